Background: an optimization exercise with open tools, aiming at small area. Do not read the settings as production practice.
Function was checked by simulation only, so behaviour that the tests miss may differ from the original.
Runs are listed by start time; runs that overlapped did not see each other's results, and the first one shown may already differ from the original design.
Some runs may be left out. An edit can pass the tests and still lose a function that they never use.
Power and IR drop assume default switching activity.

<file path="design/flow/design.v">
module traffic_lights #(
  parameter BLINK_HALF_PERIOD_MS  = 2,
  parameter BLINK_GREEN_TIME_TICK = 5,
  parameter RED_YELLOW_MS         = 10,
  parameter WIDTH                 = 16
) (
  input  logic               clk_i,           
  input  logic               srst_i,          
  input  logic [2:0]         cmd_type_i,      
  input  logic               cmd_valid_i,     
  input  logic [WIDTH-1:0]   cmd_data_i,      
  output logic               red_o,           
  output logic               yellow_o,        
  output logic               green_o          
);
typedef struct packed {
  logic [WIDTH-1:0] green_time;
  logic [WIDTH-1:0] yellow_time;
  logic [WIDTH-1:0] red_time;
} light_time;
localparam COUNT_TICK_SIZE        = $clog2(BLINK_GREEN_TIME_TICK);
localparam COUNT_HALF_PERIOD_SIZE = $clog2(BLINK_HALF_PERIOD_MS);
localparam COUNT_RED_YELLOW_SIZE  = $clog2(RED_YELLOW_MS);
localparam COUNT_WIDTH            = $clog2(WIDTH);
logic [COUNT_TICK_SIZE-1:0]        counter_tick;
logic [COUNT_HALF_PERIOD_SIZE-1:0] counter_half_period;
logic [COUNT_RED_YELLOW_SIZE-1:0]  counter_red_yellow;
logic [WIDTH-1:0]                  counter_width;
logic                              half_for_tick;
light_time                         time_entity;
enum logic [2:0] {
  NORMAL_CMD       = 3'd0,     
  SHUTDOWN_CMD     = 3'd1,     
  NOTRANSITION_CMD = 3'd2,     
  SET_GREEN_CMD    = 3'd3,     
  SET_RED_CMD      = 3'd4,     
  SET_YELLOW_CMD   = 3'd5      
} command;
enum logic [1:0] {
  IDLE_M,            
  NORMAL_M,          
  NOTRANSITION_M     
} mode, next_mode;
enum logic [2:0] {
  RED_S,             
  RED_YELLOW_S,      
  GREEN_S,           
  GREEN_BLINK_S,     
  YELLOW_S,          
  YELLOW_BLINK_S     
} state, next_state;
always_comb
  begin
    next_mode = mode;
    case( mode )
      IDLE_M:
        begin
          if( cmd_valid_i )
            case ( cmd_type_i )
              NORMAL_CMD      : next_mode = NORMAL_M;
              NOTRANSITION_CMD: next_mode = NOTRANSITION_M;
              default         : next_mode = IDLE_M;
            endcase
        end
      NORMAL_M:
        begin
          if( cmd_valid_i )
            case ( cmd_type_i )
              SHUTDOWN_CMD    : next_mode = IDLE_M;
              NOTRANSITION_CMD: next_mode = NOTRANSITION_M;
              default         : next_mode = NORMAL_M;
            endcase
        end
      NOTRANSITION_M:
        begin
          if( cmd_valid_i )
            case ( cmd_type_i )
              SHUTDOWN_CMD :  next_mode = IDLE_M;
              NORMAL_CMD   :  next_mode = NORMAL_M;
              default:        next_mode = NOTRANSITION_M;
            endcase
        end
      default:
        begin
          next_mode = IDLE_M;
        end
    endcase
  end
always_ff @( posedge clk_i )
  if( srst_i )   
    mode <= IDLE_M;
    else 
      mode <= next_mode;
always_ff @( posedge clk_i )
  if ( srst_i )
    begin
      time_entity.green_time  <= '0;
      time_entity.red_time    <= '0;
      time_entity.yellow_time <= '0;
    end
    else
      if( cmd_valid_i && mode == NOTRANSITION_M )
        begin
          case ( cmd_type_i )
            SET_GREEN_CMD : time_entity.green_time  <= ( cmd_data_i ) ? cmd_data_i : (WIDTH)'(1);
            SET_RED_CMD   : time_entity.red_time    <= ( cmd_data_i ) ? cmd_data_i : (WIDTH)'(1);
            SET_YELLOW_CMD: time_entity.yellow_time <= ( cmd_data_i ) ? cmd_data_i : (WIDTH)'(1);
          endcase
        end
always_comb
  begin
    next_state = state;
    case( mode )
      IDLE_M:
        begin
          if( cmd_valid_i )
            case ( cmd_type_i )
              NORMAL_CMD      : next_state = RED_S;
              NOTRANSITION_CMD: next_state = YELLOW_BLINK_S;
              default:
                begin
                end
            endcase
        end
      NORMAL_M:
        begin
          if( cmd_valid_i )
            case ( cmd_type_i )
              NOTRANSITION_CMD: next_state = YELLOW_BLINK_S;
              default: 
                begin
                end
            endcase
          case ( state )
            RED_S:
                if ( counter_width == time_entity.red_time - 1 )
                  next_state = RED_YELLOW_S;
            RED_YELLOW_S:
                if ( counter_red_yellow == RED_YELLOW_MS - 1 )
                  next_state = GREEN_S;
            GREEN_S:
                if ( counter_width == time_entity.green_time - 1 )
                  next_state = GREEN_BLINK_S;
            GREEN_BLINK_S:
                if ( counter_tick == BLINK_GREEN_TIME_TICK - 1 && half_for_tick && counter_half_period )
                  next_state = YELLOW_S;
            YELLOW_S:
                if ( counter_width == time_entity.yellow_time - 1 )
                  next_state = RED_S;
            default: 
                next_state = RED_S;
          endcase
        end
      NOTRANSITION_M:
        begin
          if( cmd_valid_i )
            case ( cmd_type_i )
              NORMAL_CMD: next_state = RED_S;
              default:
                begin
                end
            endcase
        end
    endcase
  end
always_ff @( posedge clk_i )
  state <= next_state;
always_ff @ ( posedge clk_i )
  begin
    if ( srst_i )
      begin
        red_o    <= 1'b0;
        green_o  <= 1'b0;
        yellow_o <= 1'b0;
      end
      else
        if ( next_mode != IDLE_M )
          begin
            if ( mode != NOTRANSITION_M && next_mode == NOTRANSITION_M )
              begin
                red_o    <= 1'b0;
                green_o  <= 1'b0;
                yellow_o <= 1'b1;
              end
            case( next_state )
            RED_S:
              begin
                red_o    <= 1'b1;
                green_o  <= 1'b0;
                yellow_o <= 1'b0;
              end
            RED_YELLOW_S:
              begin
                yellow_o <= 1'b1;
              end
            GREEN_S:
              begin
                red_o    <= 1'b0;
                green_o  <= 1'b1;
                yellow_o <= 1'b0;
              end
            GREEN_BLINK_S:              
              begin
                if ( counter_half_period == BLINK_HALF_PERIOD_MS - 1 ) green_o <= ~green_o;  
              end
            YELLOW_S:
              begin
                green_o  <= 1'b0;
                yellow_o <= 1'b1;
              end
            YELLOW_BLINK_S: 
              begin
                if ( counter_half_period == BLINK_HALF_PERIOD_MS - 1 ) yellow_o <= ~yellow_o;
              end
            default:
              begin
                red_o    <= 1'b0;
                green_o  <= 1'b0;
                yellow_o <= 1'b0;
              end
          endcase
          end
        else
          begin
            red_o    <= 1'b0;
            green_o  <= 1'b0;
            yellow_o <= 1'b0;
          end
  end
always_ff @( posedge clk_i )
  begin
    if ( srst_i )
      counter_tick <= 1'b0;
      else
        if ( next_mode == NORMAL_M && mode != NORMAL_M )
          counter_tick <= 1'b0;
      else
        if ( counter_tick == BLINK_GREEN_TIME_TICK - 1 && half_for_tick && counter_half_period )
          counter_tick <= 1'b0;
      else 
        if ( mode == NORMAL_M && counter_half_period == BLINK_HALF_PERIOD_MS - 1 && half_for_tick && state == GREEN_BLINK_S )
          counter_tick <= counter_tick + (COUNT_TICK_SIZE)'(1);
      else 
        if ( mode == NOTRANSITION_M && counter_half_period == BLINK_HALF_PERIOD_MS - 1 && half_for_tick && state == YELLOW_BLINK_S )
          counter_tick <= counter_tick + (COUNT_TICK_SIZE)'(1);
  end
always_ff @( posedge clk_i )
  begin
    if ( srst_i )
      half_for_tick <= 1'b0;
      else
        if ( next_state == GREEN_BLINK_S && state != GREEN_BLINK_S )
          half_for_tick <= 1'b0;
      else
        if ( counter_half_period == BLINK_HALF_PERIOD_MS - 1 )
          half_for_tick <= ~half_for_tick;
  end
always_ff @( posedge clk_i )
  begin
    if ( srst_i )
      counter_half_period <= 1'b0;
      else
        if ( ( next_mode == NORMAL_M  && mode != NORMAL_M ) || ( next_mode == NOTRANSITION_M && mode != NOTRANSITION_M ) )
          counter_half_period <= 1'b0;
      else
        if ( counter_half_period == BLINK_HALF_PERIOD_MS - 1 )
          counter_half_period <= 1'b0;
      else 
        if ( mode == NOTRANSITION_M && state == YELLOW_BLINK_S )
          counter_half_period <= counter_half_period + (COUNT_HALF_PERIOD_SIZE)'(1);
      else 
        if ( mode == NORMAL_M && state == GREEN_BLINK_S )
          counter_half_period <= counter_half_period + (COUNT_HALF_PERIOD_SIZE)'(1);
  end
always_ff @( posedge clk_i )
  begin
    if ( srst_i )
      counter_red_yellow <= 1'b0;
      else  
        if ( next_state == RED_YELLOW_S && state != RED_YELLOW_S )
          counter_red_yellow <= 1'b0;
      else
        if ( counter_red_yellow == RED_YELLOW_MS - 1 )
          counter_red_yellow <= 1'b0;
      else 
        if ( mode == NORMAL_M && state == RED_YELLOW_S )
          counter_red_yellow <= counter_red_yellow + (COUNT_RED_YELLOW_SIZE)'(1);
  end
always_ff @( posedge clk_i )
  begin
    if ( srst_i )
      counter_width <= 1'b0;
      else  
        if ( ( next_state == RED_S && state != RED_S ) || ( next_state == GREEN_S  && state != GREEN_S ) || ( next_state == YELLOW_S  && state != YELLOW_S ) )
          counter_width <= 1'b0;
      else
        if ( state == RED_S && counter_width == time_entity.red_time - 1 )
          counter_width <= 1'b0;
      else
        if ( state == GREEN_S && counter_width == time_entity.green_time - 1 )
          counter_width <= 1'b0;
      else
        if ( state == YELLOW_S && counter_width == time_entity.yellow_time - 1 )
          counter_width <= 1'b0;
      else 
        if ( mode == NORMAL_M && ( state == RED_S || state == GREEN_S || state == YELLOW_S ) )
          counter_width <= counter_width + (COUNT_WIDTH)'(1);
  end
endmodule
</file>
<file path="design/flow/run.sh">
#!/bin/bash
# synth_recipe.tcl (not shown) runs the flow's synth.tcl, then flattens the netlist and writes it again
# the make line also repeats each setting of config.mk as NAME=value (left out here)
make -C /OpenROAD-flow-scripts/flow DESIGN_CONFIG=/design/flow/config.mk WORK_HOME=/design/flow/orfs CLKGATE_MAP_FILE= SYNTH_SCRIPT=/design/flow/synth_recipe.tcl finish
</file>
<file path="design/flow/config.mk">
export PLATFORM = sky130hd
export DESIGN_NAME = traffic_lights
export DESIGN_NICKNAME = traffic_lights
export VERILOG_FILES = /design/flow/design.v
export SDC_FILE = /design/flow/constraint.sdc
export NUM_CORES = 4
export LEC_CHECK = 0
export CAP_MARGIN = 20
export CORE_MARGIN = 2
export CORE_UTILIZATION = 40
export SLEW_MARGIN = 20
</file>
<file path="design/flow/constraint.sdc">
create_clock -name core_clock -period 10.0 [get_ports {clk_i}]
set_input_delay 2.0000 -clock core_clock [delete_from_list [all_inputs] [get_ports {clk_i}]]
set_output_delay 2.0000 -clock core_clock [all_outputs]
set_load 0.01 [all_outputs]
</file>
==> summary.txt, run 1 <==
sequential area share after synthesis=29.4%; fin crit share=a little over half; critical path class=in2reg; final core occ=45.6%; Synth Flop Type=dfxtp_1; row count=42; initial antenna violation count=0; Starting Density=41.3%; Max Cap Viol=0; synth unique cells=73; CTS tree=yes; crit path cell chain=clkdlybuf4s50_1 > nor3b_1 > a21oi_1 > nor2_1 > o2111ai_1 > o221a_2 > a311oi_4 > inv_2 > nor3_4 > nor4b_1; total CTS buffers=9; Leak=2.17 nW; total core area=around 13,000 µm²; GRT overflow=0; RePlAce Congestion=0.907; residual DRC count=0; FF-to-FF Start=time_entity[18]$_SDFFE_PP0P_; via count of the routed design=between 5,000 and 6,000; Peak Freq=~0.19 GHz; Slew Viols, Final=0; post-CTS setup buffers=0; die outline area=14,700 µm²; Min-Delay Path Class=reg2reg; Post-Syn Nets=742; post_cts resized=0; GRT Util Overall=a little over a fifth; Post-Place Cells=862; Die Span Y=roughly 120 µm; mean routed wirelength per cell=around 17 µm; Post-synth EDFFs=0; crit end category=flop; first-pass GRT wire length=24,700 µm; ys async rst share=0%; clk buf depth=2; Ports=25; CP arrival=5.52 ns; die width=121 µm; final WL=~15,000 µm; clock root cell=clkbuf_16; DR iter-0 viols=~300; hold path endpoint=time_entity[40]$_SDFFE_PP0P_; final hold violations=0; DR vias/cell=5.74; Port-buffer cells=24; largest net degree at the start of global routing=57; Setup Skew=about 0.0072 ns; Reg2Reg Setup Slack=between 5 and 6 ns; Synthesis Warnings=1; unrepaired setup endpoints after global routing=no; final setup TNS=0 ns; Max-slew headroom=30.7%; minimum clock period=roughly 5.3 ns; final instance count without filler cells=between 800 and 900; reg2reg end=counter_width[3]$_SDFFE_PP0P_; TritonRoute pass-1 iters=5; R2R cell count=10; WHS Path Cells=2; diode count=0; vias in the first global route=between 4,000 and 5,000; Worst Max-Slew Pin Slew=just over 1 ns; synthesized area=5510 µm²; htree depth=3; result of the run=complete, no violations; nets=slightly above 700; Max FO, Critical Path=16; hold_buf cts=0; worst skew pair latency=about 0.34 ns; clk sinks=81; final setup vio count=0; Layout area overhead=10.5%; WP data required=between 10 and 15 ns; Mapped Cells=around 710; PwrDens=between 100 and 150 nW/µm²; CTS clk-pin slew, worst paths=around 0.060 ns; Max stage delay on crit path=roughly 0.85 ns; Avg Cell Area, Syn=between 7 and 8 µm²; CP Launch Type=input port; hold_sp=time_entity[40]$_SDFFE_PP0P_; antenna-violating nets left=0; dpl hpwl=11,300 µm; Min Hold Slack=0.481 ns; VDD IR max=approximately 0.000096 V; layout cells sized above 1=under 10%; Seq cells post-synth=a little over 80; Slowest-stage cell, CP=nor3b_1
[placed cells by master (no fill, tap or decap), drive strengths merged, types with 3 or more instances in the layout]
cell type      synthesis  routed
nor4                  19      19
dfxtp                 81      81
a2111oi                3       3
o211ai                 3       3
nor2                  67      67
nor3                  41      41
xor2                  29      29
nor3b                  5       5
clkdlybuf4s50          0      23
xnor2                 47      47
or2                    4       4
mux2i                 22      22
nand3b                 5       5
o21ai                 20      20
or4b                   4       4
o2111ai                3       3
nor2b                 11      11
o31ai                  4       4
clkbuf                43      10
a21oi                 47      47
a311oi                 3       3
nand4                 13      13
nand2                101     101
ha                     8       8
nand3                 10      10
and3                   3       3
or3                   11      11
a211oi                12      12
o21a                   3       3
inv                   17      17
nand4b                 5       5
or4                    8       8
nand2b                12      12
nor4b                  3       3
[worst max path at each step]
| stage | endpoint | slack [ns] | cells after the start | startpoint |
|---|---|---|---|---|
| floorplan | counter_width[10]$_SDFFE_PP0P_ | 5.44 | 11 | cmd_type_i[0] |
| global placement | counter_width[1]$_SDFFE_PP0P_ | 4.48 | 10 | cmd_type_i[0] |
| detailed placement | counter_width[4]$_SDFFE_PP0P_ | 4.40 | 10 | cmd_type_i[0] |
| CTS | counter_width[3]$_SDFFE_PP0P_ | 4.75 | 10 | cmd_type_i[0] |
| global route | counter_width[2]$_SDFFE_PP0P_ | 4.43 | 10 | cmd_type_i[0] |
| finish | counter_width[1]$_SDFFE_PP0P_ | 4.67 | 10 | cmd_type_i[0] |
[routing by layer]
metal	share of wire, %	wire [µm]	up-vias	GRT usage [%]
met3	5.0	759	25	3.85
met2	48	7270	135	35.4
met5	0	0	-	0
met4	2.4	360	0	7.18
met1	45	6900	2385	28.7
li1	-	-	2482	-
[critical path, delay by kind of cell]
| family | cells | cell delay, ns |
|---|---|---|
| and+or+nand+nor | 4 | 1.80 |
| buffers and inverters | 2 | 0.70 |
| AOI/OAI and AO/OA | 4 | 1.00 |
[flip-flops by register name (all words and copies together), names as in the netlist]
name,count
time_entity,48
red_o,1
counter_red_yellow,4
mode,2
counter_tick,3
half_for_tick,1
counter_half_period,1
yellow_o,1
counter_width,16
green_o,1
state,3
[synthesized netlist by cell type (all sizes together) (8+ instances only)]
master,count,area share [%]
or4,8,1.2
nand4,13,1.5
a211oi,12,1.6
a21oi,47,4.3
xnor2,47,7.5
buf,8,0.93
or3,11,1.2
clkbuf,43,2.9
nor2,67,4.6
inv,17,1.2
ha,8,1.8
nor2b,11,1.2
dfxtp,81,29
nand2,101,6.9
nor4,19,2.8
nand3,10,0.91
o21ai,20,1.8
mux2i,22,4.0
nand2b,12,1.4
nor3,41,4.7
xor2,29,4.6
[logic make-up (layout without fill, tap and decap cells)]
group | Yosys count | after routing | synth area share, %
adders and majority gates | 8 | 8 | 1.82
xor gates and xnor gates | 76 | 76 | 12.1
DFF | 81 | 81 | 29.4
muxes | 24 | 24 | 4.41
buffers and inverters | 68 | 56 | 5.02
and+or+nand+nor | 329 | 329 | 31.7
AOI/OAI and AO/OA | 126 | 126 | 15.5
[per-stage QoR]
stage                     power, mW  instance area (µm²)  setup WS (ns)
after floorplan               0.393                 5510           5.44
after global placement        0.418                 5770           4.48
after detailed placement      0.418                 5770           4.40
after CTS                     0.761                 6070           4.75
after global routing          0.782                 6080           4.43
final                         0.755                 6080           4.67
[report_power, final]
part | leakage (nW) | switching [mW] | internal, mW
clock network | 0.148 | 0.127 | 0.215
registers | 0.653 | 0.00711 | 0.326
logic | 1.36 | 0.0514 | 0.0290
[layout make-up]
type	count	area, µm²
multi-input combinational	563	3640
fill	1323	7260
timing repair buffer	25	243
inverter	17	63.8
sequential	81	1620
clock buffer	10	229
clock inverter	4	70.1
tap	176	220
==> run 2, diff against run 1 <==
==> design/flow/design.v (replaced) <==
module traffic_lights #(
  parameter BLINK_HALF_PERIOD_MS  = 2,
  parameter BLINK_GREEN_TIME_TICK = 5,
  parameter RED_YELLOW_MS         = 10,
  parameter WIDTH                 = 16
) (
  input  logic               clk_i,           
  input  logic               srst_i,          
  input  logic [2:0]         cmd_type_i,      
  input  logic               cmd_valid_i,     
  input  logic [WIDTH-1:0]   cmd_data_i,      
  output logic               red_o,           
  output logic               yellow_o,        
  output logic               green_o          
);
localparam int GB_TICKS = 2 * BLINK_HALF_PERIOD_MS * BLINK_GREEN_TIME_TICK;
localparam logic [1:0] IDLE_M = 2'd0,
                       NORM_M = 2'd1,
                       NT_M   = 2'd2;
logic [1:0]       mode;
logic             aux;
logic [WIDTH-1:0] cnt;
logic [WIDTH-1:0] green_time, red_time, yellow_time;
logic cmd0, cmd1, cmd2;
assign cmd0 = cmd_valid_i && ( cmd_type_i == 3'd0 );
assign cmd1 = cmd_valid_i && ( cmd_type_i == 3'd1 );
assign cmd2 = cmd_valid_i && ( cmd_type_i == 3'd2 );
logic in_r, in_ry, in_g, in_gb, in_y;
assign in_gb = aux;
assign in_r  = red_o && !yellow_o;
assign in_ry = red_o &&  yellow_o;
assign in_g  = green_o && !aux;
assign in_y  = yellow_o && !red_o;
logic cnt_one, cnt_zero;
assign cnt_one  = ( cnt == WIDTH'(1) );
assign cnt_zero = ( cnt == '0 );
logic             n_red, n_yel, n_grn, n_aux;
logic [1:0]       n_mode;
logic             ld_r, ld_g, ld_y, ld_ry, ld_gb, ld_z;
logic             dec;
always_comb
  begin
    n_mode = mode;
    n_aux  = aux;
    n_red  = red_o;
    n_yel  = yellow_o;
    n_grn  = green_o;
    ld_r   = 1'b0;
    ld_g   = 1'b0;
    ld_y   = 1'b0;
    ld_ry  = 1'b0;
    ld_gb  = 1'b0;
    ld_z   = 1'b0;
    dec    = 1'b0;
    case ( mode )
      NORM_M:
        begin
          if ( cnt_one )
            begin
              if ( in_gb )
                begin
                  n_aux = 1'b0; n_red = 1'b0; n_yel = 1'b1; n_grn = 1'b0; ld_y = 1'b1;
                end
              else if ( in_ry )
                begin
                  n_red = 1'b0; n_yel = 1'b0; n_grn = 1'b1; ld_g = 1'b1;
                end
              else if ( in_r )
                begin
                  n_yel = 1'b1; ld_ry = 1'b1;
                end
              else if ( in_g )
                begin
                  n_aux = 1'b1; ld_gb = 1'b1;
                end
              else
                begin
                  n_red = 1'b1; n_yel = 1'b0; ld_r = 1'b1;
                end
            end
          else
            begin
              dec = !cnt_zero;
              if ( in_gb && cnt[0] )
                n_grn = !green_o;
            end
          if ( cmd1 )
            begin
              n_mode = IDLE_M;
              n_red  = 1'b0; n_yel = 1'b0; n_grn = 1'b0;
              n_aux  = in_r && !cnt_one;
            end
          else if ( cmd2 )
            begin
              n_mode = NT_M;
              if ( !cnt_one )
                begin
                  n_red = 1'b0; n_yel = 1'b1; n_grn = 1'b0; n_aux = 1'b1; ld_z = 1'b1;
                  ld_r = 1'b0; ld_g = 1'b0; ld_y = 1'b0; ld_ry = 1'b0; ld_gb = 1'b0;
                  dec = 1'b0;
                end
              else
                begin
                  n_aux = 1'b0;
                  if ( !( in_y || in_ry ) )
                    begin
                      n_red = 1'b0; n_yel = 1'b1; n_grn = 1'b0;
                    end
                end
            end
        end
      NT_M:
        begin
          if ( aux )
            begin
              dec = 1'b1;
              if ( cnt[0] )
                n_yel = !yellow_o;
            end
          if ( cmd0 )
            begin
              n_mode = NORM_M;
              n_red = 1'b1; n_yel = 1'b0; n_grn = 1'b0; n_aux = 1'b0; ld_r = 1'b1; dec = 1'b0;
            end
          else if ( cmd1 )
            begin
              n_mode = IDLE_M;
              n_red = 1'b0; n_yel = 1'b0; n_grn = 1'b0; n_aux = 1'b0;
            end
        end
      default:
        begin
          n_red = 1'b0; n_yel = 1'b0; n_grn = 1'b0;
          if ( aux && cnt_one )
            ld_r = 1'b1;
          if ( cmd0 )
            begin
              n_mode = NORM_M;
              n_red  = 1'b1; n_aux = 1'b0;
              if ( !aux )
                ld_r = 1'b1;
            end
          else if ( cmd2 )
            begin
              n_mode = NT_M;
              n_yel  = 1'b1; n_aux = 1'b1; ld_z = 1'b1; ld_r = 1'b0;
            end
        end
    endcase
  end
always_ff @( posedge clk_i )
  if ( srst_i )
    begin
      mode     <= IDLE_M;
      aux      <= 1'b0;
      red_o    <= 1'b0;
      yellow_o <= 1'b0;
      green_o  <= 1'b0;
    end
  else
    begin
      mode     <= n_mode;
      aux      <= n_aux;
      red_o    <= n_red;
      yellow_o <= n_yel;
      green_o  <= n_grn;
    end
always_ff @( posedge clk_i )
  if ( ld_r || ld_g || ld_y || ld_ry || ld_gb || ld_z )
    cnt <= ( {WIDTH{ld_r}} & red_time    )
         | ( {WIDTH{ld_g}} & green_time  )
         | ( {WIDTH{ld_y}} & yellow_time )
         | ( {WIDTH{ld_ry}} & WIDTH'(RED_YELLOW_MS) )
         | ( {WIDTH{ld_gb}} & WIDTH'(GB_TICKS) );
  else if ( dec )
    cnt <= cnt - WIDTH'(1);
logic [WIDTH-1:0] set_val;
assign set_val = ( cmd_data_i != '0 ) ? cmd_data_i : WIDTH'(1);
always_ff @( posedge clk_i )
  if ( srst_i )
    begin
      green_time  <= '0;
      red_time    <= '0;
      yellow_time <= '0;
    end
  else if ( cmd_valid_i && mode == NT_M )
    case ( cmd_type_i )
      3'd3: green_time  <= set_val;
      3'd4: red_time    <= set_val;
      3'd5: yellow_time <= set_val;
      default: ;
    endcase
endmodule
==> run 2 against run 1 <==
Against the previous run: largest power group is now registers; non-clock buffer count increased by 2; via count decreased by 35%; critical endpoint is now cnt[1]$_DFFE_PP_; setup slack improved by 0.63 ns; sequential power decreased by 7.2%; synthesized cell count decreased by 38%; sequential cell count decreased by 11; final area decreased by 28%; critical path type unchanged; global-route usage decreased by 1.7 points; die area decreased by 28%; utilization decreased by 0.18 points.
==> summary.txt, run 2 <==
result of the run=complete, no violations; nets=476; synth unique cells=60; Tot Pwr=between 0.6 and 0.7 mW; switch share=27.5%; clock root cell=clkbuf_8; most common cell after layout, fill and taps aside=nand2_1; total core area=a little under 10,000 µm²; Clock power frac=between 30% and 40%; Post-DP Area=4180 µm²; FF-to-FF Start=cnt[6]$_DFFE_PP_; WP data required=~10 ns; Die Span Y=~100 µm; final hold violations=0; TritonRoute pass-1 iters=4; Setup WS pre-CTS=4.94 ns; hold path endpoint=red_time[6]$_SDFFE_PP0P_; fin crit share=a little under half; die width=~100 µm; unrepaired setup endpoints after global routing=no; final WL=9680 µm; R2R cell count=5; CP Launch Type=input port; Peak Freq=around 0.21 GHz; Min Hold Slack=~0.46 ns; CTS tree=yes; critical path class=in2reg; FF+latch area=~1600 µm²; sequential area share after synthesis=between 30% and 40%; final core occ=45.4%; GRT Util Overall=19.9%; Ports=25; Reg2Reg Setup Slack=6.39 ns; vias in the first global route=about 3,000; switching power total=0.170 mW; WHS Path Cells=2; post-CTS setup buffers=0; row count=36; residual DRC count=0; area of the multi-input gates=2160 µm²; hold_sp=red_time[6]$_SDFFE_PP0P_; die outline area=~11,000 µm²; Post-Place Cells=between 500 and 600; share of power burned in registers=50.1%; dpl hpwl=about 7000 µm; antenna-violating nets left=0; post-route cell area=between 4000 and 5000 µm²; clk buf depth=2; Synthesis Warnings=1; initial antenna violation count=0; Fillers=between 900 and 1,000; layout cells sized above 1=a little over 10%; Synth Flop Type=dfxtp_1; Port-buffer cells=24; post_cts resized=0; crit end category=flop; DR vias/cell=roughly 5.6; fin worst setup slack=between 5 and 6 ns; Synth top cells by count=nand2_1, dfxtp_1, nor2_1, mux2i_1, a21oi_1; final setup TNS=0 ns; Synth top area share=27.5%; CTS clk-pin slew, worst paths=approximately 0.070 ns; VDD IR max=0.0000882 V; GRT overflow=0; Starting Density=between 40% and 50%; final instance count without filler cells=slightly below 600; minimum clock period=~4.7 ns; mean routed wirelength per cell=16.5 µm; final setup vio count=0; Max FO, Critical Path=17; Min-Delay Path Class=reg2reg; internal power=roughly 0.45 mW; Max-slew headroom=29.7%; diode count=0; PwrDens=141 nW/µm²; Logic pwr share=roughly 12%; hold_buf cts=0; Area contributors post-synth=dfxtp_1, edfxtp_1, mux2i_1; RePlAce Congestion=0.885; CP arrival=about 4.7 ns; Leak=~1.5 nW; Post-Syn Nets=470; Worst Max-Slew Pin Slew=1.05 ns; htree depth=3; Post-synth EDFFs=16; Avg Cell Area, Syn=just under 9 µm²; synthesized area=between 3000 and 4000 µm²; reg2reg end=cnt[1]$_DFFE_PP_; first-pass GRT wire length=approximately 16,000 µm; Seq cells post-synth=70; worst skew pair latency=between 0.3 and 0.4 ns; top-count cell post-synth=nand2_1; via count of the routed design=about 3,300; clk sinks=70; area leader, netlist=dfxtp_1; Max Cap Viol=0; Slew Viols, Final=0; Mapped Cells=approximately 440; ys async rst share=0%; Layout area overhead=11.5%; DR iter-0 viols=284; commonest non-fill, non-tap cells in the layout=nand2_1, dfxtp_1, nor2_1, mux2i_1, a21oi_1; total CTS buffers=9; Setup Skew=approximately 0.011 ns; largest net degree at the start of global routing=between 50 and 60
## run 2: cell count changes in the layout (fill, tap and decap cells not counted), sizes merged, moves of 16 or more
cell	change
nor3	-35
nor2	-20
dfxtp	-27
a21oi	-22
xnor2	-40
nand2	-31
edfxtp	+16
xor2	-23
## run 2: worst max-delay path by stage
| stage | from | end | slack, ns | cells past startpoint |
|---|---|---|---|---|
| final | cmd_type_i[1] | cnt[1]$_DFFE_PP_ | 5.30 | 6 |
| after global placement | cmd_type_i[1] | cnt[7]$_DFFE_PP_ | 5.04 | 6 |
| after CTS | cmd_type_i[1] | cnt[9]$_DFFE_PP_ | 5.33 | 6 |
| after global routing | cmd_type_i[1] | cnt[1]$_DFFE_PP_ | 5.12 | 6 |
| after detailed placement | cmd_type_i[1] | cnt[7]$_DFFE_PP_ | 4.94 | 6 |
| after floorplan | cmd_type_i[0] | cnt[0]$_DFFE_PP_ | 6.01 | 6 |
## run 2: critical path, stage by stage
cell and delay (ns):
clkdlybuf4s50_1 0.59, or4b_1 0.66, o21ai_0 0.23, a31o_4 0.24, and2_4 0.35, or3_1 0.60
## run 2: cell type report
type                    instances  share of cell area (%)
flip-flops and latches         70                    35.7
clock buffers                  10                    2.92
repair buffers                 27                    5.89
inverters                       8                   0.686
clock inverters                 6                    1.57
well taps                     133                    3.80
multi-input cells             333                    49.4
## run 2: power groups by stage
stage	Combinational [mW]	Sequential, mW	Clock [mW]
floorplan	0.0543	0.313	0
global placement	0.0728	0.315	0
detailed placement	0.0743	0.315	0
CTS	0.0745	0.309	0.239
global route	0.0823	0.310	0.252
finish	0.0747	0.309	0.233
## run 2: kinds of logic (layout without fill, tap and decap cells)
family | count (synthesis) | count (layout) | synth area share, %
AO/OA/AOI/OAI | 105 | 105 | 20.0
multiplexers | 31 | 31 | 8.03
adder cells (fa/ha/maj) | 5 | 5 | 1.59
XOR/XNOR | 13 | 13 | 2.90
buffers and inverters | 40 | 51 | 5.29
flip-flops | 70 | 70 | 39.8
AND/OR/NAND/NOR | 179 | 179 | 22.4
## run 2: per-layer routing
metal	routed length (µm)	GRT usage, %	vias up
met4	156	6.28	0
met2	4150	29.0	85
met1	4890	29.5	1542
met3	473	4.00	12
li1	-	-	1621
met5	0	0	-
==> run 3, diff against run 2 <==
--- a/design/flow/design.v
+++ b/design/flow/design.v
@@ -165,29 +165,27 @@
       yellow_o <= n_yel;
       green_o  <= n_grn;
     end
+logic             ld_any;
+logic [WIDTH-1:0] ld_val;
+assign ld_any = ld_r || ld_g || ld_y || ld_ry || ld_gb || ld_z;
+assign ld_val = ( {WIDTH{ld_r}} & red_time    )
+              | ( {WIDTH{ld_g}} & green_time  )
+              | ( {WIDTH{ld_y}} & yellow_time )
+              | ( {WIDTH{ld_ry}} & WIDTH'(RED_YELLOW_MS) )
+              | ( {WIDTH{ld_gb}} & WIDTH'(GB_TICKS) );
 always_ff @( posedge clk_i )
-  if ( ld_r || ld_g || ld_y || ld_ry || ld_gb || ld_z )
-    cnt <= ( {WIDTH{ld_r}} & red_time    )
-         | ( {WIDTH{ld_g}} & green_time  )
-         | ( {WIDTH{ld_y}} & yellow_time )
-         | ( {WIDTH{ld_ry}} & WIDTH'(RED_YELLOW_MS) )
-         | ( {WIDTH{ld_gb}} & WIDTH'(GB_TICKS) );
-  else if ( dec )
-    cnt <= cnt - WIDTH'(1);
+  cnt <= ld_any ? ld_val : cnt - WIDTH'(dec);
 logic [WIDTH-1:0] set_val;
-assign set_val = ( cmd_data_i != '0 ) ? cmd_data_i : WIDTH'(1);
+logic             set_ok, we_g, we_r, we_y;
+assign set_val = ( ( cmd_data_i != '0 ) ? cmd_data_i : WIDTH'(1) ) & {WIDTH{!srst_i}};
+assign set_ok  = cmd_valid_i && ( mode == NT_M );
+assign we_g    = srst_i || ( set_ok && cmd_type_i == 3'd3 );
+assign we_r    = srst_i || ( set_ok && cmd_type_i == 3'd4 );
+assign we_y    = srst_i || ( set_ok && cmd_type_i == 3'd5 );
 always_ff @( posedge clk_i )
-  if ( srst_i )
-    begin
-      green_time  <= '0;
-      red_time    <= '0;
-      yellow_time <= '0;
-    end
-  else if ( cmd_valid_i && mode == NT_M )
-    case ( cmd_type_i )
-      3'd3: green_time  <= set_val;
-      3'd4: red_time    <= set_val;
-      3'd5: yellow_time <= set_val;
-      default: ;
-    endcase
+  begin
+    if ( we_g ) green_time  <= set_val;
+    if ( we_r ) red_time    <= set_val;
+    if ( we_y ) yellow_time <= set_val;
+  end
 endmodule
==> design/flow/flow/run.sh (new file) <==
#!/bin/bash
# The standard layout, with three changes:
#  - synthesis runs synth_recipe.tcl unchanged, but ABC maps the logic with an
#    area-oriented script (flow/abc_area_map.script) instead of ORFS's speed script
#  - ports are buffered with sky130_fd_sc_hd__buf_1
#  - the clock tree uses clkbuf_4 and no dummy loads
set -euo pipefail
HERE=$PWD
rm -rf "$HERE/scripts_abc"
cp -r "$FLOW_HOME/scripts" "$HERE/scripts_abc"
cp "$HERE/flow/abc_area_map.script" "$HERE/scripts_abc/abc_speed.script"
cat >> config.mk <<'E2'
export BUFFER_PORTS_ARGS = -buffer_cell sky130_fd_sc_hd__buf_1
export CTS_ARGS = -sink_clustering_enable -repair_clock_nets -dont_use_dummy_load -buf_list sky130_fd_sc_hd__clkbuf_4
E2
bash standard.sh SCRIPTS_DIR="$HERE/scripts_abc" synth > synth_make.log 2>&1
bash standard.sh > layout_make.log 2>&1
==> design/flow/flow/abc_area_map.script (new file) <==
strash
&get -n
&st
&syn2
&dch -f
&nf -R 1000 -p
&put
==> design/flow/standard.sh (new file) <==
#!/bin/bash
# synth_recipe.tcl (not shown) runs the flow's synth.tcl, then flattens the netlist and writes it again
# the make line also repeats each setting of config.mk as NAME=value (left out here)
make -C /OpenROAD-flow-scripts/flow DESIGN_CONFIG=/design/flow/config.mk WORK_HOME=/design/flow/orfs CLKGATE_MAP_FILE= SYNTH_SCRIPT=/design/flow/synth_recipe.tcl "${@:-finish}"
--- a/design/flow/config.mk
+++ b/design/flow/config.mk
@@ -9,3 +9,5 @@
 export CORE_MARGIN = 2
 export CORE_UTILIZATION = 40
 export SLEW_MARGIN = 20
+export BUFFER_PORTS_ARGS = -buffer_cell sky130_fd_sc_hd__buf_1
+export CTS_ARGS = -sink_clustering_enable -repair_clock_nets -dont_use_dummy_load -buf_list sky130_fd_sc_hd__clkbuf_4
removed: design/flow/run.sh
==> run 3 against run 2 <==
Against the previous run: still clean on timing, DRC and antenna; synthesized area decreased by 20%; power fell by 5.2%; critical path depth is 10 higher; critical path type unchanged.
==> summary.txt, run 3 <==
Synth top cells by count=edfxtp_1, nand2_1, nor2_1, dfxtp_1, nor2b_1; switch share=between 20% and 30%; Avg Cell Area, Syn=between 10 and 15 µm²; residual DRC count=0; VDD IR max=just over 0.00008 V; die outline area=8550 µm²; final setup vio count=0; Fillers=702; Logic pwr share=between 15 and 20%; hold_buf cts=0; DR iter-0 viols=~190; Seq cells post-synth=70; reg2reg end=cnt[2]$_DFF_P_; GRT overflow=0; Setup WS pre-CTS=between 5 and 6 ns; final setup TNS=0 ns; Post-synth EDFFs=48; worst skew pair latency=about 0.4 ns; crit path cell chain=buf_1 > nor2b_1 > nand2_1 > or2_0 > a32oi_1 > nor2_1 > ha_1 > nand2_1 > nor2_1 > nand2_1 > nor4_1 > nand2b_1 > nor4_1 > xor2_1 > nand2_1 > nand2_1; CP Launch Type=input port; area leader, netlist=edfxtp_1; Post-Syn Nets=306; Worst Max-Slew Pin Slew=~0.92 ns; nets=between 300 and 400; synthesized area=approximately 3100 µm²; clk buf depth=2; Mapped Cells=between 200 and 300; WP data required=between 10 and 15 ns; Ports=25; diode count=0; Port-buffer cells=24; clock root cell=clkbuf_4; Synth top area share=between 40 and 50%; Max-slew headroom=a little under two fifths; Max Cap Viol=0; post-CTS setup buffers=0; CP dominant cell by count=nand2_1; Clock power frac=between 20% and 30%; row count=32; Synthesis Warnings=1; Reg2Reg Setup Slack=just under 7 ns; final core occ=a little under half; delay-heaviest family, CP=simple AND/OR/NAND/NOR gates; FF-to-FF Start=cnt[6]$_DFF_P_; sequential area share after synthesis=between 60 and 70%; R2R cell count=10; total CTS buffers=9; critical path class=in2reg; Slowest-stage cell, CP=nor4_1; WHS Path Cells=2; most common cell after layout, fill and taps aside=edfxtp_1; Layout area overhead=10.6%; hold path endpoint=cnt[1]$_DFF_P_; Leak=1.24 nW; dpl hpwl=4480 µm; vias in the first global route=roughly 2,200; largest net degree at the start of global routing=20; top-count cell post-synth=edfxtp_1; htree depth=3; clk sinks=70; hold_sp=red_time[1]$_DFFE_PP_; Die Span Y=92.5 µm; Tot Pwr=just under 0.6 mW; Starting Density=roughly two fifths; layout cells sized above 1=4.72%; RePlAce Congestion=0.901; minimum clock period=4.23 ns; total core area=7650 µm²; commonest non-fill, non-tap cells in the layout=edfxtp_1, nand2_1, nor2_1, buf_1, dfxtp_1; unrepaired setup endpoints after global routing=no; die width=slightly above 90 µm; CP arrival=about 4.6 ns; crit end category=flop; synth unique cells=38; antenna-violating nets left=0; internal power=0.423 mW; CTS clk-pin slew, worst paths=approximately 0.11 ns; final hold violations=0; fin crit share=a little over two fifths; ys async rst share=0%; Max stage delay on crit path=about 0.39 ns; final WL=about 6500 µm; initial antenna violation count=0; switching power total=0.161 mW; first-pass GRT wire length=10,700 µm; post_cts resized=0; Min-Delay Path Class=reg2reg; CTS tree=yes; TritonRoute pass-1 iters=6; Slew Viols, Final=0; DR vias/cell=roughly 5.4; mean routed wirelength per cell=15.4 µm; via count of the routed design=about 2,300; result of the run=complete, no violations; PwrDens=roughly 170 nW/µm²; Min Hold Slack=around 0.47 ns; Synth Flop Type=edfxtp_1; GRT Util Overall=16.4%; fin worst setup slack=roughly 5.8 ns; Area contributors post-synth=edfxtp_1, dfxtp_1, nand2_1; worst path bufs/invs=1; Setup Skew=around 0.036 ns; Max FO, Critical Path=6; Peak Freq=between 0.2 and 0.25 GHz; share of power burned in registers=a little over three fifths
[run 3: cell types whose count changed in the layout (fill, tap and decap cells not counted), moves of 16 or more]
cell             change
buf_1               +24
a21oi_1             -16
dfxtp_1             -32
mux2i_1             -28
nor2_1              -20
nor2b_1             +19
clkdlybuf4s50_1     -23
nand2_1             -25
edfxtp_1            +32
[run 3: layout make-up]
class | count | area (µm²) | share of cell area (%)
inverter | 6 | 22.5 | 0.651
multi-input combinational | 203 | 1220 | 35.4
sequential | 70 | 1880 | 54.4
tap | 102 | 128 | 3.69
timing repair buffer | 30 | 135 | 3.91
clock buffer | 9 | 67.6 | 1.95
[run 3: stage by stage]
step                      std cells  area (µm²)
final                           420        3460
after global routing            420        3460
after CTS                       420        3460
after detailed placement        411        3390
after global placement          409        3380
after floorplan                 279        3130
[run 3: worst max path at each step]
stage	startpoint	to	slack, ns	cells past startpoint
4_1_cts	cmd_valid_i	cnt[15]$_DFF_P_	5.84	16
2_1_floorplan	cmd_valid_i	cnt[2]$_DFF_P_	5.54	7
3_3_place_gp	cmd_valid_i	cnt[15]$_DFF_P_	5.57	16
5_1_grt	cmd_valid_i	cnt[15]$_DFF_P_	5.49	16
6_report	cmd_valid_i	cnt[15]$_DFF_P_	5.77	16
3_5_place_dp	cmd_valid_i	cnt[15]$_DFF_P_	5.43	16
[run 3: cells by family (layout without fill, tap and decap cells)]
group           after synthesis  in the layout  synth area share, %
fa+ha+maj                     5              5                 2.00
xor+xnor                     13             13                 3.64
flops                        70             70                 60.1
buf+inv                       6             45                0.720
compound gates               55             55                 13.0
simple gates                128            128                 19.8
mux                           2              2                0.640
[run 3: metal layers]
layer  vias to the layer above  wire length, µm  track usage [%]  share of wire [%]
li1                       1143                -                -                  -
met1                      1050             3110             22.3                 48
met2                        64             2920             24.9                 45
met3                        12              292             3.58                4.5
met4                         0              140             7.96                2.2
met5                         -                0                0                  0
[run 3: worst reg2reg max path: stages, from the launching register on]
cell      delay [ns]
dfxtp_1         0.35
nor2_1          0.15
nand2_1         0.09
nor4b_1         0.36
nand4_1         0.19
nand2b_1        0.33
nor2b_1         0.22
o21ai_0         0.18
o21ai_0         0.17
nor2_1          0.73
a221o_1         0.26
[run 3: power groups by stage]
stage	Clock (mW)	Combinational (mW)	Sequential, mW
floorplan	0	0.0680	0.368
global placement	0	0.0921	0.373
detailed placement	0	0.0918	0.373
CTS	0.130	0.0930	0.367
global route	0.141	0.105	0.372
finish	0.124	0.0927	0.367
==> run 4, diff against run 3 <==
==> design/flow/design.v (replaced) <==
module traffic_lights #(
  parameter BLINK_HALF_PERIOD_MS  = 2,
  parameter BLINK_GREEN_TIME_TICK = 5,
  parameter RED_YELLOW_MS         = 10,
  parameter WIDTH                 = 16
) (
  input  logic               clk_i,           
  input  logic               srst_i,          
  input  logic [2:0]         cmd_type_i,      
  input  logic               cmd_valid_i,     
  input  logic [WIDTH-1:0]   cmd_data_i,      
  output logic               red_o,           
  output logic               yellow_o,        
  output logic               green_o          
);
localparam int GB_TICKS = 2 * BLINK_HALF_PERIOD_MS * BLINK_GREEN_TIME_TICK;
logic             mode_n, mode_u, mode_i;
logic             aux;
logic [WIDTH-1:0] cnt;
logic [WIDTH-1:0] green_time, red_time, yellow_time;
logic c0, c1, c2;
assign c0 = cmd_valid_i && ( cmd_type_i == 3'd0 );
assign c1 = cmd_valid_i && ( cmd_type_i == 3'd1 );
assign c2 = cmd_valid_i && ( cmd_type_i == 3'd2 );
assign mode_i = !mode_n && !mode_u;
logic p_r, p_ry, p_g, p_y;
assign p_r  = red_o && !yellow_o;
assign p_ry = red_o &&  yellow_o;
assign p_g  = green_o && !aux;
assign p_y  = yellow_o && !red_o;
logic one, zero, fire;
assign one  = ( cnt == WIDTH'(1) );
assign zero = ( cnt == '0 );
assign fire = mode_n && one;
logic n_n, n_u, n_aux, n_red, n_yel, n_grn;
assign n_n = !srst_i && ( c0 || ( mode_n && !c1 && !c2 ) );
assign n_u = !srst_i && ( c2 || ( mode_u && !c0 && !c1 ) );
always_comb
  begin
    if ( mode_n )
      begin
        if ( c1 )
          begin
            n_aux = p_r && !one;
            n_red = 1'b0;
            n_yel = 1'b0;
            n_grn = 1'b0;
          end
        else if ( c2 )
          begin
            n_aux = !one;
            n_red = one && p_y;
            n_yel = !( one && yellow_o );
            n_grn = one && p_ry;
          end
        else if ( one )
          begin
            n_aux = p_g;
            n_red = p_r || p_y;
            n_yel = p_r || aux;
            n_grn = p_ry || p_g;
          end
        else
          begin
            n_aux = aux;
            n_red = red_o;
            n_yel = yellow_o;
            n_grn = green_o ^ ( aux && cnt[0] );
          end
      end
    else if ( mode_u )
      begin
        n_aux = !c0 && !c1 && aux;
        n_red = c0 || ( !c1 && red_o );
        n_yel = !c0 && !c1 && ( yellow_o ^ ( aux && cnt[0] ) );
        n_grn = !c0 && !c1 && green_o;
      end
    else
      begin
        n_aux = c2 || ( !c0 && aux );
        n_red = c0;
        n_yel = c2;
        n_grn = 1'b0;
      end
  end
always_ff @( posedge clk_i )
  if ( srst_i )
    begin
      mode_n   <= 1'b0;
      mode_u   <= 1'b0;
      aux      <= 1'b0;
      red_o    <= 1'b0;
      yellow_o <= 1'b0;
      green_o  <= 1'b0;
    end
  else
    begin
      mode_n   <= n_n;
      mode_u   <= n_u;
      aux      <= n_aux;
      red_o    <= n_red;
      yellow_o <= n_yel;
      green_o  <= n_grn;
    end
logic ld_r, ld_g, ld_y, ld_ry, ld_gb, ld_z, ld_any, dec;
assign ld_r   = ( fire && p_y ) || ( mode_u && c0 )
             || ( mode_i && !c2 && ( aux ? one : c0 ) );
assign ld_g   = fire && p_ry;
assign ld_y   = fire && aux;
assign ld_ry  = fire && p_r;
assign ld_gb  = fire && p_g;
assign ld_z   = c2 && ( mode_i || ( mode_n && !one ) );
assign ld_any = ld_r || ld_g || ld_y || ld_ry || ld_gb || ld_z;
assign dec    = ( mode_n && !zero ) || ( mode_u && aux );
logic [WIDTH-1:0] ld_val;
assign ld_val = ( {WIDTH{ld_r}} & red_time    )
              | ( {WIDTH{ld_g}} & green_time  )
              | ( {WIDTH{ld_y}} & yellow_time )
              | ( {WIDTH{ld_ry}} & WIDTH'(RED_YELLOW_MS) )
              | ( {WIDTH{ld_gb}} & WIDTH'(GB_TICKS) );
always_ff @( posedge clk_i )
  cnt <= ld_any ? ld_val : cnt - WIDTH'(dec);
logic [WIDTH-1:0] set_val;
logic             set_ok, we_g, we_r, we_y;
assign set_val = ( ( cmd_data_i != '0 ) ? cmd_data_i : WIDTH'(1) ) & {WIDTH{!srst_i}};
assign set_ok  = cmd_valid_i && mode_u;
assign we_g    = srst_i || ( set_ok && cmd_type_i == 3'd3 );
assign we_r    = srst_i || ( set_ok && cmd_type_i == 3'd4 );
assign we_y    = srst_i || ( set_ok && cmd_type_i == 3'd5 );
always_ff @( posedge clk_i )
  begin
    if ( we_g ) green_time  <= set_val;
    if ( we_r ) red_time    <= set_val;
    if ( we_y ) yellow_time <= set_val;
  end
endmodule
==> design/flow/config.mk (replaced) <==
export PLATFORM = sky130hd
export DESIGN_NAME = traffic_lights
export DESIGN_NICKNAME = traffic_lights
export VERILOG_FILES = /design/flow/design.v
export SDC_FILE = /design/flow/constraint.sdc
export NUM_CORES = 4
export LEC_CHECK = 0
export CAP_MARGIN = 0
export CORE_MARGIN = 2
export CORE_UTILIZATION = 75
export GPL_TIMING_DRIVEN = 0
export PLACE_DENSITY = 0.85
export SLEW_MARGIN = 0
export BUFFER_PORTS_ARGS = -buffer_cell sky130_fd_sc_hd__buf_1
export CTS_ARGS = -sink_clustering_enable -repair_clock_nets -dont_use_dummy_load -buf_list sky130_fd_sc_hd__clkbuf_4
==> run 4 against run 3 <==
Against the previous run: combinational power is 2.7% lower; synthesized cell count is 7.9% lower; clock power hardly changed; critical path depth is 5 lower; utilization is 38 points higher; sequential share of layout area is 3.2 points higher; first-iteration DRC count is 33% higher; wire length is 4.4% lower; non-clock buffer count is 5 lower; cell count is 19% lower.
==> summary.txt, run 4 <==
diode count=0; Mapped Cells=about 260; clk sinks=70; area of the multi-input gates=1130 µm²; unrepaired setup endpoints after global routing=no; vias in the first global route=1,878; Post-Syn Nets=284; final WL=6190 µm; total CTS buffers=9; sequential area share after synthesis=between 60% and 70%; Seq cells post-synth=70; row count=23; GRT Util Overall=29.4%; residual DRC count=0; Peak Freq=approximately 0.25 GHz; CTS clk-pin slew, worst paths=around 0.10 ns; commonest non-fill, non-tap cells in the layout=edfxtp_1, nand2_1, buf_1, dfxtp_1, nor2b_1; Die Span Y=approximately 68 µm; Starting Density=roughly three quarters; Worst Max-Slew Pin Slew=0.758 ns; die width=~68 µm; CP arrival=around 4.4 ns; die outline area=about 4600 µm²; R2R cell count=8; synthesized area=just over 3000 µm²; Tot Pwr=approximately 0.60 mW; via count of the routed design=2,243; Min-Delay Path Class=reg2reg; hold_buf cts=0; CP Launch Type=input port; largest net degree at the start of global routing=18; synth unique cells=37; final setup TNS=0 ns; total core area=between 3000 and 4000 µm²; PwrDens=about 180 nW/µm²; Port-buffer cells=24; Max-slew headroom=between 40% and 50%; antenna-violating nets left=0; initial antenna violation count=0; clk buf depth=2; ys async rst share=0%; TritonRoute pass-1 iters=5; Synthesis Warnings=1; first-pass GRT wire length=between 9000 and 10,000 µm; final setup vio count=0; Avg Cell Area, Syn=between 10 and 15 µm²; mean routed wirelength per cell=about 18 µm; htree depth=3; Ports=25; FF+latch area=about 1900 µm²; RePlAce Congestion=between 0.8 and 0.9; WP data required=10.35 ns; minimum clock period=between 4 and 5 ns; Max Cap Viol=0; post_cts resized=0; Synth top cells by count=edfxtp_1, nand2_1, dfxtp_1, nor2b_1, nor2_1; Fillers=236; clock root cell=clkbuf_4; nets=320; layout cells sized above 1=3.78%; Area contributors post-synth=edfxtp_1, dfxtp_1, nand2_1; post-CTS setup buffers=0; DR iter-0 viols=248; dpl hpwl=~4200 µm; Leak=1.18 nW; VDD IR max=0.000110 V; area leader, netlist=edfxtp_1; Setup Skew=around 0.023 ns; worst skew pair latency=approximately 0.4 ns; Layout area overhead=7.80%; Slew Viols, Final=0; final hold violations=0; Synth Flop Type=edfxtp_1; fin crit share=between 40 and 50%; Synth top area share=47.6%; WHS Path Cells=2; crit end category=flop; Max FO, Critical Path=17; critical path class=in2reg; top-count cell post-synth=edfxtp_1; result of the run=complete, no violations; most common cell after layout, fill and taps aside=edfxtp_1; GRT overflow=0; DR vias/cell=6.58; CTS tree=yes; Post-synth EDFFs=48
==> run 4: kinds of logic (layout without fill, tap and decap cells) <==
family	count (synthesis)	after routing	synth area share (%)
buf+inv	5	39	0.619
xor+xnor	12	12	3.47
simple gates	110	110	17.6
compound gates	54	54	13.8
mux	1	1	0.330
flops	70	70	62.1
fa+ha+maj	5	5	2.06
==> run 4: power by group <==
part           total, mW  internal, mW  switching (mW)  leakage [nW]
combinational     0.0902        0.0419          0.0483         0.458
sequential         0.381         0.348          0.0334         0.677
clock              0.126        0.0418          0.0842        0.0414
total              0.597         0.432           0.166          1.18
==> run 4: critical path, stage by stage <==
cell	delay, ns
buf_1	0.09
nand2b_1	0.21
nor2_1	0.11
nand2_1	0.26
o211ai_1	0.18
a21oi_1	0.06
a221o_1	0.56
nor3_2	0.51
buf_6	0.22
nor2b_1	0.06
a31oi_1	0.12
==> run 4: final timing paths <==
check / end / start / slack [ns]
hold / removal: cnt[4]$_DFF_P_ / red_time[4]$_DFFE_PP_ / 0.47
setup / recovery: cnt[9]$_DFF_P_ / cmd_type_i[2] / 5.96
setup reg to reg: cnt[2]$_DFF_P_ / cnt[10]$_DFF_P_ / 6.84
hold reg to reg: cnt[4]$_DFF_P_ / red_time[4]$_DFFE_PP_ / 0.47
==> run 4: metal layers <==
layer | share of wire [%] | vias to the layer above | global-route usage [%]
met2 | 46 | 124 | 43.6
li1 | - | 1071 | -
met4 | 2.0 | 0 | 10.5
met1 | 42 | 1036 | 41.8
met3 | 9.9 | 12 | 8.33
met5 | 0 | - | 0
==> run 4: stage by stage <==
step	hold slack, ns	cell area [µm²]	std cells	utilization [%]	worst slack, ns
finish	0.466	3270	341	82.9	5.96
global route	0.483	3270	341	82.9	5.80
CTS	0.464	3270	341	82.9	6.01
detailed placement	0.448	3200	332	81.1	5.61
global placement	0.425	3180	331	80.7	4.60
floorplan	0.421	3030	257	-	5.51
==> run 4: layout make-up <==
| type | count | share of cell area, % |
|---|---|---|
| Clock buffer | 9 | 2.07 |
| Inverter | 5 | 0.574 |
| Multi-Input combinational cell | 182 | 34.7 |
| Sequential cell | 70 | 57.6 |
| Tap cell | 50 | 1.91 |
| Timing Repair Buffer | 25 | 3.10 |
==> run 5, diff against run 4 <==
--- a/design/flow/config.mk
+++ b/design/flow/config.mk
@@ -7,9 +7,8 @@
 export LEC_CHECK = 0
 export CAP_MARGIN = 0
 export CORE_MARGIN = 2
-export CORE_UTILIZATION = 75
+export CORE_UTILIZATION = 40
 export GPL_TIMING_DRIVEN = 0
-export PLACE_DENSITY = 0.85
 export SLEW_MARGIN = 0
 export BUFFER_PORTS_ARGS = -buffer_cell sky130_fd_sc_hd__buf_1
 export CTS_ARGS = -sink_clustering_enable -repair_clock_nets -dont_use_dummy_load -buf_list sky130_fd_sc_hd__clkbuf_4
==> run 5 against run 4 <==
Against the previous run: still clean; die area rose by 82%; clock power barely moved; cell count rose by 14%; sequential share of layout area fell by 1.1 points; synthesized area did not move; combinational power barely moved; non-clock buffer count did not move; sequential power barely moved; wire length rose by 0.65%; utilization fell by 37 points; largest power group unchanged.
==> summary.txt, run 5 <==
post_cts resized=0; Synthesis Warnings=1; initial antenna violation count=0; top-count cell post-synth=edfxtp_1; via count of the routed design=~2,100; final hold violations=0; dpl hpwl=about 4200 µm; total CTS buffers=9; final setup TNS=0 ns; Leak=around 1.2 nW; area leader, netlist=edfxtp_1; vias in the first global route=just over 2,000; diode count=0; Die Span Y=approximately 90 µm; Avg Cell Area, Syn=11.8 µm²; die outline area=between 8000 and 9000 µm²; Mapped Cells=257; post-CTS setup buffers=0; sequential area share after synthesis=~62%; CTS tree=yes; Worst Max-Slew Pin Slew=roughly 0.8 ns; commonest non-fill, non-tap cells in the layout=edfxtp_1, nand2_1, buf_1, dfxtp_1, nor2b_1; hold_buf cts=0; CP Launch Type=input port; Post-Place Cells=between 300 and 400; Seq cells post-synth=70; Max stage delay on crit path=0.56 ns; Slew Viols, Final=0; synthesized area=slightly above 3000 µm²; fin crit share=about two fifths; most common cell after layout, fill and taps aside=edfxtp_1; WHS Path Cells=1; WP data required=between 10 and 15 ns; Post-synth EDFFs=48; mean routed wirelength per cell=between 15 and 20 µm; Post-Syn Nets=284; delay-heaviest family, CP=simple AND/OR/NAND/NOR gates; Max Cap Viol=0; clk buf depth=2; largest net degree at the start of global routing=18; hold_sp=red_time[3]$_DFFE_PP_; htree depth=3; Starting Density=roughly 42%; crit path cell chain=buf_1 > nand2b_1 > nor2_1 > nand2_1 > o211ai_1 > a21oi_1 > a221o_1 > nor3_2 > buf_6 > mux2i_1; Min Hold Slack=0.471 ns; Synth Flop Type=edfxtp_1; GRT Util Overall=between 15 and 20%; TritonRoute pass-1 iters=6; die width=between 90 and 100 µm; Layout area overhead=9.83%; post-route cell area=around 3300 µm²; worst path bufs/invs=2; final WL=about 6200 µm; crit end category=flop; Reg2Reg Setup Slack=about 7.0 ns; Ports=25; minimum clock period=between 3 and 4 ns; CTS clk-pin slew, worst paths=around 0.080 ns; nets=320; synth unique cells=37; layout cells sized above 1=~3.8%; critical path class=in2reg; FF-to-FF Start=cnt[10]$_DFF_P_; ys async rst share=0%; unrepaired setup endpoints after global routing=no; first-pass GRT wire length=roughly 10,000 µm; DR iter-0 viols=about 210; PwrDens=178 nW/µm²; row count=31; result of the run=complete, no violations; Port-buffer cells=24; VDD IR max=0.0000904 V; hold path endpoint=cnt[3]$_DFF_P_; Min-Delay Path Class=reg2reg; Area contributors post-synth=edfxtp_1, dfxtp_1, nand2_1; RePlAce Congestion=0.819; GRT overflow=0; R2R cell count=8; antenna-violating nets left=0; clock root cell=clkbuf_4; Peak Freq=between 0.2 and 0.3 GHz; residual DRC count=0; reg2reg end=cnt[1]$_DFF_P_; final setup vio count=0; Max FO, Critical Path=17; Synth top area share=between 40 and 50%; clk sinks=70; Synth top cells by count=edfxtp_1, nand2_1, dfxtp_1, nor2b_1, nor2_1; Post-DP Area=3260 µm²; Setup Skew=between 0.02 and 0.03 ns; final instance count without filler cells=390; Slowest-stage cell, CP=a221o_1; DR vias/cell=5.49; worst skew pair latency=around 0.41 ns; CP arrival=~4.3 ns; total core area=around 7300 µm²; Max-slew headroom=around 45%
## run 5: worst max-delay path by stage
stage | startpoint | to | slack [ns] | cells past startpoint
after floorplan | cmd_type_i[2] | cnt[7]$_DFF_P_ | 5.51 | 9
after global placement | cmd_type_i[2] | cnt[7]$_DFF_P_ | 4.41 | 10
after detailed placement | cmd_valid_i | cnt[9]$_DFF_P_ | 5.65 | 11
after CTS | cmd_valid_i | cnt[9]$_DFF_P_ | 6.06 | 11
after global routing | cmd_valid_i | cnt[9]$_DFF_P_ | 5.84 | 11
final | cmd_valid_i | cnt[0]$_DFF_P_ | 6.03 | 10
## run 5: per-layer routing
| layer | vias up | routed length (µm) | GRT usage [%] |
|---|---|---|---|
| met2 | 63 | 2740 | 22.3 |
| met5 | - | 0 | 0 |
| li1 | 1068 | - | - |
| met1 | 1000 | 3060 | 23.5 |
| met3 | 11 | 297 | 2.74 |
| met4 | 0 | 131 | 8.21 |
## run 5: cell families after synthesis
group	Yosys count	share of synthesized area [%]
simple gates	110	17.6
fa+ha+maj	5	2.06
mux	1	0.330
compound gates	54	13.8
xor+xnor	12	3.47
flops	70	62.1
buf+inv	5	0.619
## run 5: stage by stage
step / setup WS (ns) / util [%] / power, mW
6_report: 6.03 / 45.6 / 0.593
5_1_grt: 5.84 / 45.6 / 0.628
4_1_cts: 6.06 / 45.6 / 0.599
3_5_place_dp: 5.65 / 44.7 / 0.477
3_3_place_gp: 4.41 / 44.5 / 0.474
2_1_floorplan: 5.51 / - / 0.448
## run 5: power breakdown
part           switching (mW)  internal (mW)
clock                  0.0814         0.0418
combinational          0.0482         0.0420
sequential             0.0320          0.348
total                   0.162          0.432
## run 5: cell type report
class | instances | area, µm²
Fill cell | 726 | 3960
Timing Repair Buffer | 25 | 101
Inverter | 5 | 18.8
Tap cell | 99 | 124
Clock buffer | 9 | 67.6
Multi-Input combinational cell | 182 | 1130
Sequential cell | 70 | 1880
==> run 6, diff against run 5 <==
==> design/flow/flow/abc_area_map.script (replaced) <==
strash
&get -n
&st
&deepsyn -J 1000 -T 600
&dch -f
&nf -R 1000 -p
&put
==> run 6 against run 5 <==
Against the previous run: hold slack lost 0.0080 ns; non-clock buffer count shrank 1; sequential share of layout area grew 1.7 points; combinational power shrank 16%; synthesized area shrank 2.8%; die area shrank 2.7%; critical path depth shrank 1; setup slack lost 0.64 ns; first-iteration DRC count shrank 15%; power shrank 3.1%; highest routed layer unchanged.
==> summary.txt, run 6 <==
result of the run=complete, no violations; hold_sp=red_time[15]$_DFFE_PP_; clk buf depth=2; Area contributors post-synth=edfxtp_1, dfxtp_1, nor2b_1; Worst Max-Slew Pin Slew=roughly 1.2 ns; worst skew pair latency=approximately 0.40 ns; Max-slew headroom=21.4%; nets=roughly 300; final setup TNS=0 ns; htree depth=3; CTS tree=yes; Mapped Cells=between 200 and 250; Synth top area share=approximately half; Seq cells post-synth=70; VDD IR max=between 0.00009 and 0.0001 V; Synthesis Warnings=1; residual DRC count=0; minimum clock period=between 4 and 5 ns; synth unique cells=35; CP startpoint=cmd_type_i[2]; Synth Flop Type=edfxtp_1; final core occ=between 40% and 50%; Ports=25; Die Span Y=89.8 µm; layout cells sized above 1=~4%; die outline area=8070 µm²; Port-buffer cells=24; row count=31; Post-synth EDFFs=48; DR vias/cell=~5.3; top-count cell post-synth=edfxtp_1; post_cts resized=0; GRT Util Overall=about 16%; Peak Freq=0.217 GHz; critical path class=in2reg; Leak=roughly 1.1 nW; Min Hold Slack=~0.46 ns; FF-to-FF Start=cnt[8]$_DFF_P_; CP arrival=between 4 and 5 ns; DR iter-0 viols=~180; CP Launch Type=input port; largest net degree at the start of global routing=22; Max FO, Critical Path=17; diode count=0; Setup WS pre-CTS=around 4.9 ns; ys async rst share=0%; PwrDens=178 nW/µm²; Post-Syn Nets=268; WP data required=10.28 ns; area leader, netlist=edfxtp_1; WHS Path Cells=2; most common cell after layout, fill and taps aside=edfxtp_1; TritonRoute pass-1 iters=4; final setup vio count=0; die width=around 90 µm; Synth top cells by count=edfxtp_1, dfxtp_1, nand2_1, o21ai_0, nor2b_1; Slew Viols, Final=0; fin crit share=a little under half; post-route cell area=3230 µm²; GRT overflow=0; R2R cell count=9; crit end category=flop; initial antenna violation count=0; clk sinks=70; hold_buf cts=0; RePlAce Congestion=roughly 0.77; Min-Delay Path Class=reg2reg; post-CTS setup buffers=0; fin worst setup slack=5.39 ns; Setup Skew=0.0405 ns; Layout area overhead=9.77%; total CTS buffers=9; dpl hpwl=3940 µm; clock root cell=clkbuf_4; mean routed wirelength per cell=roughly 16 µm; CTS clk-pin slew, worst paths=approximately 0.090 ns; synthesized area=2950 µm²; total core area=7180 µm²; unrepaired setup endpoints after global routing=no; antenna-violating nets left=0; commonest non-fill, non-tap cells in the layout=edfxtp_1, buf_1, dfxtp_1, nand2_1, o21ai_0; vias in the first global route=between 1,500 and 2,000; final WL=roughly 6000 µm; Avg Cell Area, Syn=12.2 µm²; Post-DP Area=about 3200 µm²; via count of the routed design=between 1,500 and 2,000; Max Cap Viol=0; Starting Density=between 40 and 50%; sequential area share after synthesis=a little under two thirds; final hold violations=0; first-pass GRT wire length=around 9900 µm
[run 6: cell types whose count changed in the layout (fill, tap and decap cells not counted), moves of 4 or more]
cell	change
a222oi_1	-5
o21ai_0	+12
nand2_1	-19
a21oi_1	+4
a22o_1	+7
nor3_1	-4
[run 6: power breakdown]
part	internal, mW	switching [mW]	total, mW	leakage [nW]
Combinational	0.0334	0.0422	0.0755	0.358
Clock	0.0418	0.0829	0.125	0.0414
Sequential	0.347	0.0276	0.375	0.677
Total	0.422	0.153	0.575	1.08
[run 6: routing by layer]
layer | routed length (µm) | vias up | global-route usage, %
li1 | - | 1001 | -
met3 | 258 | 7 | 4.11
met5 | 0 | - | 0
met4 | 101 | 0 | 6.92
met1 | 2810 | 943 | 22.0
met2 | 2800 | 43 | 24.6
[run 6: layout make-up]
type | instances | area [µm²]
well taps | 99 | 124
flip-flops and latches | 70 | 1880
multi-input cells | 166 | 1050
fillers | 677 | 3940
repair buffers | 24 | 90.1
inverters | 5 | 18.8
clock buffers | 9 | 67.6
[run 6: cells by family after synthesis]
family | count (synthesis) | synth area share (%)
AO/OA/AOI/OAI | 63 | 14.7
XOR/XNOR | 11 | 3.27
adder cells (fa/ha/maj) | 5 | 2.12
buffers and inverters | 5 | 0.637
flip-flops | 70 | 63.9
multiplexers | 1 | 0.340
AND/OR/NAND/NOR | 86 | 15.0
[run 6: stage by stage]
step,instances,total power [mW]
CTS,373,0.580
finish,373,0.575
global placement,364,0.455
detailed placement,364,0.457
floorplan,241,0.430
global route,373,0.606
[run 6: final timing paths]
check | to | slack, ns
worst max-delay path | cnt[3]$_DFF_P_ | 5.39
worst min-delay path | cnt[15]$_DFF_P_ | 0.46
worst max register to register | cnt[3]$_DFF_P_ | 6.00
worst min register to register | cnt[15]$_DFF_P_ | 0.46
[run 6: critical path, cell delays in order]
cell      delay [ns]
buf_1           0.09
nand2b_1        0.22
nor2_1          0.28
mux2i_1         0.15
nor2b_1         0.19
o21ai_0         0.09
nand3_1         0.60
or4_1           1.00
o211ai_1        0.26
==> run 7, diff against run 6 <==
--- a/design/flow/design.v
+++ b/design/flow/design.v
@@ -22,11 +22,15 @@
 assign c0 = cmd_valid_i && ( cmd_type_i == 3'd0 );
 assign c1 = cmd_valid_i && ( cmd_type_i == 3'd1 );
 assign c2 = cmd_valid_i && ( cmd_type_i == 3'd2 );
+logic in_n, in_u, gb;
+assign in_n   = mode_n;
+assign in_u   = mode_u && !mode_n;
+assign gb     = mode_n && mode_u;
 assign mode_i = !mode_n && !mode_u;
 logic p_r, p_ry, p_g, p_y;
 assign p_r  = red_o && !yellow_o;
 assign p_ry = red_o &&  yellow_o;
-assign p_g  = green_o && !aux;
+assign p_g  = green_o && !gb;
 assign p_y  = yellow_o && !red_o;
 logic one, zero, fire;
 assign one  = ( cnt == WIDTH'(1) );
@@ -34,7 +38,7 @@
 assign fire = mode_n && one;
 logic n_n, n_u, n_aux, n_red, n_yel, n_grn;
 assign n_n = !srst_i && ( c0 || ( mode_n && !c1 && !c2 ) );
-assign n_u = !srst_i && ( c2 || ( mode_u && !c0 && !c1 ) );
+assign n_u = !srst_i && ( c2 || ( in_u && !c0 && !c1 ) || ( in_n && !c1 && ( one ? p_g : gb ) ) );
 always_comb
   begin
     if ( mode_n )
@@ -55,20 +59,20 @@
           end
         else if ( one )
           begin
-            n_aux = p_g;
+            n_aux = p_r && !one;
             n_red = p_r || p_y;
-            n_yel = p_r || aux;
+            n_yel = p_r || gb;
             n_grn = p_ry || p_g;
           end
         else
           begin
-            n_aux = aux;
+            n_aux = p_r && !one;
             n_red = red_o;
             n_yel = yellow_o;
-            n_grn = green_o ^ ( aux && cnt[0] );
+            n_grn = green_o ^ ( gb && cnt[0] );
           end
       end
-    else if ( mode_u )
+    else if ( in_u )
       begin
         n_aux = !c0 && !c1 && aux;
         n_red = c0 || ( !c1 && red_o );
@@ -103,15 +107,15 @@
       green_o  <= n_grn;
     end
 logic ld_r, ld_g, ld_y, ld_ry, ld_gb, ld_z, ld_any, dec;
-assign ld_r   = ( fire && p_y ) || ( mode_u && c0 )
+assign ld_r   = ( fire && p_y ) || ( in_u && c0 )
              || ( mode_i && !c2 && ( aux ? one : c0 ) );
 assign ld_g   = fire && p_ry;
-assign ld_y   = fire && aux;
+assign ld_y   = fire && gb;
 assign ld_ry  = fire && p_r;
 assign ld_gb  = fire && p_g;
 assign ld_z   = c2 && ( mode_i || ( mode_n && !one ) );
 assign ld_any = ld_r || ld_g || ld_y || ld_ry || ld_gb || ld_z;
-assign dec    = ( mode_n && !zero ) || ( mode_u && aux );
+assign dec    = ( mode_n && !zero ) || ( in_u && aux );
 logic [WIDTH-1:0] ld_val;
 assign ld_val = ( {WIDTH{ld_r}} & red_time    )
               | ( {WIDTH{ld_g}} & green_time  )
@@ -123,7 +127,7 @@
 logic [WIDTH-1:0] set_val;
 logic             set_ok, we_g, we_r, we_y;
 assign set_val = ( ( cmd_data_i != '0 ) ? cmd_data_i : WIDTH'(1) ) & {WIDTH{!srst_i}};
-assign set_ok  = cmd_valid_i && mode_u;
+assign set_ok  = cmd_valid_i && in_u;
 assign we_g    = srst_i || ( set_ok && cmd_type_i == 3'd3 );
 assign we_r    = srst_i || ( set_ok && cmd_type_i == 3'd4 );
 assign we_y    = srst_i || ( set_ok && cmd_type_i == 3'd5 );
==> design/flow/flow/run.sh (replaced) <==
#!/bin/bash
# The standard layout, with these changes:
#  - synthesis runs synth_recipe.tcl unchanged, but ABC maps the logic with an
#    area-oriented script (flow/abc_area_map.script) instead of ORFS's speed
#    script, and adders are left to ABC (no ADDER_MAP_FILE half-adder cells)
#  - ports are buffered with sky130_fd_sc_hd__buf_1
#  - the clock tree uses clkbuf_4 and no dummy loads
set -euo pipefail
HERE=$PWD
rm -rf "$HERE/scripts_abc"
cp -r "$FLOW_HOME/scripts" "$HERE/scripts_abc"
cp "$HERE/flow/abc_area_map.script" "$HERE/scripts_abc/abc_speed.script"
cat >> config.mk <<'E2'
export ADDER_MAP_FILE =
export BUFFER_PORTS_ARGS = -buffer_cell sky130_fd_sc_hd__buf_1
export CTS_ARGS = -sink_clustering_enable -repair_clock_nets -dont_use_dummy_load -buf_list sky130_fd_sc_hd__clkbuf_4
E2
bash standard.sh SCRIPTS_DIR="$HERE/scripts_abc" synth > synth_make.log 2>&1
bash standard.sh > layout_make.log 2>&1
--- a/design/flow/config.mk
+++ b/design/flow/config.mk
@@ -10,5 +10,6 @@
 export CORE_UTILIZATION = 40
 export GPL_TIMING_DRIVEN = 0
 export SLEW_MARGIN = 0
+export ADDER_MAP_FILE =
 export BUFFER_PORTS_ARGS = -buffer_cell sky130_fd_sc_hd__buf_1
 export CTS_ARGS = -sink_clustering_enable -repair_clock_nets -dont_use_dummy_load -buf_list sky130_fd_sc_hd__clkbuf_4
==> run 7 against run 6 <==
Against the previous run: sequential power is essentially flat; global-route usage shrank 0.25 points; hold slack lost 0.017 ns; synthesized cell count shrank 0.41%; via count shrank 2.5%; sequential cell count is the same; utilization grew 0.90 points; clock power shrank 3%; clock skew shrank 0.0063 ns; first-iteration DRC count grew 11%; largest cell class unchanged.
==> summary.txt, run 7 <==
compound-cell area share of the yosys netlist=12.1%; Synth Area in XOR/XNOR=about 2.1%; fraction of synthesized area in multiplexers=0%; GRT Util Overall=15.9%; largest family of logic cells by synthesized area=simple AND/OR/NAND/NOR gates; total CTS buffers=9; crit end category=flop; Synth Flop Type=edfxtp_1; delay-heaviest family, CP=simple AND/OR/NAND/NOR gates; die width=slightly below 90 µm; internal power=approximately 0.43 mW; sequential area share after synthesis=approximately 66%; post-route cell area=around 3100 µm²; minimum clock period=4.03 ns; Peak Freq=around 0.25 GHz; GRT overflow=0; FF+latch area=about 1900 µm²; Post-Syn Nets=between 200 and 300; crit path cell chain=buf_1 > nand2b_1 > nor3_1 > a21oi_1 > nor2b_1 > o21ai_0 > nor2_1 > xor2_1; via count of the routed design=1,944; largest net degree at the start of global routing=22; DR vias/cell=between 5 and 6; switching power total=0.149 mW; total core area=a little under 7000 µm²; switch share=about 26%; Die Span Y=~88 µm; critical path class=in2reg; post-CTS setup buffers=0; VDD IR max=0.0000882 V; Max FO, Critical Path=16; Max Cap Viol=0; Setup Skew=0.0343 ns; dpl hpwl=3660 µm; final setup vio count=0; Max-slew headroom=roughly 14%; result of the run=complete, no violations; clk sinks=70; Slowest-stage cell, CP=nor2b_1; CP Launch Type=input port; htree depth=3; mean routed wirelength per cell=around 15 µm; Slew Viols, Final=0; Logic pwr share=14.6%; worst path bufs/invs=1; WP data required=around 10 ns; final WL=roughly 5600 µm; Port-buffer cells=24; clock root cell=clkbuf_4; diode count=0; Tot Pwr=between 0.5 and 0.6 mW; worst skew pair latency=approximately 0.38 ns; clk buf depth=2; residual DRC count=0; share of power burned in registers=between 60 and 70%; Ports=25; PwrDens=around 190 nW/µm²; Min-Delay Path Class=reg2reg; final setup TNS=0 ns; synth unique cells=32; top-count cell post-synth=edfxtp_1; RePlAce Congestion=~0.85; fin worst setup slack=about 6.0 ns; synthesized area=roughly 2900 µm²; Worst Max-Slew Pin Slew=around 1.3 ns; row count=30; DR iter-0 viols=196; most common cell after layout, fill and taps aside=edfxtp_1; Layout area overhead=10.0%; Clock power frac=a little over a fifth; Post-Synth Simple-Gate Area=between 10% and 20%; CTS clk-pin slew, worst paths=0.08 ns; vias in the first global route=around 1,800; Synth top cells by count=edfxtp_1, nand2_1, dfxtp_1, nor2b_1, nor2_1; area of the multi-input gates=965 µm²; Seq cells post-synth=70; antenna-violating nets left=0; die outline area=7820 µm²; post-synthesis adder-cell area fraction=0%; area leader, netlist=edfxtp_1; hold_buf cts=0; Starting Density=approximately two fifths; first-pass GRT wire length=roughly 9000 µm; Area contributors post-synth=edfxtp_1, dfxtp_1, nand2_1; commonest non-fill, non-tap cells in the layout=edfxtp_1, nand2_1, buf_1, dfxtp_1, nor2b_1; nets=around 300; Max stage delay on crit path=0.88 ns; layout cells sized above 1=between 4 and 5%; Setup WS pre-CTS=around 5.6 ns; fin crit share=roughly two fifths; Leak=1.13 nW; Mapped Cells=between 200 and 250; post_cts resized=0; CTS tree=yes; TritonRoute pass-1 iters=5; Avg Cell Area, Syn=~12 µm²; Fillers=about 650; CP arrival=about 4.3 ns; Post-DP Area=around 3100 µm²; unrepaired setup endpoints after global routing=no; final hold violations=0; Synthesis Warnings=1; ys async rst share=0%; Post-synth EDFFs=48; final core occ=about 46%; initial antenna violation count=0; Synth top area share=between 50% and 60%
run 7: stage by stage:
stage          instances  hold slack [ns]
2_1_floorplan        240            0.418
3_3_place_gp         360            0.430
3_5_place_dp         360            0.434
4_1_cts              369            0.451
5_1_grt              369            0.485
6_report             369            0.446
run 7: worst min-delay path, stage by stage (launching register included):
cell	delay, ns
edfxtp_1	0.32
nand2_1	0.05
nand3_1	0.05
run 7: area by class of cell:
cell class                 instances  share of cell area, %
clock buffer                       9                   2.15
inverter                           4                  0.478
multi-input combinational        166                   30.7
sequential                        70                   59.9
tap                               96                   3.83
timing repair buffer              24                   2.87
run 7: routing by layer:
| metal | vias to the layer above | GRT usage [%] | share of wire [%] |
|---|---|---|---|
| met5 | - | 0 | 0 |
| met4 | 0 | 8.54 | 2.1 |
| met3 | 8 | 3.64 | 3.4 |
| met2 | 43 | 25.4 | 48 |
| met1 | 915 | 20.0 | 47 |
| li1 | 978 | - | - |
run 7: path summary, 6_finish.rpt:
kind | start | end | slack (ns) | depth (start not counted)
worst min-delay path | red_time[0]$_DFFE_PP_ | cnt[0]$_DFF_P_ | 0.45 | 2
worst min register to register | red_time[0]$_DFFE_PP_ | cnt[0]$_DFF_P_ | 0.45 | 2
worst max-delay path | cmd_type_i[2] | cnt[15]$_DFF_P_ | 5.97 | 8
worst max register to register | cnt[5]$_DFF_P_ | cnt[15]$_DFF_P_ | 6.29 | 9
run 7: kinds of logic after synthesis:
kind of cell           after synthesis
buffers and inverters                4
AO/OA/AOI/OAI                       47
AND/OR/NAND/NOR                    112
XOR/XNOR                             7
flip-flops                          70
run 7: power groups by stage:
| stage | Combinational (mW) | Clock [mW] | Sequential (mW) |
|---|---|---|---|
| after floorplan | 0.0666 | 0 | 0.376 |
| after global placement | 0.0854 | 0 | 0.383 |
| after detailed placement | 0.0859 | 0 | 0.384 |
| after CTS | 0.0865 | 0.126 | 0.377 |
| after global routing | 0.0996 | 0.136 | 0.383 |
| final | 0.0852 | 0.121 | 0.377 |
==> run 8, diff against run 7 <==
==> design/flow/flow/abc_area_map.script (replaced) <==
strash
&get -n
&st
&deepsyn -J 300 -T 600 -S 7
&dch -f
&nf -R 1000 -p
&put
==> run 8 against run 7 <==
Against the previous run: critical path depth unchanged; largest power group unchanged; hold slack gained 0.0096 ns; sequential cell count is the same; die area decreased by 1.2%; power decreased by 0.58%; first-iteration DRC count grew 16%; still clean; combinational power is about 10% lower; sequential power hardly changed; highest routed layer unchanged; non-clock buffer count up 3; synthesized area is 1.3% lower; via count is 3.2% higher.
==> summary.txt, run 8 <==
delay-heaviest family, CP=compound AO/OA/AOI/OAI gates; die outline area=7730 µm²; vias in the first global route=1,845; row count=30; Synth top cells by count=edfxtp_1, dfxtp_1, nand2_1, o21ai_0, nor2b_1; Synth top area share=approximately half; TritonRoute pass-1 iters=5; largest family of logic cells by synthesized area=compound AO/OA/AOI/OAI gates; first-pass GRT wire length=between 9000 and 10,000 µm; DR iter-0 viols=between 200 and 250; worst path bufs/invs=2; WP data required=just over 10 ns; Max FO, Critical Path=10; die width=between 80 and 90 µm; switching power total=~0.15 mW; DR vias/cell=approximately 5.6; CP startpoint=cmd_type_i[0]; CTS tree=yes; area leader, netlist=edfxtp_1; minimum clock period=approximately 4.2 ns; Leak=1.05 nW; final instance count without filler cells=356; residual DRC count=0; via count of the routed design=2,007; Stages on worst setup path=8; CP arrival=4.49 ns; fraction of synthesized area in multiplexers=0%; share of power burned in registers=65.3%; Fillers=approximately 650; R2R cell count=12; Ports=25; initial antenna violation count=0; antenna-violating nets left=0; final setup TNS=0 ns; final hold violations=0; Reg2Reg Setup Slack=between 6 and 7 ns; sequential area share after synthesis=roughly two thirds; commonest non-fill, non-tap cells in the layout=edfxtp_1, buf_1, dfxtp_1, nand2_1, o21ai_0; Setup Skew=roughly 0.020 ns; Worst Setup EP=cnt[4]$_DFF_P_; FF-to-FF Start=cnt[1]$_DFF_P_; top-count cell post-synth=edfxtp_1; PwrDens=approximately 190 nW/µm²; post_cts resized=0; post-synthesis adder-cell area fraction=0%; layout cells sized above 1=5.38%; total core area=~6800 µm²; Die Span Y=87.9 µm; critical path class=in2reg; internal power=between 0.4 and 0.5 mW; ys async rst share=0%; fin crit share=a little over two fifths; Max stage delay on crit path=0.75 ns; Synth Flop Type=edfxtp_1; Logic pwr share=around an eighth; nets=about 280; Port-buffer cells=24; CTS clk-pin slew, worst paths=0.10 ns; dpl hpwl=around 4100 µm; fin worst setup slack=5.81 ns; Avg Cell Area, Syn=around 13 µm²; Post-synth EDFFs=between 40 and 50; post-CTS setup buffers=0; Max Cap Viol=0; Min-Delay Path Class=reg2reg; total CTS buffers=9; clk buf depth=2; Synth Area in XOR/XNOR=3.11%; Layout area overhead=11.3%; hold_buf cts=0; GRT overflow=0; Seq cells post-synth=70; GRT Util Overall=17.0%; RePlAce Congestion=around 0.83; final setup vio count=0; Worst Max-Slew Pin Slew=1.05 ns; unrepaired setup endpoints after global routing=no; Mapped Cells=approximately 220; CP Launch Type=input port; clk sinks=70; Setup WS pre-CTS=roughly 5.4 ns; synth unique cells=31; Slowest-stage cell, CP=a31oi_1; Post-Place Cells=roughly 350; synthesized area=roughly 2800 µm²; compound-cell area share of the yosys netlist=between 10% and 20%; final core occ=between 40% and 50%; Post-Synth Simple-Gate Area=between 10% and 20%; Peak Freq=0.238 GHz; diode count=0; Clock power frac=a little over a fifth; Starting Density=between 40% and 50%; result of the run=complete, no violations; CP dominant cell by count=a31oi_1; crit end category=flop; Post-Syn Nets=around 250; htree depth=3; Tot Pwr=0.580 mW; final WL=a little under 6000 µm; Max-slew headroom=roughly 30%; worst skew pair latency=~0.4 ns; reg2reg end=cnt[15]$_DFF_P_; Area contributors post-synth=edfxtp_1, dfxtp_1, a222oi_1; VDD IR max=a little under 0.00009 V; Synthesis Warnings=1; Slew Viols, Final=0; most common cell after layout, fill and taps aside=edfxtp_1; largest net degree at the start of global routing=22; clock root cell=clkbuf_4; switch share=roughly a quarter; mean routed wirelength per cell=about 17 µm; crit path cell chain=buf_1 > nand3b_1 > nor3_1 > a31oi_1 > a32oi_1 > a31oi_1 > clkinv_1 > o211ai_1
-- run 8: changes by cell type after synthesis, sizes merged, moves of 3 or more --
cell	before	now
a31oi	3	6
nor2b	19	15
o21ai	8	17
a222oi	10	14
clkinv	4	7
nand3	8	2
nand2b	7	3
nor2	16	12
nor4	4	10
nand2	40	21
a22oi	3	0
-- run 8: cells by family (layout without fill, tap and decap cells) --
kind of cell	after synthesis	count (layout)
compound gates	58	58
xor+xnor	10	10
buf+inv	7	43
flops	70	70
simple gates	79	79
-- run 8: metal layers --
metal / global-route usage (%) / vias up / part of all wire [%]
li1: - / 960 / -
met1: 24.7 / 976 / 48
met2: 24.8 / 64 / 46
met3: 2.83 / 7 / 4.1
met4: 8.39 / 0 / 1.4
met5: 0 / - / 0
-- run 8: final cells by class --
class / instances / area [µm²] / share of cell area (%)
multi-input combinational: 147 / 920 / 29.3
sequential: 70 / 1880 / 60.0
inverter: 7 / 26.3 / 0.838
tap: 96 / 120 / 3.83
timing repair buffer: 27 / 120 / 3.83
clock buffer: 9 / 67.6 / 2.15
-- run 8: metrics by stage --
stage,instance area (µm²),hold WS (ns)
after CTS,3140,0.456
after floorplan,2820,0.408
after detailed placement,3070,0.422
final,3140,0.456
after global placement,3030,0.423
after global routing,3140,0.481
-- run 8: power by group through the flow --
stage	Sequential, mW	Combinational, mW	Clock (mW)
6_report	0.379	0.0767	0.125
3_3_place_gp	0.384	0.0752	0
3_5_place_dp	0.385	0.0764	0
5_1_grt	0.384	0.0874	0.141
2_1_floorplan	0.377	0.0571	0
4_1_cts	0.379	0.0772	0.129
-- run 8: how the worst min path moves through the flow --
stage,from,end,slack (ns),cells after the start
floorplan,yellow_time[11]$_DFFE_PP_,cnt[11]$_DFF_P_,0.41,2
global placement,yellow_time[11]$_DFFE_PP_,cnt[11]$_DFF_P_,0.42,2
detailed placement,yellow_time[11]$_DFFE_PP_,cnt[11]$_DFF_P_,0.42,2
CTS,yellow_time[11]$_DFFE_PP_,cnt[11]$_DFF_P_,0.46,2
global route,yellow_time[11]$_DFFE_PP_,cnt[11]$_DFF_P_,0.48,2
finish,yellow_time[11]$_DFFE_PP_,cnt[11]$_DFF_P_,0.46,2
-- run 8: worst register-to-register path, cell delays in order, from the launching register on --
cell	delay (ns)
dfxtp_1	0.42
nor4_1	0.09
nand4_1	0.13
and2_0	0.20
a31oi_1	0.10
nor4_1	0.46
nand2b_1	0.23
nor4_1	0.61
nand2_1	0.24
or3_1	0.44
nor4_1	0.26
xnor2_1	0.16
o21ai_0	0.08
==> run 9, diff against run 8 <==
==> design/flow/flow/abc_area_map.script (replaced) <==
strash
&get -n
&st
&deepsyn -J 300 -T 600 -S 2
&nf -R 1000 -p
&put
==> run 9 against run 8 <==
Against the previous run: synthesized area increased by 0.27%; first-iteration DRC count is 26% lower; power is 0.70% lower; utilization decreased by 0.58 points; sequential cell count is the same; sequential power hardly changed; critical path type unchanged; critical endpoint is now cnt[5]$_DFF_P_; highest routed layer unchanged.
==> summary.txt, run 9 <==
GRT overflow=0; Leak=1.03 nW; layout cells sized above 1=4.25%; Avg Cell Area, Syn=about 13 µm²; TritonRoute pass-1 iters=5; Port-buffer cells=24; Reg2Reg Setup Slack=around 6.6 ns; synth unique cells=31; hold_sp=red_time[0]$_DFFE_PP_; row count=30; Seq cells post-synth=70; Synthesis Warnings=1; crit path cell chain=buf_1 > nor3_1 > nor2_1 > a22oi_1 > o21ai_1 > buf_4 > a222oi_1 > o21ai_0; dpl hpwl=3780 µm; post-CTS setup buffers=0; Worst Max-Slew Pin Slew=about 1.3 ns; final setup TNS=0 ns; post_cts resized=0; via count of the routed design=about 1,900; Max Cap Viol=0; Slowest-stage cell, CP=nor3_1; Layout area overhead=10.2%; Synth top cells by count=edfxtp_1, dfxtp_1, nor2b_1, o21ai_0, nor2_1; Die Span Y=~88 µm; Post-Syn Nets=roughly 250; DR vias/cell=5.43; DR iter-0 viols=around 170; Area contributors post-synth=edfxtp_1, dfxtp_1, nor2b_1; initial antenna violation count=0; fin worst setup slack=a little over 6 ns; Starting Density=41.3%; ys async rst share=0%; largest net degree at the start of global routing=22; Max-slew headroom=a little over an eighth; Synth Flop Type=edfxtp_1; Setup Skew=between 0.03 and 0.04 ns; most common cell after layout, fill and taps aside=edfxtp_1; Setup WS pre-CTS=roughly 5.8 ns; Ports=25; clk sinks=70; Synth top area share=51.0%; CP arrival=4.07 ns; delay-heaviest family, CP=compound AO/OA/AOI/OAI gates; final setup vio count=0; residual DRC count=0; die width=88.0 µm; total CTS buffers=9; die outline area=a little under 8000 µm²; CP Launch Type=input port; worst skew pair latency=0.41 ns; sequential area share after synthesis=66.6%; vias in the first global route=1,868; RePlAce Congestion=between 0.8 and 0.9; CP startpoint=cmd_type_i[0]; first-pass GRT wire length=between 9000 and 10,000 µm; CTS clk-pin slew, worst paths=0.10 ns; total core area=a little under 7000 µm²; htree depth=3; worst path bufs/invs=2; PwrDens=185 nW/µm²; Post-synth EDFFs=48; clk buf depth=2; Min-Delay Path Class=reg2reg; final WL=around 5800 µm; GRT Util Overall=between 15 and 20%; result of the run=complete, no violations; Max FO, Critical Path=12; top-count cell post-synth=edfxtp_1; synthesized area=2820 µm²; WP data required=10.25 ns; CTS tree=yes; clock root cell=clkbuf_4; VDD IR max=a little under 0.0001 V; crit end category=flop; area leader, netlist=edfxtp_1; fin crit share=38.3%; critical path class=in2reg; minimum clock period=roughly 3.8 ns; antenna-violating nets left=0; mean routed wirelength per cell=16.3 µm; commonest non-fill, non-tap cells in the layout=edfxtp_1, buf_1, dfxtp_1, nor2b_1, o21ai_0; Slew Viols, Final=0; nets=283; diode count=0; unrepaired setup endpoints after global routing=no; final core occ=a little under half; Peak Freq=0.261 GHz; final hold violations=0; Mapped Cells=around 230; hold_buf cts=0; Max stage delay on crit path=roughly 0.48 ns; FF-to-FF Start=cnt[12]$_DFF_P_
run 9: changes by cell type in the layout (fill, tap and decap cells not counted), sizes merged, moves of 3 or more:
cell,delta
nand2,-7
nor2b,+4
nor2,+4
nor4,-3
a222oi,-3
nand2b,+3
a31oi,-5
a21oi,+4
clkinv,-3
nor3,+3
o21a,+3
run 9: layer usage:
| layer | GRT usage (%) | wire (µm) |
|---|---|---|
| met1 | 22.3 | 2690 |
| met2 | 25.3 | 2730 |
| met3 | 3.77 | 341 |
| met4 | 7.44 | 31 |
| met5 | 0 | 0 |
run 9: worst register-to-register path, delay by kind of cell (launching register included):
kind | cells | cell delay, ns
compound gates | 1 | 0.08
xor+xnor | 1 | 0.16
flops | 1 | 0.39
simple gates | 11 | 2.65
run 9: path summary, 6_finish.rpt:
check,depth (start not counted),to
worst min register to register,2,cnt[0]$_DFF_P_
worst min-delay path,2,cnt[0]$_DFF_P_
worst max register to register,13,cnt[15]$_DFF_P_
worst max-delay path,8,cnt[5]$_DFF_P_
run 9: cell type report:
type | count | area [µm²]
Fill cell | 673 | 3720
Sequential cell | 70 | 1880
Multi-Input combinational cell | 151 | 931
Tap cell | 96 | 120
Timing Repair Buffer | 25 | 97.6
Clock buffer | 9 | 67.6
Inverter | 4 | 15.0
run 9: where the power goes:
group | leakage, nW | switching (mW) | total, mW | internal (mW)
logic | 0.317 | 0.0376 | 0.0733 | 0.0356
registers | 0.676 | 0.0282 | 0.378 | 0.350
clock network | 0.0414 | 0.0829 | 0.125 | 0.0419
total | 1.03 | 0.149 | 0.576 | 0.427
run 9: through the flow:
step,hold WS (ns),cells,instance area (µm²),power [mW]
after floorplan,0.408,225,2820,0.434
after global placement,0.424,345,3030,0.456
after detailed placement,0.422,346,3050,0.458
after CTS,0.445,355,3110,0.580
after global routing,0.476,355,3110,0.612
final,0.449,355,3110,0.576
run 9: cell families after synthesis:
family / after synthesis / synth area share, %
compound gates: 63 / 15.6
xor+xnor: 9 / 2.79
buf+inv: 4 / 0.532
flops: 70 / 66.6
simple gates: 79 / 14.4
==> run 10, diff against run 9 <==
--- a/design/flow/design.v
+++ b/design/flow/design.v
@@ -14,8 +14,8 @@
   output logic               green_o          
 );
 localparam int GB_TICKS = 2 * BLINK_HALF_PERIOD_MS * BLINK_GREEN_TIME_TICK;
-logic             mode_n, mode_u, mode_i;
-logic             aux;
+logic             st_a, st_b;
+logic             lit, mode_n, mode_i, aux;
 logic [WIDTH-1:0] cnt;
 logic [WIDTH-1:0] green_time, red_time, yellow_time;
 logic c0, c1, c2;
@@ -23,10 +23,13 @@
 assign c1 = cmd_valid_i && ( cmd_type_i == 3'd1 );
 assign c2 = cmd_valid_i && ( cmd_type_i == 3'd2 );
 logic in_n, in_u, gb;
+assign lit    = red_o || yellow_o || green_o;
+assign mode_n = st_a && ( lit || st_b );
 assign in_n   = mode_n;
-assign in_u   = mode_u && !mode_n;
-assign gb     = mode_n && mode_u;
-assign mode_i = !mode_n && !mode_u;
+assign in_u   = !st_a && ( lit || st_b );
+assign gb     = st_a && st_b;
+assign mode_i = !lit && !st_b;
+assign aux    = mode_i ? st_a : st_b;
 logic p_r, p_ry, p_g, p_y;
 assign p_r  = red_o && !yellow_o;
 assign p_ry = red_o &&  yellow_o;
@@ -90,18 +93,16 @@
 always_ff @( posedge clk_i )
   if ( srst_i )
     begin
-      mode_n   <= 1'b0;
-      mode_u   <= 1'b0;
-      aux      <= 1'b0;
+      st_a     <= 1'b0;
+      st_b     <= 1'b0;
       red_o    <= 1'b0;
       yellow_o <= 1'b0;
       green_o  <= 1'b0;
     end
   else
     begin
-      mode_n   <= n_n;
-      mode_u   <= n_u;
-      aux      <= n_aux;
+      st_a     <= n_n || ( !n_u && n_aux );
+      st_b     <= n_u && ( n_n || n_aux );
       red_o    <= n_red;
       yellow_o <= n_yel;
       green_o  <= n_grn;
==> design/flow/flow/abc_area_map.script (replaced) <==
strash
&get -n
&st
&deepsyn -J 300 -T 600 -S 7
&nf -R 1000 -p
&put
==> run 10 against run 9 <==
Against the previous run: synthesized cell count unchanged; combinational power is 3.8% lower; hold slack got worse by 0.0050 ns; setup slack worse by 0.12 ns; cell count rose by 0.85%; largest cell class unchanged; global-route usage decreased by 0.16 points; critical path depth down 2; utilization rose by 0.79 points; still clean; wire length shrank 1.0%; synthesized area rose by 0.18%.
==> summary.txt, run 10 <==
final core occ=46.4%; total core area=just under 7000 µm²; via count of the routed design=1,979; highest routed metal layer=met4; row count=30; Slew Viols, Final=0; result of the run=complete, no violations; Ports=25; final setup TNS=0 ns; Min-Delay Path Class=reg2reg; unrepaired setup endpoints after global routing=no; antenna-violating nets left=0; Starting Density=approximately two fifths; first-pass GRT wire length=a little over 9000 µm; met2 routed WL=approximately 2500 µm; Synthesis Warnings=1; Post-DP Area=~3100 µm²; Port-buffer cells=24; final instance count without filler cells=roughly 360; Peak Freq=0.254 GHz; Tot Pwr=roughly 0.56 mW; GRT Util Overall=between 15 and 20%; hold_buf cts=0; RePlAce Congestion=between 0.9 and 1; Mapped Cells=between 200 and 250; diode count=0; metal1 wirelength=about 2900 µm; Die Span Y=slightly below 90 µm; final hold violations=0; Layout area overhead=11.9%; fin crit share=between 30 and 40%; synth unique cells=36; met3 routed WL=about 280 µm; initial antenna violation count=0; total CTS buffers=9; GRT overflow=0; CTS tree=yes; CP Launch Type=input port; Seq cells post-synth=slightly below 70; dpl hpwl=between 3000 and 4000 µm; Max Cap Viol=0; Post-synth EDFFs=48; commonest non-fill, non-tap cells in the layout=edfxtp_1, buf_1, dfxtp_1, nor2b_1, nor2_1; Post-Syn Nets=approximately 250; synthesized area=roughly 2800 µm²; Min Hold Slack=0.444 ns; post-CTS setup buffers=0; WP data required=around 10 ns; Max-slew headroom=between 10% and 20%; fin worst setup slack=6.06 ns; CTS clk-pin slew, worst paths=roughly 0.08 ns; nets=between 200 and 300; ys async rst share=0%; area leader, netlist=edfxtp_1; critical path class=in2reg; TritonRoute pass-1 iters=5; crit end category=flop; worst skew pair latency=0.39 ns; PwrDens=176 nW/µm²; post-route cell area=3170 µm²; CP arrival=4.24 ns; clock root cell=clkbuf_4; Avg Cell Area, Syn=12.6 µm²; top-count cell post-synth=edfxtp_1; Post-Place Cells=about 350; DR vias/cell=5.53; Max FO, Critical Path=16; Worst Max-Slew Pin Slew=roughly 1.2 ns; mean routed wirelength per cell=between 15 and 20 µm; post_cts resized=0; minimum clock period=approximately 4 ns; die width=just under 90 µm; largest net degree at the start of global routing=19; final WL=~5700 µm; Leak=between 1 and 1.5 nW; clk sinks=a little under 70; Synth top cells by count=edfxtp_1, dfxtp_1, nor2b_1, o21ai_0, nor2_1; Area contributors post-synth=edfxtp_1, dfxtp_1, a222oi_1; vias in the first global route=between 1,500 and 2,000; most common cell after layout, fill and taps aside=edfxtp_1; die outline area=7760 µm²; DR iter-0 viols=159; clk buf depth=2; Setup WS pre-CTS=between 5 and 6 ns; Setup Skew=0.0296 ns; VDD IR max=0.0000820 V; Synth top area share=between 50% and 60%; residual DRC count=0; final setup vio count=0; sequential area share after synthesis=between 60% and 70%; Synth Flop Type=edfxtp_1; layout cells sized above 1=between 6 and 7%; htree depth=3
==> run 10: cell count changes after synthesis, sizes merged, moves of 3 or more <==
cell | previous run | this run
o21ai | 19 | 16
and2 | 2 | 5
o21a | 4 | 1
or4 | 0 | 3
or3 | 2 | 5
==> run 10: where the power goes <==
part / switching [mW] / leakage, nW / internal [mW]
clock network: 0.0819 / 0.0414 / 0.0419
registers: 0.0225 / 0.663 / 0.341
logic: 0.0383 / 0.322 / 0.0322
total: 0.143 / 1.03 / 0.416
==> run 10: path summary, 6_finish.rpt <==
check	start	end	slack, ns	cells after the start
min	red_time[4]$_DFFE_PP_	cnt[4]$_DFF_P_	0.44	1
min reg2reg	red_time[4]$_DFFE_PP_	cnt[4]$_DFF_P_	0.44	1
max	cmd_valid_i	cnt[6]$_DFF_P_	6.06	6
max reg2reg	cnt[2]$_DFF_P_	cnt[6]$_DFF_P_	6.34	9
==> run 10: layer usage <==
layer | GRT usage, % | vias up
met1 | 23.6 | 940
met4 | 8.26 | 0
li1 | - | 967
met3 | 3.30 | 7
met2 | 23.3 | 65
met5 | 0 | -
==> run 10: critical path, stage by stage <==
cell and delay [ns]:
buf_1 0.13, or3b_1 0.40, o31a_1 0.27, nor2_1 0.92, a222oi_1 0.35, o21ai_0 0.15
==> run 10: logic make-up after synthesis <==
kind of cell / synth area share (%)
compound gates: 14.9
xor+xnor: 2.48
buf+inv: 0.398
flops: 65.8
simple gates: 16.5
==> run 10: cell type report <==
type,count,area [µm²]
inverters,3,11.3
fillers,668,3660
flip-flops and latches,69,1860
repair buffers,28,135
well taps,96,120
clock buffers,9,67.6
multi-input cells,153,971
==> run 11, diff against run 10 <==
==> design/flow/flow/abc_area_map.script (replaced) <==
strash
&get -n
&st
&deepsyn -J 300 -T 600 -S 10
&nf -R 1000 -p
&put
==> run 11 against run 10 <==
Against the previous run: final area shrank 2.3%; synthesized area is 0.75% lower; die area is 0.71% lower; count of clock-buffer cells in the layout unchanged; register-to-register slack got worse by 0.22 ns; largest cell class unchanged; largest power group unchanged.
==> summary.txt, run 11 <==
sequential area share after synthesis=between 60% and 70%; residual DRC count=0; internal power=roughly 0.42 mW; gr busiest metal=met2; die outline area=~7700 µm²; CP arrival=a little over 4 ns; Synth top cells by count=edfxtp_1, dfxtp_1, nor2b_1, nor2_1, o21ai_0; synth unique cells=35; layout cells sized above 1=~4.3%; CP startpoint=yellow_o$_SDFFE_PP0P_; met1 Track Usage GR=between 20% and 30%; Min-Delay Path Class=reg2reg; DR vias/cell=5.58; Port-buffer cells=24; largest net degree at the start of global routing=23; Tot Pwr=0.563 mW; via count of the routed design=roughly 1,900; vias in the first global route=1,694; Post-Syn Nets=between 200 and 250; Synthesis Warnings=1; Post-DP Area=~3000 µm²; post-route cell area=roughly 3100 µm²; Ports=25; fin crit share=approximately two fifths; share of power burned in registers=66.6%; Slew Viols, Final=0; Reg2Reg Setup Slack=6.12 ns; Worst Setup EP=cnt[15]$_DFF_P_; initial antenna violation count=0; delay-heaviest family, CP=simple AND/OR/NAND/NOR gates; final setup TNS=0 ns; total core area=6790 µm²; Clock power frac=a little over a fifth; worst path bufs/invs=0; RePlAce Congestion=roughly 0.8; mean routed wirelength per cell=between 15 and 20 µm; Setup Skew=0.0462 ns; final setup vio count=0; result of the run=complete, no violations; CTS tree=yes; final core occ=between 40% and 50%; CP Launch Type=flop; Peak Freq=0.258 GHz; reg2reg end=cnt[15]$_DFF_P_; commonest non-fill, non-tap cells in the layout=edfxtp_1, buf_1, nor2b_1, dfxtp_1; post-CTS setup buffers=0; minimum clock period=about 3.9 ns; Max FO, Critical Path=10; Slowest-stage cell, CP=dfxtp_1; Max Cap Viol=0; R2R cell count=16; Fillers=634; ys async rst share=0%; unrepaired setup endpoints after global routing=no; hold_buf cts=0; met3 Usage GRT=4.24%; antenna-violating nets left=0; synthesized area=around 2800 µm²; Synth Flop Type=edfxtp_1; row count=30; FF-to-FF Start=yellow_o$_SDFFE_PP0P_; Logic pwr share=between 10% and 20%; Leak=1.02 nW; worst skew pair latency=0.41 ns; Avg Cell Area, Syn=between 10 and 15 µm²; clk sinks=69; Synth top area share=roughly 50%; CTS clk-pin slew, worst paths=approximately 0.090 ns; Layout area overhead=10.2%; Die Span Y=a little under 90 µm; Mapped Cells=220; Post-synth EDFFs=48; Seq cells post-synth=69; VDD IR max=around 0.000087 V; top-count cell post-synth=edfxtp_1; area leader, netlist=edfxtp_1; TritonRoute pass-1 iters=7; Starting Density=41.3%; Max stage delay on crit path=between 0.5 and 0.6 ns; GRT overflow=0; Stages on worst setup path=16; total CTS buffers=9; first-pass GRT wire length=8760 µm; die width=~88 µm; Worst Max-Slew Pin Slew=1.11 ns; htree depth=3; switching power total=between 0.1 and 0.15 mW; crit path cell chain=or4_1 > nand2_1 > nand2b_1 > nand3b_1 > or2_0 > nor4_1 > nor2b_1 > nor2b_1 > nand2b_1 > nor3_1 > nand2b_1 > nor3_1 > nand2b_1 > nor2_1 > and2_0 > o31ai_1; clock root cell=clkbuf_4; DR iter-0 viols=between 150 and 200; PwrDens=182 nW/µm²; clk buf depth=2; GR Util met2=between 20% and 30%; switch share=25.4%; Min Hold Slack=around 0.46 ns; diode count=0; CP dominant cell by count=nand2b_1; final hold violations=0; final WL=~5400 µm; crit end category=flop; WP data required=just over 10 ns; GRT Util Overall=approximately 16%; dpl hpwl=3610 µm; most common cell after layout, fill and taps aside=edfxtp_1; critical path class=reg2reg; post_cts resized=0; Area contributors post-synth=edfxtp_1, dfxtp_1, nor2b_1; nets=between 200 and 300; Max-slew headroom=25.5%
==> run 11: cell types whose count changed in the layout (fill, tap and decap cells not counted), sizes merged, moves of 4 or more <==
cell / before / now
nor2b: 17 / 21
buf: 28 / 24
or3: 5 / 1
nand2: 14 / 9
==> run 11: power groups by stage <==
stage	combinational [mW]	sequential [mW]	clock, mW
6_report	0.0661	0.375	0.122
5_1_grt	0.0749	0.381	0.138
4_1_cts	0.0665	0.374	0.124
3_5_place_dp	0.0659	0.381	0
3_3_place_gp	0.0649	0.380	0
2_1_floorplan	0.0495	0.374	0
==> run 11: layout make-up <==
cell class	instances	area (µm²)	share of cell area, %
flip-flops and latches	69	1860	60.2
multi-input cells	147	938	30.3
well taps	96	120	3.88
repair buffers	24	90.1	2.91
clock buffers	9	67.6	2.18
inverters	4	15.0	0.485
==> run 11: worst min path at each step <==
stage / slack [ns] / end / depth (start not counted) / startpoint
finish: 0.46 / cnt[0]$_DFF_P_ / 2 / yellow_time[0]$_DFFE_PP_
global route: 0.48 / cnt[0]$_DFF_P_ / 2 / yellow_time[0]$_DFFE_PP_
CTS: 0.46 / cnt[0]$_DFF_P_ / 2 / yellow_time[0]$_DFFE_PP_
detailed placement: 0.44 / cnt[0]$_DFF_P_ / 2 / yellow_time[0]$_DFFE_PP_
global placement: 0.46 / cnt[4]$_DFF_P_ / 2 / green_time[4]$_DFFE_PP_
floorplan: 0.42 / cnt[0]$_DFF_P_ / 2 / yellow_time[0]$_DFFE_PP_
==> run 11: metrics by stage <==
stage | cells | setup WS, ns
after CTS | 349 | 6.08
after floorplan | 220 | 6.35
after global placement | 340 | 5.68
after global routing | 349 | 5.66
final | 349 | 6.12
after detailed placement | 340 | 5.65
==> run 11: cell families after synthesis <==
logic type      count (synthesis)  share of synthesized area [%]
compound gates                 56                           14.2
buf+inv                         4                          0.535
simple gates                   80                           15.6
flops                          69                           66.3
xor+xnor                       11                           3.43
==> run 11: worst register-to-register path: stages, from the launching register on <==
cell	delay, ns
dfxtp_1	0.51
or4_1	0.24
nand2_1	0.11
nand2b_1	0.12
nand3b_1	0.14
or2_0	0.31
nor4_1	0.33
nor2b_1	0.24
nor2b_1	0.23
nand2b_1	0.14
nor3_1	0.32
nand2b_1	0.17
nor3_1	0.34
nand2b_1	0.17
nor2_1	0.14
and2_0	0.15
o31ai_1	0.07
==> run 11: routing by layer <==
| metal | part of all wire, % | vias to the layer above | wire length (µm) |
|---|---|---|---|
| met5 | 0 | - | 0 |
| met4 | 1.5 | 0 | 82 |
| met3 | 5.7 | 11 | 310 |
| met2 | 45 | 77 | 2440 |
| met1 | 48 | 927 | 2580 |
| li1 | - | 932 | - |
==> run 12, diff against run 11 <==
==> design/flow/flow/abc_area_map.script (replaced) <==
strash
&get -n
&st
&deepsyn -J 300 -T 600 -S 27
&nf -R 1000 -p
&put
==> run 12 against run 11 <==
Against the previous run: wire length increased by 2.8%; die area is 0.81% lower; count of clock-buffer cells in the layout unchanged; register-to-register slack improved by 0.12 ns; critical path depth down 4; synthesized cell count is 1.4% lower; setup slack gained 0.12 ns; synthesized area shrank 0.85%; utilization fell by 0.36 points; final area decreased by 1.3%; hold slack lost 0.0035 ns; critical endpoint unchanged; largest cell class unchanged.
==> summary.txt, run 12 <==
initial antenna violation count=0; die outline area=approximately 7600 µm²; top-count cell post-synth=edfxtp_1; final setup TNS=0 ns; FF+latch area=approximately 1900 µm²; diode count=0; crit end category=flop; via count of the routed design=between 1,500 and 2,000; Post-synth EDFFs=48; sequential area share after synthesis=~67%; Synth top area share=between 50% and 60%; TritonRoute pass-1 iters=7; Starting Density=41.2%; Max stage delay on crit path=between 0.4 and 0.5 ns; post_cts resized=0; Leak=between 1 and 1.5 nW; dpl hpwl=about 3700 µm; Seq cells post-synth=between 60 and 70; VDD IR max=approximately 0.0001 V; Layout area overhead=9.62%; final setup vio count=0; Die Span Y=slightly below 90 µm; fin worst setup slack=6.24 ns; Max Cap Viol=0; nets=around 270; synthesized area=around 2800 µm²; row count=30; fin crit share=37.6%; Ports=25; Fillers=651; area of the multi-input gates=906 µm²; Min-Delay Path Class=reg2reg; Synthesis Warnings=1; critical path class=reg2reg; ys async rst share=0%; GRT Util Overall=between 10% and 20%; final WL=around 5600 µm; htree depth=3; Post-Syn Nets=approximately 240; Max-slew headroom=a little under two fifths; CTS clk-pin slew, worst paths=~0.090 ns; Synth top cells by count=edfxtp_1, dfxtp_1, o21ai_0, nor2b_1, a222oi_1; Slowest-stage cell, CP=nor4_1; GRT overflow=0; Post-DP Area=just under 3000 µm²; hold_buf cts=0; worst skew pair latency=about 0.4 ns; result of the run=complete, no violations; Max FO, Critical Path=10; clock root cell=clkbuf_4; WP data required=10.26 ns; Mapped Cells=217; CP Launch Type=flop; synth unique cells=37; minimum clock period=3.76 ns; total CTS buffers=9; area leader, netlist=edfxtp_1; CTS tree=yes; Worst Max-Slew Pin Slew=~0.94 ns; Port-buffer cells=24; CP arrival=about 4 ns; first-pass GRT wire length=between 8000 and 9000 µm; unrepaired setup endpoints after global routing=no; post-CTS setup buffers=0; layout cells sized above 1=under 10%; Area contributors post-synth=edfxtp_1, dfxtp_1, a222oi_1; final hold violations=0; vias in the first global route=approximately 1,800; most common cell after layout, fill and taps aside=edfxtp_1; Synth Flop Type=edfxtp_1; RePlAce Congestion=approximately 0.8; Setup WS pre-CTS=around 6.0 ns; residual DRC count=0; DR vias/cell=~5.7; mean routed wirelength per cell=around 17 µm; antenna-violating nets left=0; PwrDens=~190 nW/µm²; largest net degree at the start of global routing=22; Peak Freq=0.266 GHz; clk sinks=between 60 and 70; Slew Viols, Final=0; Setup Skew=0.0353 ns; commonest non-fill, non-tap cells in the layout=edfxtp_1, buf_1, dfxtp_1, o21ai_0, nor2b_1; DR iter-0 viols=177; clk buf depth=2; post-route cell area=3050 µm²; Avg Cell Area, Syn=roughly 13 µm²; crit path cell chain=nor4_1 > nand2b_1 > o21ai_0 > nor3_1 > clkinv_1 > or3_1 > nor3_1 > nand2_1 > nor4_1 > nand2b_1 > xor2_1 > o21ai_0; total core area=about 6800 µm²; die width=around 90 µm
[run 12: report_power, final]
group | switching [mW] | leakage (nW) | internal (mW)
combinational | 0.0422 | 0.303 | 0.0356
clock | 0.0818 | 0.0414 | 0.0418
sequential | 0.0284 | 0.665 | 0.346
total | 0.152 | 1.01 | 0.424
[run 12: area by class of cell]
class,count,share of cell area [%]
clock buffers,9,2.21
well taps,80,3.28
inverters,7,0.861
multi-input cells,141,29.7
flip-flops and latches,69,61.0
repair buffers,24,2.95
[run 12: path summary, 6_finish.rpt]
| check | start | slack, ns | end | cells after the start |
|---|---|---|---|---|
| worst max-delay path | yellow_o$_SDFFE_PP0P_ | 6.24 | cnt[15]$_DFF_P_ | 12 |
| worst min register to register | red_time[4]$_DFFE_PP_ | 0.46 | cnt[4]$_DFF_P_ | 1 |
| worst min-delay path | red_time[4]$_DFFE_PP_ | 0.46 | cnt[4]$_DFF_P_ | 1 |
| worst max register to register | yellow_o$_SDFFE_PP0P_ | 6.24 | cnt[15]$_DFF_P_ | 12 |
[run 12: cells by family (layout without fill, tap and decap cells)]
| family | after synthesis | after routing | share of synthesized area (%) |
|---|---|---|---|
| and+or+nand+nor | 70 | 70 | 13.4 |
| DFF | 69 | 69 | 66.9 |
| AOI/OAI and AO/OA | 62 | 62 | 15.9 |
| xor gates and xnor gates | 9 | 9 | 2.83 |
| buffers and inverters | 7 | 40 | 0.944 |
[run 12: critical path, delay by kind of cell (launching register included)]
family	cells	cell delay, ns
DFF	1	0.41
xor gates and xnor gates	1	0.15
buffers and inverters	1	0.13
and+or+nand+nor	8	2.63
AOI/OAI and AO/OA	2	0.29
[run 12: per-stage QoR]
stage | std cells | total power, mW | hold WS (ns) | utilization, %
finish | 330 | 0.576 | 0.458 | 45.2
global route | 330 | 0.607 | 0.496 | 45.2
CTS | 330 | 0.579 | 0.461 | 45.2
detailed placement | 321 | 0.460 | 0.441 | 44.2
global placement | 321 | 0.458 | 0.438 | 44.0
floorplan | 217 | 0.432 | 0.408 | -
[run 12: metal layers]
| metal | part of all wire (%) | global-route usage (%) | wire (µm) | vias up |
|---|---|---|---|---|
| met5 | 0 | 0 | 0 | - |
| met2 | 45 | 23.3 | 2490 | 62 |
| met1 | 48 | 22.4 | 2670 | 871 |
| li1 | - | - | - | 927 |
| met4 | 2.0 | 8.39 | 113 | 0 |
| met3 | 5.3 | 2.94 | 295 | 9 |

==> port drivers added, routing unchanged <==
Ports are ideal in the flow. The routed layouts listed here were re-timed in OpenROAD.
Step 1 (the two cells are an assumption about what drives the block):
set clk [get_ports {clk_i}]
set_driving_cell -lib_cell sky130_fd_sc_hd__clkbuf_16 $clk
set_driving_cell -lib_cell sky130_fd_sc_hd__buf_2 [delete_from_list [all_inputs] $clk]
Step 2, shift: input delay + t, output delay - t, t = (earliest + latest rising clock arrival at the registers) / 2. This alone moves slack from input paths to output paths.
Three values: ideal, step 1, step 2; two values: the first two.
run | shift t [ns] | setup WS [ns] | clock arrival spread, ns
run 1 | 0.376 | 4.668 / 4.686 / 4.310 | 0.007 / 0.007
run 2 | 0.384 | 5.299 / 5.311 / 4.927 | 0.012 / 0.011
run 3 | 0.414 | 5.769 / 5.774 / 5.359 | 0.046 / 0.045
run 4 | 0.428 | 5.956 / 5.964 / 5.535 | 0.025 / 0.025
run 5 | 0.421 | 6.031 / 6.031 / 5.610 | 0.030 / 0.030
run 6 | 0.412 | 5.395 / 5.402 / 4.990 | 0.054 / 0.053
run 7 | 0.392 | 5.966 / 5.969 / 5.577 | 0.034 / 0.034
run 8 | 0.410 | 5.805 / 5.811 / 5.401 | 0.021 / 0.021
run 9 | 0.416 | 6.174 / 6.178 / 5.762 | 0.032 / 0.032
run 10 | 0.403 | 6.058 / 6.063 / 5.660 | 0.038 / 0.038
run 11 | 0.416 | 6.119 / 6.119 / 5.708 | 0.046 / 0.046
run 12 | 0.417 | 6.244 / 6.244 / 5.992 | 0.035 / 0.036
After both steps every run listed still meets setup and hold.
